Source: an optimization exercise on an open RTL-to-GDS flow (aim: small area, a short achievable clock period and few clock cycles per item). Production flows keep margins and buffers that such runs may drop. In this exercise RTL edits were held to simulation tests only and were not proved equivalent to the original. Runs are listed by start time; runs that overlapped did not see each other's results, and the first one shown may already differ from the original design. Some runs may be left out. An edit can pass the tests and still lose a function that they never use. Power and IR drop assume default switching activity.

==> flow/design.v <==
module draw_line (
    input logic clk,
    input logic rst,                
    input logic [7:0] start_x_pos,  
    input logic [6:0] start_y_pos,  
    input logic [7:0] x_length,     
    input logic [7:0] y_length,     
    input logic start_line,
    output logic wr_valid,
    output logic [7:0] write_x_pos,
    output logic [6:0] write_y_pos,
    output logic running
);
localparam integer VGA_WIDTH_C = 160;
localparam integer VGA_HEIGHT_C = 120;
typedef enum logic {
    IDLE,
    WRITE_PIXELS
} line_state_t;
line_state_t line_state_reg;
logic [13:0] x_length_fp;  
assign x_length_fp = {7'b0000000, x_length};
logic [13:0] y_length_pos_fp, y_length_neg_fp, y_length_fp;  
assign y_length_pos_fp = {y_length, 6'b000000};    
assign y_length_neg_fp = {~y_length+1, 6'b000000};
assign y_length_fp = (y_length[7] == 1) ? y_length_neg_fp : y_length_pos_fp;
logic [13:0] div_slope_pipe0;
logic zero_check_pipe0;
logic [13:0] slope_out_pipe1;
logic [7:0] x_max_pipe0, x_max_pipe1;
logic [7:0] y_max_pipe0, y_max_pipe1;
logic [6:0] vert_slope_pipe0;  
logic [7:0] y_length_pipe0;
logic       y_sign_pipe0,      y_sign_pipe1;
logic [7:0] start_x_pos_pipe0, start_x_pos_pipe1;
logic [6:0] start_y_pos_pipe0, start_y_pos_pipe1;
logic       start_line_pipe0,  start_line_pipe1;
always_ff @(posedge clk) begin
    div_slope_pipe0 <= y_length_fp / x_length_fp;
    zero_check_pipe0 <= (x_length == 0) ? 1 : 0;
    x_max_pipe0    <= start_x_pos + x_length;
    y_max_pipe0 <= {1'b0, start_y_pos} + y_length;
    y_length_pipe0 <= y_length;
    start_x_pos_pipe0 <= start_x_pos;
    start_y_pos_pipe0 <= start_y_pos;
    y_sign_pipe0   <= y_length[7];
    y_length_pipe0 <= y_length;  
    start_line_pipe0 <= start_line;
    if (rst) start_line_pipe0 <= 0;
    slope_out_pipe1 <= (zero_check_pipe0) ? y_length_pipe0 : ((y_sign_pipe0) ? ~div_slope_pipe0 + 1 : div_slope_pipe0);
    start_x_pos_pipe1 <= start_x_pos_pipe0;
    start_y_pos_pipe1 <= start_y_pos_pipe0;
    x_max_pipe1 <= (x_max_pipe0 > VGA_WIDTH_C) ? VGA_WIDTH_C : x_max_pipe0;
    if (y_max_pipe0[7] == 1) begin
        y_max_pipe1 <= 0; 
    end else begin
        y_max_pipe1 <= (y_max_pipe0 > VGA_WIDTH_C) ? VGA_WIDTH_C : y_max_pipe0;
    end
    y_sign_pipe1   <= y_sign_pipe0;
    start_line_pipe1 <= start_line_pipe0;
    if (rst) start_line_pipe1 <= 0;
end
logic [13:0] y_ideal_reg;
logic [13:0] slope_reg;
logic [6:0] y_added_reg;  
logic [7:0] x_added_reg;
logic [7:0] x_max_reg;
logic [6:0] y_max_reg;
logic [13:0] y_difference;
logic inc_y_reg, inc_x_reg, inc_ideal_reg;
logic invalid_pixel_reg, invalid_pixel_s;
logic x_diff_reg;
logic [7:0] x_pos_out_reg;
logic [6:0] y_pos_out_reg;
logic [6:0] y_add_value_reg;
logic wr_valid_reg;
always_ff @(posedge clk) begin
    line_state_reg <= line_state_reg;
    y_ideal_reg <= y_ideal_reg;
    slope_reg <= slope_reg;
    y_added_reg <= y_added_reg;
    x_added_reg <= x_added_reg;
    x_diff_reg  <= x_diff_reg;
    x_max_reg <= x_max_reg;
    y_max_reg <= y_max_reg;
    wr_valid_reg <= 0;
    case (line_state_reg)
        IDLE: begin
            y_ideal_reg <= {1'b0, start_y_pos_pipe1, 6'b0};
            slope_reg <= slope_out_pipe1;
            y_added_reg <= 0;
            x_added_reg <= 0;
            x_diff_reg  <= 0;
            x_pos_out_reg  <= start_x_pos_pipe1;
            y_pos_out_reg  <= start_y_pos_pipe1;
            x_max_reg <= x_max_pipe1;
            y_max_reg <= y_max_pipe1;
            y_add_value_reg <= (y_sign_pipe1) ? 7'h7f : 7'h1;
            if (start_line_pipe1) begin
                line_state_reg <= WRITE_PIXELS;
                wr_valid_reg   <= 1;  
            end
        end
        WRITE_PIXELS : begin
            wr_valid_reg <= 1;
            if (invalid_pixel_reg || (x_pos_out_reg == x_max_reg && y_pos_out_reg == y_max_reg)) begin
                line_state_reg <= IDLE;
            end else begin
                if (slope_reg != 0 && y_pos_out_reg != y_ideal_reg[12:6]) begin
                    y_pos_out_reg <= y_pos_out_reg + y_add_value_reg;
                end else begin
                    if (x_pos_out_reg != x_max_reg) begin
                        x_pos_out_reg <= x_pos_out_reg + 1;
                    end
                    if (y_pos_out_reg != y_max_reg) begin
                        y_ideal_reg <= y_ideal_reg + slope_reg;
                    end
                end
            end
        end
        default : begin
            line_state_reg <= IDLE;
        end
    endcase
    if (rst) begin
        line_state_reg <= IDLE;
        wr_valid_reg   <= 0;
    end
end
assign invalid_pixel_s = (x_pos_out_reg > VGA_WIDTH_C-1) || (y_pos_out_reg > VGA_HEIGHT_C-1);
always_ff @(posedge clk) begin
    if (line_state_reg == IDLE)
        invalid_pixel_reg <= (start_x_pos_pipe1 > VGA_WIDTH_C-1) || (start_y_pos_pipe1 > VGA_HEIGHT_C-1);
    else
        invalid_pixel_reg <= invalid_pixel_s;
end
assign wr_valid = (invalid_pixel_s || invalid_pixel_reg) ? 0 : wr_valid_reg;
assign write_x_pos = x_pos_out_reg;
assign write_y_pos = y_pos_out_reg;
assign running = (line_state_reg == WRITE_PIXELS);
endmodule
==> flow/run.sh <==
#!/bin/bash
# synth_recipe.tcl (not shown) runs the flow's synth.tcl, then flattens the netlist and writes it again
# the make line also repeats each setting of config.mk as NAME=value (left out here)
make -C /OpenROAD-flow-scripts/flow DESIGN_CONFIG=/design/flow/config.mk WORK_HOME=/design/flow/orfs CLKGATE_MAP_FILE= SYNTH_SCRIPT=/design/flow/synth_recipe.tcl finish
==> flow/config.mk <==
export PLATFORM = sky130hd
export DESIGN_NAME = draw_line
export DESIGN_NICKNAME = draw_line
export VERILOG_FILES = /design/flow/design.v
export SDC_FILE = /design/flow/constraint.sdc
export NUM_CORES = 4
export LEC_CHECK = 0
export CAP_MARGIN = 20
export CORE_MARGIN = 2
export CORE_UTILIZATION = 40
export SLEW_MARGIN = 20
==> flow/constraint.sdc <==
create_clock -name core_clock -period 29.0 [get_ports {clk}]
set_input_delay 5.8000 -clock core_clock [delete_from_list [all_inputs] [get_ports {clk}]]
set_output_delay 5.8000 -clock core_clock [all_outputs]
set_load 0.01 [all_outputs]
==> results of run 1 <==
cell families after synthesis:
logic type,after synthesis,share of synthesized area
DFF,162,0.356
AOI/OAI and AO/OA,299,0.189
adders and majority gates,119,0.142
muxes,41,0.0433
buffers and inverters,84,0.0305
xor gates and xnor gates,113,0.0933
and+or+nand+nor,301,0.146
placed cells by master (no fill, tap or decap), types with 9 or more instances in the layout:
cell type and instances:
ha_1 108, a21o_1 37, inv_1 57, and2_1 18, nor2b_1 24, edfxtp_1 58
nand4_1 10, dfxtp_1 104, xnor2_1 54, mux2_2 26, nor2_1 74, o21a_1 28
nor3_1 22, buf_4 70, o21bai_1 17, o21ai_0 46, nand2_1 64, clkdlybuf4s50_1 48
nand2b_1 13, a21oi_1 61, clkbuf_16 17, o31ai_1 9, xor2_1 58, nand3_1 10
mux2i_1 12, a21oi_2 11
cells in the mapped netlist, types with 7 or more instances:
library cell | number | area share
a21o_1 | 37 | 0.026
a21oi_1 | 69 | 0.032
a31oi_1 | 10 | 0.0058
and2_1 | 19 | 0.011
and3_1 | 8 | 0.0047
clkbuf_1 | 14 | 0.0049
dfxtp_1 | 104 | 0.19
edfxtp_1 | 58 | 0.16
ha_1 | 114 | 0.13
inv_1 | 59 | 0.021
mux2_2 | 26 | 0.027
mux2i_1 | 12 | 0.011
nand2_1 | 64 | 0.022
nand2b_1 | 13 | 0.0076
nand3_1 | 10 | 0.0047
nand4_1 | 10 | 0.0058
nor2_1 | 77 | 0.027
nor2b_1 | 25 | 0.015
nor3_1 | 23 | 0.011
nor4_1 | 8 | 0.0047
o211ai_1 | 8 | 0.0056
o21a_1 | 28 | 0.020
o21ai_0 | 54 | 0.025
o21bai_1 | 17 | 0.012
o31ai_1 | 10 | 0.0070
or2_2 | 7 | 0.0041
or3_1 | 9 | 0.0052
xnor2_1 | 54 | 0.044
xor2_1 | 58 | 0.047
final timing paths:
kind,start,to,slack (ns),cells past startpoint
setup reg to reg,slope_reg[0],y_ideal_reg[12],26.08,16
setup / recovery,y_length[3],div_slope_pipe0[0],1.07,119
hold reg to reg,start_y_pos_pipe0[2],start_y_pos_pipe1[2],0.32,0
hold / removal,start_y_pos_pipe0[2],start_y_pos_pipe1[2],0.32,0
critical path, delay by kind of cell:
kind,cells,cell delay (ns)
simple gates,33,5.85
mux,4,1.16
compound gates,57,9.89
buf+inv,11,1.56
fa+ha+maj,14,3.90
layout make-up:
| type | instances | share of cell area |
|---|---|---|
| multi-input cells | 874 | 0.529 |
| flip-flops and latches | 162 | 0.295 |
| clock inverters | 14 | 0.00976 |
| clock buffers | 18 | 0.0339 |
| inverters | 64 | 0.0187 |
| repair buffers | 121 | 0.0805 |
| well taps | 341 | 0.0329 |
per-stage QoR:
stage | std cells | hold WS (ns) | utilization | cell area (sq um) | TNS, ns
3_3_place_gp | 1537 | 0.311 | 0.449 | 12000 | 0
4_1_cts | 1569 | 0.326 | 0.471 | 12600 | 0
2_1_floorplan | 1119 | 0.310 | - | 10800 | 0
3_5_place_dp | 1537 | 0.312 | 0.449 | 12000 | -0.555
6_report | 1594 | 0.324 | 0.486 | 13000 | 0
5_1_grt | 1594 | 0.335 | 0.486 | 13000 | -0.189
timing repair:
| item | CTS | global route |
|---|---|---|
| pin swaps | 0 | 24 |
| cloned | 0 | 1 |
| setup endpoints to repair | 1 | 1 |
| gates resized for setup | 4 | 52 |
| setup buffers | 0 | 24 |
metal layers:
metal | vias to the layer above | track usage | wire length, microns
li1 | 4315 | - | -
met1 | 3993 | 0.246 | 12700
met2 | 135 | 0.315 | 12600
met3 | 26 | 0.0242 | 670
met4 | 2 | 0.0416 | 296
met5 | - | 0 | 11
==> results.json, run 1 <==
{
  "grtUsageTotal": 0.183,
  "netlist_area_sq_um": 10800,
  "setup_violations": 0,
  "synth_edf_count": 58,
  "num_vias": 8471,
  "max_freq_ghz": 0.0358,
  "worstMarginPinSlew_ns": 0.780,
  "grt_pass1_wl_microns": 41700,
  "crit_arrival_ns": 28.22,
  "n_fill_cell": 2492,
  "htree_levels": 4,
  "synth-seq-cells": 162,
  "cp-end-kind": "flip-flop",
  "path_clk_slew_ns": 0.06,
  "period_share": 0.963,
  "cp-start-kind": "input port",
  "clock_path_buffers": 2,
  "core-area_sq_um": 26700,
  "fin_nets": 1393,
  "die_h_microns": 168,
  "period_minus_slack_ns": 27.93,
  "hold_viol": 0,
  "multiInputGateArea_sq_um": 6850,
  "postRouteAntennaNets": 0,
  "drive_above_1_share": 0.164,
  "rows": 60,
  "status": "timing/DRC/antenna clean",
  "synth_cell_types": 90,
  "area_growth_pct": 20.5,
  "synthCells": 1119,
  "final-seq-area_sq_um": 3820,
  "grt_overflow": 0,
  "synth_top_flop_cell": "dfxtp_1",
  "ios": 51,
  "grt_pass1_vias": 8078,
  "slew_headroom": 0.479,
  "portBuffers": 50,
  "post_drt_wl_per_cell_microns": 16.4,
  "grt_antenna_before_repair": 1,
  "yosysSeqAreaShare": 0.356,
  "cts_sinks": 162,
  "wirelength_microns": 26200,
  "critical_path.max_stage_delay_ns": 0.53,
  "cp_max_fo": 15,
  "hold_class": "reg2reg",
  "cts_hold_buf": 0,
  "drc": 0,
  "die_x_microns": 168,
  "clk_latency_ns": 0.42,
  "path_class": "in2reg",
  "start_util": 0.403,
  "die-area_sq_um": 28200,
  "cts_made_buffers": 17,
  "async_flop_share": 0,
  "preCtsSetupSlack_ns": -0.555,
  "gp_congestion": 0.879,
  "root_buffer": "clkbuf_16",
  "clock_skew_ns": 0.00758,
  "ys_warn_count": 1,
  "dr.first_iter.drc_count": 573,
  "syn_nets": 1272,
  "dp_hpwl_microns": 20300,
  "cap_violations": 0,
  "slowest_stage": "or4b_1",
  "slew_violations": 0,
  "avgViaCountPerCell": 5.31,
  "crit_top_cell": "o21a_1",
  "worstPathRequired_ns": 29.29,
  "cts_tree": "done",
  "diodes": 0,
  "dr.pass1.iters": 5,
  "grt_max_degree": 46,
  "worst_slack_ns": 1.07,
  "avgSynthCellArea_sq_um": 9.61
}
Testbench counts, summed over its fixed seeds: cycles 212,509, lines 2,400.
Power of run 1 is not shown: default switching activity piles up to over one toggle a cycle in this logic, so the estimate is an artifact.
==> inputs of run 2 (changes only) <==
==> flow/design.v (replaced) <==
module draw_line (
    input  logic       clk,
    input  logic       rst,           
    input  logic [7:0] start_x_pos,   
    input  logic [6:0] start_y_pos,   
    input  logic [7:0] x_length,      
    input  logic [7:0] y_length,      
    input  logic       start_line,
    output logic       wr_valid,
    output logic [7:0] write_x_pos,
    output logic [6:0] write_y_pos,
    output logic       running
);
    logic [7:0] x_reg;
    logic [6:0] y_reg;
    logic       run_reg, wv_reg;
    logic [7:0] xm_reg;       
    logic [6:0] ym_reg;       
    logic       dir_reg;      
    logic       neg_reg;      
    logic       nz_reg;       
    logic [12:0] ideal_reg;
    logic [12:0] slope_reg;   
    logic pv_reg;             
    logic ex_reg, ey_reg;     
    logic [7:0] rem_reg;
    logic [3:0] cnt_reg;
    logic [7:0] ymag;
    logic [6:0] lowor;
    always_comb begin
        lowor[0] = y_length[0];
        for (int i = 1; i < 7; i++) lowor[i] = lowor[i-1] | y_length[i];
        ymag[0] = y_length[0];
        for (int i = 1; i < 8; i++) ymag[i] = y_length[i] ^ (y_length[7] & lowor[i-1]);
    end
    logic in_xz, in_yz, in_off;
    assign in_xz  = (x_length == 8'd0);
    assign in_yz  = (y_length == 8'd0);
    assign in_off = (start_x_pos > 8'd159) || (start_y_pos > 7'd119);
    logic [8:0] dtry;
    logic [8:0] dsub;
    logic       qbit;
    assign dtry = {rem_reg, slope_reg[12]};
    assign dsub = dtry - {1'b0, xm_reg};
    assign qbit = ~dsub[8];
    logic [7:0] xsum, ysum;
    assign xsum = x_reg + xm_reg;
    assign ysum = {1'b0, y_reg} + {dir_reg, ym_reg};
    logic       off_cur, off_nxt, ystep;
    logic [7:0] x_nxt;
    logic [6:0] y_nxt;
    logic [12:0] ideal_nxt;
    logic       ex_nxt, ey_nxt;
    assign off_cur = (x_reg > 8'd159) || (y_reg > 7'd119);
    assign ystep   = nz_reg && (y_reg != ideal_reg[12:6]);
    always_comb begin
        x_nxt     = x_reg;
        y_nxt     = y_reg;
        ideal_nxt = ideal_reg;
        if (ystep) begin
            y_nxt = dir_reg ? y_reg - 7'd1 : y_reg + 7'd1;
        end else begin
            if (!ex_reg) x_nxt = x_reg + 8'd1;
            if (!ey_reg) ideal_nxt = ideal_reg + slope_reg + {12'd0, neg_reg};
        end
    end
    assign off_nxt = (x_nxt > 8'd159) || (y_nxt > 7'd119);
    assign ex_nxt  = (x_nxt == xm_reg);
    assign ey_nxt  = (y_nxt == ym_reg);
    always_ff @(posedge clk) begin
        if (start_line) begin
            x_reg     <= start_x_pos;
            y_reg     <= start_y_pos;
            ideal_reg <= {start_y_pos, 6'd0};
            xm_reg    <= x_length;
            ym_reg    <= y_length[6:0];
            dir_reg   <= y_length[7];
            neg_reg   <= y_length[7] & ~in_xz;
            nz_reg    <= ~in_yz;
            slope_reg <= in_xz ? {5'd0, y_length} : {ymag[6:0], 6'd0};
            rem_reg   <= {7'd0, ymag[7]};
            cnt_reg   <= (in_xz || in_yz) ? 4'd1 : 4'd13;
            pv_reg    <= in_off;
            ex_reg    <= in_xz;
            ey_reg    <= in_yz || (start_y_pos == 7'd0 && y_length[7]);
            run_reg   <= 1'b1;
            wv_reg    <= ~in_off;
        end else if (run_reg) begin
            if (pv_reg || (ex_reg && ey_reg)) begin
                run_reg <= 1'b0;
                wv_reg  <= 1'b0;
            end else if (cnt_reg != 4'd0) begin
                cnt_reg   <= cnt_reg - 4'd1;
                rem_reg   <= qbit ? dsub[7:0] : dtry[7:0];
                slope_reg <= (nz_reg && !ex_reg) ? {slope_reg[11:0], qbit ^ neg_reg} : slope_reg;
                if (cnt_reg == 4'd1) begin
                    xm_reg <= (xsum > 8'd160) ? 8'd160 : xsum;
                    ym_reg <= ysum[7] ? 7'd0 : ysum[6:0];
                end
            end else begin
                x_reg     <= x_nxt;
                y_reg     <= y_nxt;
                ideal_reg <= ideal_nxt;
                pv_reg    <= off_cur;
                ex_reg    <= ex_nxt;
                ey_reg    <= ey_nxt;
                run_reg   <= !(off_cur || (ex_nxt && ey_nxt));
                wv_reg    <= !(off_cur || off_nxt);
            end
        end else begin
            wv_reg <= 1'b0;
        end
        if (rst) begin
            run_reg <= 1'b0;
            wv_reg  <= 1'b0;
        end
    end
    assign wr_valid    = wv_reg;
    assign write_x_pos = x_reg;
    assign write_y_pos = y_reg;
    assign running     = run_reg;
endmodule
==> run 2 against run 1 <==
Effect of this change: register-to-register slack got worse by 0.34 ns; maximum frequency rose to 3.6 times the previous value; non-clock buffer count fell by 68; critical path depth fell by 113; synthesized area fell by 46%.
==> results.json, run 2 <==
{
  "setup_violations": 0,
  "cts_made_buffers": 9,
  "min_to": "ideal_reg[2]",
  "grt_antenna_before_repair": 0,
  "async_flop_share": 0,
  "slowest_stage": "or4_1",
  "syn_nets": 709,
  "worstPathRequired_ns": 29.10,
  "muxShareOfSynthArea": 0.0354,
  "r2r_end": "rem_reg[0]",
  "cp-start-kind": "input port",
  "peakVddDrop_uv": 39.0,
  "dp_cells": 842,
  "wirelength_microns": 14500,
  "hold_class": "reg2reg",
  "mostFrequentLayoutCells": "edfxtp_1 (61), nand2_1 (53), inv_1 (51), clkdlybuf4s50_1 (49), o21ai_0 (45)",
  "area_growth_pct": 16.8,
  "post_drt_wl_per_cell_microns": 16.9,
  "dr.pass1.iters": 5,
  "grtUsageMet3": 0.0378,
  "grt_pass1_wl_microns": 23700,
  "clk_latency_ns": 0.35,
  "layout_commonest_cell": "edfxtp_1",
  "synthTopCellsByArea": "edfxtp_1 (31%), ha_1 (8.8%), xnor2_1 (6.0%), dfxtp_1 (5.2%), xor2_1 (4.5%)",
  "synth_fa_ha_area_frac": 0.109,
  "use_met2": 0.334,
  "grt_pass1_vias": 4765,
  "busiest_layer": "met2",
  "grtUsageTotal": 0.191,
  "cp-end-kind": "flip-flop",
  "tns_ns": 0,
  "cts_hold_buf": 0,
  "synth-xor-area-share": 0.116,
  "status": "timing/DRC/antenna clean",
  "die_h_microns": 125,
  "cts_tree": "done",
  "die-area_sq_um": 15600,
  "synth_edf_count": 61,
  "dp_hpwl_microns": 10900,
  "clock_path_buffers": 2,
  "drive_above_1_share": 0.0490,
  "reg2reg_depth": 10,
  "netlist_area_sq_um": 5830,
  "portBuffers": 50,
  "die_x_microns": 125,
  "fin_nets": 750,
  "period_minus_slack_ns": 7.79,
  "critical_path.max_stage_delay_ns": 0.57,
  "synth-seq-cells": 76,
  "slew_headroom": 0.279,
  "cp_cell_sequence": "clkdlybuf4s50_1 > or4_1 > nor4_1 > nor2b_1 > o21ai_0 > o21a_1",
  "synth.top_cell.area_share": 0.314,
  "synth-simple-area-share": 0.146,
  "synth_cell_types": 56,
  "gp_congestion": 0.854,
  "path_clk_slew_ns": 0.06,
  "hold_viol": 0,
  "ios": 51,
  "start_util": 0.406,
  "cp_max_fo": 7,
  "instances_no_fill": 858,
  "post_cts_resized": 0,
  "period_share": 0.268,
  "power_w": 0.000381,
  "powerDensity_nw_per_um2": 56.0,
  "hold_start": "ideal_reg[2]",
  "grt_max_degree": 113,
  "avgViaCountPerCell": 5.51,
  "max_freq_ghz": 0.128,
  "r2r_setup_slack_ns": 25.74,
  "synth_top_flop_cell": "edfxtp_1",
  "postCtsSetupBuffers": 0,
  "avgSynthCellArea_sq_um": 9.28,
  "yosysSeqAreaShare": 0.366,
  "num_vias": 4730,
  "synthCells": 628,
  "final_core_util": 0.474,
  "path_class": "in2reg",
  "met1_usage": 0.238,
  "worstHoldPathCells": 2,
  "postRouteAntennaNets": 0,
  "synthTopCellsByCount": "edfxtp_1 (61), nand2_1 (53), inv_1 (51), o21ai_0 (45), ha_1 (41)",
  "clock_skew_ns": 0.00759,
  "path_buf_inv": 1,
  "rows": 44,
  "drc": 0,
  "synth_top_area_cell": "edfxtp_1",
  "cap_violations": 0,
  "yosysMostFrequentCell": "edfxtp_1",
  "power_leakage_nw": 2.68,
  "htree_levels": 3,
  "cts_sinks": 76,
  "worstMarginPinSlew_ns": 1.08,
  "diodes": 0,
  "dr.first_iter.drc_count": 304,
  "rsz0062_at_grt": "no",
  "ys_warn_count": 1,
  "cp_top_family": "simple AND/OR/NAND/NOR gates",
  "rr_startpoint": "xm_reg[0]",
  "root_buffer": "clkbuf_16",
  "synth_compound_area_frac": 0.180,
  "slew_violations": 0,
  "grt_overflow": 0,
  "crit_arrival_ns": 7.88,
  "synth_top_family_by_area": "compound AO/OA/AOI/OAI gates",
  "core-area_sq_um": 14400
}
[run 2: cell count changes after synthesis, sizes merged, moves of 12 or more]
| cell | change |
|---|---|
| nor2b | -19 |
| mux2 | -23 |
| ha | -73 |
| inv | -12 |
| xnor2 | -14 |
| and2 | -18 |
| o21a | -24 |
| dfxtp | -89 |
| a21o | -28 |
| a21oi | -42 |
| nor2 | -39 |
| xor2 | -27 |
[run 2: layout make-up]
type	instances	area (sq um)
clock buffer	9	225
clock inverter	7	91.3
fill	1363	7560
inverter	51	191
multi-input combinational	478	3420
sequential	76	2130
tap	184	230
timing repair buffer	53	520
[run 2: how the worst max path moves through the flow]
stage,start,endpoint,cells past startpoint
6_report,y_length[1],cnt_reg[2],6
5_1_grt,y_length[1],cnt_reg[3],6
4_1_cts,y_length[1],cnt_reg[2],6
3_5_place_dp,y_length[1],cnt_reg[2],6
3_3_place_gp,y_length[1],cnt_reg[2],6
2_1_floorplan,y_length[3],cnt_reg[2],5
[run 2: metal layers]
layer / vias up / part of all wire
met3: 9 / 0.036
met4: 0 / 0.010
met5: - / 0
met1: 2270 / 0.45
met2: 89 / 0.50
li1: 2362 / -
[run 2: through the flow]
stage                     hold slack, ns  setup slack [ns]  instance area [sq um]
after floorplan                    0.454             21.73                   5830
after global placement             0.469             20.95                   6490
after detailed placement           0.485             20.85                   6490
after CTS                          0.498             21.21                   6810
after global routing               0.537             21.06                   6810
final                              0.493             21.21                   6810
[run 2: where the power goes]
part	switching, W	leakage (nW)	internal (W)
logic	0.0000612	1.79	0.0000533
registers	0.0000141	0.732	0.000131
clock network	0.0000467	0.155	0.0000750
total	0.000122	2.68	0.000259
[run 2: worst register-to-register path: cells and delay by family, from the launching register on]
family,cells,cell delay (ns)
AO/OA/AOI/OAI,5,0.88
flip-flops,1,0.46
XOR/XNOR,1,0.53
adder cells (fa/ha/maj),2,0.68
multiplexers,1,0.41
AND/OR/NAND/NOR,1,0.12
[run 2: cells by family after synthesis]
kind of cell | Yosys count
AOI/OAI and AO/OA | 165
xor gates and xnor gates | 73
adders and majority gates | 47
buffers and inverters | 74
DFF | 76
muxes | 20
and+or+nand+nor | 173
Testbench counts for the RTL of run 2, summed over its fixed seeds: cycles 235,321, lines 2,400.
==> inputs of run 3 (changes only) <==
==> flow/design.v (replaced) <==
module draw_line (
    input  logic       clk,
    input  logic       rst,           
    input  logic [7:0] start_x_pos,   
    input  logic [6:0] start_y_pos,   
    input  logic [7:0] x_length,      
    input  logic [7:0] y_length,      
    input  logic       start_line,
    output logic       wr_valid,
    output logic [7:0] write_x_pos,
    output logic [6:0] write_y_pos,
    output logic       running
);
    logic [7:0] x_reg;
    logic [6:0] y_reg;
    logic       run_reg, wv_reg;
    logic [7:0] xr_reg;       
    logic [7:0] yr_reg;       
    logic       dir_reg;      
    logic [12:0] ideal_reg;
    logic [12:0] slope_reg;   
    logic [7:0] rem_reg;
    logic [3:0] cnt_reg;
    logic [7:0] ymag;
    logic [6:0] lowor;
    always_comb begin
        lowor[0] = y_length[0];
        for (int i = 1; i < 7; i++) lowor[i] = lowor[i-1] | y_length[i];
        ymag[0] = y_length[0];
        for (int i = 1; i < 8; i++) ymag[i] = y_length[i] ^ (y_length[7] & lowor[i-1]);
    end
    logic [8:0] dtry, dsub;
    logic [9:0] dcy;
    logic       qbit;
    always_comb begin
        dtry   = {rem_reg, slope_reg[12]};
        dcy[0] = 1'b1;
        for (int i = 0; i < 9; i++) begin
            logic b;
            b = (i < 8) ? ~xr_reg[i] : 1'b1;
            dsub[i]  = dtry[i] ^ b ^ dcy[i];
            dcy[i+1] = (dtry[i] & b) | (dcy[i] & (dtry[i] ^ b));
        end
        qbit = dcy[9];
    end
    function automatic logic at_ymax(input logic [7:0] yr, input logic [6:0] y, input logic dn);
        logic z7;
        z7 = (yr[6:0] == 7'd0);
        at_ymax = (z7 && !yr[7]) || (dn && (y == 7'd0) && (!yr[7] || z7));
    endfunction
    logic       ex_cur, ey_cur, stop_cur, go, ystep, xstep, iadd, div;
    logic [7:0] x_nxt, xr_nxt, yr_nxt;
    logic [6:0] y_nxt;
    logic [12:0] ideal_sum;
    logic       off_nxt, ex_nxt, ey_nxt;
    assign ex_cur   = (xr_reg == 8'd0);
    assign ey_cur   = at_ymax(yr_reg, y_reg, dir_reg);
    assign stop_cur = !wv_reg || (ex_cur && ey_cur);
    assign div      = (cnt_reg != 4'd0);
    assign go       = run_reg && !stop_cur && !div;
    assign ystep = go && (ex_cur || (y_reg != ideal_reg[12:6]));
    assign xstep = go && !ystep;
    assign iadd  = xstep && !ey_cur;
    always_comb begin
        logic c, b, u, a;
        c = xstep;
        b = xstep;
        for (int i = 0; i < 8; i++) begin
            x_nxt[i]  = x_reg[i] ^ c;
            c         = c & x_reg[i];
            xr_nxt[i] = xr_reg[i] ^ b;
            b         = b & ~xr_reg[i];
        end
        u = ystep;
        b = ystep;
        for (int i = 0; i < 7; i++) begin
            y_nxt[i] = y_reg[i] ^ u;
            u        = u & (y_reg[i] ^ dir_reg);
        end
        for (int i = 0; i < 8; i++) begin
            yr_nxt[i] = yr_reg[i] ^ b;
            b         = b & ~yr_reg[i];
        end
        a = dir_reg & iadd;
        for (int i = 0; i < 13; i++) begin
            logic sb;
            sb = slope_reg[i] & iadd;
            ideal_sum[i] = ideal_reg[i] ^ sb ^ a;
            a = (ideal_reg[i] & sb) | (a & (ideal_reg[i] ^ sb));
        end
    end
    assign off_nxt = (x_nxt > 8'd159) || (y_nxt > 7'd119);
    assign ex_nxt  = (xr_nxt == 8'd0);
    assign ey_nxt  = at_ymax(yr_nxt, y_nxt, dir_reg);
    always_ff @(posedge clk) begin
        x_reg     <= start_line ? start_x_pos : x_nxt;
        y_reg     <= start_line ? start_y_pos : y_nxt;
        xr_reg    <= start_line ? x_length : xr_nxt;
        yr_reg    <= start_line ? ymag : yr_nxt;
        ideal_reg <= start_line ? {start_y_pos, 6'd0} : ideal_sum;
        rem_reg   <= start_line ? {7'd0, ymag[7]} : (qbit ? dsub[7:0] : dtry[7:0]);
        if (start_line) begin
            dir_reg   <= y_length[7];
            slope_reg <= {ymag[6:0], 6'd0};
            cnt_reg   <= 4'd13;
        end else if (div) begin
            cnt_reg   <= cnt_reg - 4'd1;
            slope_reg <= {slope_reg[11:0], qbit ^ dir_reg};
        end
        if (start_line) begin
            run_reg <= 1'b1;
            wv_reg  <= (start_x_pos <= 8'd159) && (start_y_pos <= 7'd119);
        end else if (run_reg && stop_cur) begin
            run_reg <= 1'b0;
            wv_reg  <= 1'b0;
        end else if (go) begin
            run_reg <= !(off_nxt || (ex_nxt && ey_nxt));
            wv_reg  <= !off_nxt;
        end else if (!run_reg) begin
            wv_reg  <= 1'b0;
        end
        if (rst) begin
            run_reg <= 1'b0;
            wv_reg  <= 1'b0;
        end
    end
    assign wr_valid    = wv_reg;
    assign write_x_pos = x_reg;
    assign write_y_pos = y_reg;
    assign running     = run_reg;
endmodule
==> run 3 against run 2 <==
Effect of this change: maximum frequency up 3.3%; flip-flop and latch count down 4; setup slack better by 0.25 ns; still clean on timing, DRC and antenna; critical endpoint is now slope_reg[12]; synthesized area down 30%; first-iteration DRC count down 55%; count of clock-buffer cells in the layout up 1; global-route usage down 2.2 points; highest routed layer unchanged; final cell count down 29%; utilization up 2.0 points; non-clock buffer count unchanged.
==> results.json, run 3 <==
{
  "cap_violations": 0,
  "path_clk_slew_ns": 0.08,
  "worstMarginPinSlew_ns": 0.996,
  "worstHoldPathCells": 2,
  "clock_path_buffers": 2,
  "area_growth_pct": 18.9,
  "diodes": 0,
  "reg2reg_depth": 20,
  "clkPwrFrac": 0.283,
  "cp-end-kind": "flip-flop",
  "async_flop_share": 0,
  "dr.pass1.iters": 4,
  "grtUsageTotal": 0.168,
  "path_class": "in2reg",
  "status": "timing/DRC/antenna clean",
  "core-area_sq_um": 9860,
  "portBuffers": 50,
  "final_area_sq_um": 4870,
  "cp_top_family": "simple AND/OR/NAND/NOR gates",
  "instances_no_fill": 609,
  "drive_above_1_share": 0.0945,
  "intPower_w": 0.000179,
  "postRouteAntennaNets": 0,
  "die_x_microns": 105,
  "critical_path.max_stage_delay_ns": 0.58,
  "cts_made_buffers": 9,
  "path_buf_inv": 1,
  "die_h_microns": 105,
  "hold_class": "reg2reg",
  "htree_levels": 3,
  "r2r_end": "ideal_reg[11]",
  "post_cts_resized": 0,
  "pwr-share-seq": 0.483,
  "dp_hpwl_microns": 6520,
  "grt_max_degree": 90,
  "drc": 0,
  "synth_edf_count": 8,
  "rsz0062_at_grt": "no",
  "synthTopCellsByArea": "dfxtp_1 (31%), fa_1 (9.3%), ha_1 (7.0%), edfxtp_1 (5.9%), nand2_1 (4.8%)",
  "tns_ns": 0,
  "grt_antenna_before_repair": 0,
  "power_leakage_nw": 1.97,
  "grt_pass1_vias": 2990,
  "postCtsSetupBuffers": 0,
  "worstPathRequired_ns": 29.06,
  "placed_cell_area_sq_um": 4690,
  "setup_violations": 0,
  "clk_latency_ns": 0.34,
  "wirelength_microns": 8610,
  "grt_pass1_wl_microns": 14800,
  "p_sw_frac": 0.308,
  "cts_tree": "done",
  "comb_power_share": 0.233,
  "synth_top_flop_cell": "dfxtp_1",
  "min_to": "slope_reg[2]",
  "clock_skew_ns": 0.00989,
  "synthCells": 427,
  "synth_top_area_cell": "dfxtp_1",
  "die-area_sq_um": 11100,
  "rr_startpoint": "y_reg[2]",
  "root_buffer": "clkbuf_8",
  "synth-seq-cells": 72,
  "ios": 51,
  "yosysSeqAreaShare": 0.371,
  "period_share": 0.260,
  "slowest_stage": "or4_1",
  "cts_sinks": 72,
  "synth.top_cell.area_share": 0.313,
  "start_util": 0.416,
  "cts_hold_buf": 0,
  "hold_viol": 0,
  "mostFrequentLayoutCells": "dfxtp_1 (64), nand2_1 (52), clkdlybuf4s50_1 (49), inv_1 (46), ha_1 (23)",
  "period_minus_slack_ns": 7.54,
  "peakVddDrop_uv": 25.2,
  "p_switching_w": 0.0000799,
  "slew_violations": 0,
  "dp_cells": 593,
  "fin_nets": 547,
  "gp_congestion": 0.802,
  "max_freq_ghz": 0.133,
  "dr.first_iter.drc_count": 138,
  "cp_max_fo": 6,
  "syn_nets": 503,
  "synth_cell_types": 54,
  "slew_headroom": 0.336,
  "grt_overflow": 0,
  "final_core_util": 0.494,
  "r2r_setup_slack_ns": 22.18,
  "preCtsSetupSlack_ns": 21.09,
  "num_vias": 3010,
  "crit_arrival_ns": 7.60,
  "layout_commonest_cell": "dfxtp_1",
  "cp_cell_sequence": "clkdlybuf4s50_1 > or4_1 > or3_1 > nand2_1 > xor2_1 > mux2i_1",
  "cp-start-kind": "input port",
  "netlist_area_sq_um": 4100,
  "worst_slack_ns": 21.46,
  "powerDensity_nw_per_um2": 53.2,
  "post_drt_wl_per_cell_microns": 14.1,
  "ys_warn_count": 1,
  "avgViaCountPerCell": 4.94,
  "hold_start": "slope_reg[2]",
  "yosysMostFrequentCell": "dfxtp_1",
  "rows": 36,
  "avgSynthCellArea_sq_um": 9.60,
  "synthTopCellsByCount": "dfxtp_1 (64), nand2_1 (52), inv_1 (46), ha_1 (23)"
}
run 3: cell count changes after synthesis, moves of 9 or more:
cell | before | now
a21o_1 | 9 | 0
a21oi_1 | 30 | 11
dfxtp_1 | 15 | 64
edfxtp_1 | 61 | 8
fa_1 | 6 | 19
ha_1 | 41 | 23
nand3_1 | 15 | 6
nor2_1 | 40 | 22
o21ai_0 | 45 | 22
o22ai_1 | 13 | 0
o31ai_1 | 19 | 1
xnor2_1 | 40 | 5
xor2_1 | 30 | 20
run 3: worst min-delay path, stage by stage, from the launching register on:
cell	delay (ns)
dfxtp_1	0.33
nand2_1	0.06
a21oi_1	0.05
run 3: metal layers:
layer | routed length (microns) | global-route usage | share of wire
met5 | 0 | 0 | 0
met4 | 79 | 0.0429 | 0.0092
met3 | 328 | 0.0383 | 0.038
met2 | 3900 | 0.265 | 0.45
met1 | 4300 | 0.233 | 0.50
run 3: worst max path at each step:
stage	cells past startpoint	startpoint	to
floorplan	5	y_length[0]	slope_reg[12]
global placement	6	y_length[0]	slope_reg[12]
detailed placement	6	y_length[0]	slope_reg[12]
CTS	6	y_length[0]	slope_reg[12]
global route	6	y_length[0]	slope_reg[12]
finish	6	y_length[0]	slope_reg[12]
run 3: cell type report:
| type | count | area [sq um] |
|---|---|---|
| flip-flops and latches | 72 | 1520 |
| clock inverters | 6 | 32.5 |
| well taps | 133 | 166 |
| multi-input cells | 289 | 2310 |
| repair buffers | 53 | 518 |
| fillers | 933 | 4990 |
| clock buffers | 10 | 149 |
| inverters | 46 | 173 |
run 3: cell families (layout without fill, tap and decap cells):
| logic type | count (synthesis) | in the layout | share of synthesized area |
|---|---|---|---|
| AOI/OAI and AO/OA | 65 | 65 | 0.118 |
| xor gates and xnor gates | 25 | 25 | 0.0534 |
| adders and majority gates | 42 | 42 | 0.163 |
| buffers and inverters | 66 | 115 | 0.0647 |
| DFF | 72 | 72 | 0.371 |
| muxes | 29 | 29 | 0.0748 |
| and+or+nand+nor | 128 | 128 | 0.155 |
run 3: power by group through the flow:
stage	Clock [W]	Combinational, W	Sequential (W)
after floorplan	0	0.0000431	0.000125
after global placement	0	0.0000586	0.000127
after detailed placement	0	0.0000610	0.000128
after CTS	0.0000756	0.0000613	0.000125
after global routing	0.0000809	0.0000697	0.000128
final	0.0000735	0.0000605	0.000125
run 3: metrics by stage:
stage          power [W]  hold WS [ns]
3_5_place_dp    0.000189         0.466
6_report        0.000259         0.475
3_3_place_gp    0.000186         0.459
5_1_grt         0.000278         0.503
2_1_floorplan   0.000168         0.445
4_1_cts         0.000262         0.477
Testbench counts for the RTL of run 3, summed over its fixed seeds: cycles 230,894, lines 2,400.
==> inputs of run 4 (changes only) <==
==> flow/flow/run.sh (new file) <==
#!/bin/bash
set -euo pipefail
export BUFFER_PORTS_ARGS="-buffer_cell sky130_fd_sc_hd__buf_2"
bash standard.sh > standard.log 2>&1
==> flow/standard.sh (new file) <==
#!/bin/bash
# synth_recipe.tcl (not shown) runs the flow's synth.tcl, then flattens the netlist and writes it again
# the make line also repeats each setting of config.mk as NAME=value (left out here)
make -C /OpenROAD-flow-scripts/flow DESIGN_CONFIG=/design/flow/config.mk WORK_HOME=/design/flow/orfs CLKGATE_MAP_FILE= SYNTH_SCRIPT=/design/flow/synth_recipe.tcl "${@:-finish}"
removed: flow/run.sh
==> run 4 against run 3 <==
Effect of this change: synthesized cell count did not move; critical path depth unchanged; register-to-register slack is essentially flat; via count up 1.3%; clock power decreased by 9.5%; largest power group unchanged; sequential share of layout area increased by 1.9 points.
==> results.json, run 4 <==
{
  "slew_headroom": 0.332,
  "post_cts_resized": 0,
  "gp_congestion": 0.826,
  "clock_path_buffers": 2,
  "cts_tree": "done",
  "crit_arrival_ns": 7.22,
  "dr.first_iter.drc_count": 123,
  "max_freq_ghz": 0.140,
  "avgViaCountPerCell": 5.00,
  "grtUsageTotal": 0.168,
  "netlist_area_sq_um": 4100,
  "grt_antenna_before_repair": 0,
  "status": "timing/DRC/antenna clean",
  "slowest_stage": "or4_1",
  "path_buf_inv": 1,
  "async_flop_share": 0,
  "num_vias": 3048,
  "critical_path.max_stage_delay_ns": 0.55,
  "htree_levels": 3,
  "drc": 0,
  "start_util": 0.416,
  "cp-start-kind": "input port",
  "yosysMostFrequentCell": "dfxtp_1",
  "path_class": "in2reg",
  "final_core_util": 0.466,
  "core-area_sq_um": 9860,
  "synthTopCellsByArea": "dfxtp_1 (31%), fa_1 (9.3%), ha_1 (7.0%), edfxtp_1 (5.9%), nand2_1 (4.8%)",
  "clock_skew_ns": 0.00970,
  "post_drt_wl_per_cell_microns": 14.3,
  "grt_pass1_wl_microns": 14600,
  "die-area_sq_um": 11100,
  "cp_top_family": "simple AND/OR/NAND/NOR gates",
  "cp_cell_sequence": "buf_2 > or4_1 > or3_1 > nand2_1 > xor2_1 > mux2i_1",
  "power_leakage_nw": 1.96,
  "ys_warn_count": 1,
  "cts_hold_buf": 0,
  "cts_sinks": 72,
  "dr.pass1.iters": 4,
  "grt_pass1_vias": 2955,
  "worstPathRequired_ns": 29.07,
  "postCtsSetupBuffers": 0,
  "hold_viol": 0,
  "cts_made_buffers": 9,
  "path_clk_slew_ns": 0.07,
  "grt_max_degree": 90,
  "period_minus_slack_ns": 7.15,
  "synth_top_flop_cell": "dfxtp_1",
  "postRouteAntennaNets": 0,
  "rows": 36,
  "grt_overflow": 0,
  "portBuffers": 50,
  "wirelength_microns": 8700,
  "ios": 51,
  "final_area_sq_um": 4600,
  "setup_violations": 0,
  "cp-end-kind": "flip-flop",
  "avgSynthCellArea_sq_um": 9.60,
  "synth_cell_types": 54,
  "powerDensity_nw_per_um2": 53.9,
  "synthCells": 427,
  "worstMarginPinSlew_ns": 1.00,
  "synth-seq-cells": 72,
  "synth_top_area_cell": "dfxtp_1",
  "mostFrequentLayoutCells": "dfxtp_1 (64), nand2_1 (52), buf_2 (50), inv_1 (46), ha_1 (23)",
  "hold_class": "reg2reg",
  "synthTopCellsByCount": "dfxtp_1 (64), nand2_1 (52), inv_1 (46), ha_1 (23)",
  "syn_nets": 503,
  "area_growth_pct": 12.1,
  "cap_violations": 0,
  "layout_commonest_cell": "dfxtp_1",
  "synth.top_cell.area_share": 0.313,
  "die_h_microns": 105,
  "drive_above_1_share": 0.191,
  "rsz0062_at_grt": "no",
  "diodes": 0,
  "peakVddDrop_uv": 24.4,
  "yosysSeqAreaShare": 0.371,
  "dp_hpwl_microns": 6500,
  "period_share": 0.247,
  "clk_latency_ns": 0.35,
  "placed_cell_area_sq_um": 4450,
  "root_buffer": "clkbuf_8",
  "die_x_microns": 105,
  "fin_nets": 547,
  "synth_edf_count": 8,
  "tns_ns": 0,
  "slew_violations": 0,
  "cp_max_fo": 6
}
run 4: layout make-up:
class | count | area, sq um
clock inverter | 1 | 5.00
timing repair buffer | 53 | 273
sequential | 72 | 1520
multi-input combinational | 289 | 2310
clock buffer | 15 | 146
inverter | 46 | 173
tap | 133 | 166
fill | 990 | 5270
run 4: final timing paths:
check | from | end | slack, ns | cells after the start
worst min-delay path | slope_reg[3] | slope_reg[3] | 0.48 | 2
worst min register to register | slope_reg[3] | slope_reg[3] | 0.48 | 2
worst max register to register | y_reg[2] | ideal_reg[11] | 22.19 | 20
worst max-delay path | y_length[0] | slope_reg[12] | 21.85 | 6
run 4: metal layers:
metal	vias to the layer above	GRT usage	routed length [microns]
met5	-	0	0
met4	0	0.0600	117
met3	10	0.0365	368
met2	48	0.256	3990
met1	1459	0.233	4230
li1	1531	-	-
run 4: where the power goes:
part           internal [W]  switching [W]
clock network     0.0000312      0.0000353
logic             0.0000250      0.0000310
registers          0.000115      0.0000105
run 4: per-stage QoR:
step / hold WS (ns) / total power, W / worst slack (ns) / cells
floorplan: 0.445 / 0.000168 / 21.72 / 427
detailed placement: 0.470 / 0.000184 / 21.49 / 593
CTS: 0.481 / 0.000251 / 21.87 / 609
global placement: 0.458 / 0.000182 / 21.51 / 593
global route: 0.494 / 0.000267 / 21.76 / 609
finish: 0.479 / 0.000248 / 21.85 / 609
run 4: kinds of logic (layout without fill, tap and decap cells):
| group | Yosys count | after routing | share of synthesized area |
|---|---|---|---|
| AO/OA/AOI/OAI | 65 | 65 | 0.118 |
| XOR/XNOR | 25 | 25 | 0.0534 |
| adder cells (fa/ha/maj) | 42 | 42 | 0.163 |
| buffers and inverters | 66 | 115 | 0.0647 |
| flip-flops | 72 | 72 | 0.371 |
| multiplexers | 29 | 29 | 0.0748 |
| AND/OR/NAND/NOR | 128 | 128 | 0.155 |
run 4: worst reg2reg max path, cell delays in order (launching register included):
cell     delay (ns)
dfxtp_1        0.57
xor2_1         0.12
nor4_1         0.49
nand3_1        0.29
nor4_1         0.23
buf_4          0.23
nand2_1        0.09
fa_1           0.41
fa_1           0.39
fa_1           0.40
fa_1           0.41
fa_1           0.40
fa_1           0.42
fa_1           0.39
fa_1           0.39
fa_1           0.37
inv_1          0.07
fa_1           0.18
fa_1           0.18
fa_1           0.41
mux2_2         0.26
==> inputs of run 5 (changes only) <==
==> flow/flow/run.sh (replaced) <==
#!/bin/bash
set -euo pipefail
export BUFFER_PORTS_ARGS="-buffer_cell sky130_fd_sc_hd__buf_2"
export SETUP_SLACK_MARGIN=22.3
bash standard.sh > standard.log 2>&1
==> run 5 against run 4 <==
Effect of this change: still clean on timing, DRC and antenna; synthesized cell count is the same; critical path depth unchanged; total power increased by 7.8%; cell area up 6.5%; sequential power about the same; die area unchanged; final cell count rose by 2.6%; count of clock-buffer cells in the layout shrank 3; flip-flop and latch count is the same; utilization up 3.0 points; worst hold slack worse by 0.0065 ns; combinational power rose by 11%; critical endpoint unchanged.
==> results.json, run 5 <==
{
  "status": "timing/DRC/antenna clean",
  "hold_class": "reg2reg",
  "netlist_area_sq_um": 4100,
  "postRouteAntennaNets": 0,
  "grt_max_degree": 90,
  "yosysMostFrequentCell": "dfxtp_1",
  "die_x_microns": 105,
  "power_leakage_nw": 2.10,
  "grt_antenna_before_repair": 0,
  "dr.pass1.iters": 4,
  "cp_cell_sequence": "buf_6 > or4_4 > or3_4 > nand2_2 > xor2_2 > mux2i_1",
  "synth_cell_types": 54,
  "synthTopCellsByArea": "dfxtp_1 (31%), fa_1 (9.3%), ha_1 (7.0%), edfxtp_1 (5.9%), nand2_1 (4.8%)",
  "cp_max_fo": 2,
  "post_drt_wl_per_cell_microns": 14.3,
  "slew_headroom": 0.451,
  "intPower_w": 0.000186,
  "n_fill_cell": 963,
  "clock_skew_ns": 0.00850,
  "comb_power_share": 0.232,
  "gp_congestion": 0.807,
  "slew_violations": 0,
  "wirelength_microns": 8910,
  "worstMarginPinSlew_ns": 0.817,
  "fin_nets": 564,
  "setup_violations": 0,
  "synth_top_flop_cell": "dfxtp_1",
  "area_growth_pct": 19.4,
  "hold_viol": 0,
  "peakVddDrop_uv": 30.0,
  "p_sw_frac": 0.303,
  "tns_ns": 0,
  "die_h_microns": 105,
  "rsz0062_at_grt": "yes",
  "cap_violations": 0,
  "syn_nets": 503,
  "synth_top_area_cell": "dfxtp_1",
  "synth-seq-cells": 72,
  "period_minus_slack_ns": 7.02,
  "grt_pass1_vias": 3131,
  "p_switching_w": 0.0000808,
  "die-area_sq_um": 11100,
  "final-seq-area_sq_um": 1550,
  "htree_levels": 3,
  "path_class": "in2reg",
  "grtUsageTotal": 0.172,
  "drc": 0,
  "max_freq_ghz": 0.142,
  "pwr-share-seq": 0.463,
  "async_flop_share": 0,
  "ios": 51,
  "whs_ns": 0.472,
  "cts_tree": "done",
  "crit_arrival_ns": 7.10,
  "synthCells": 427,
  "clkPwrFrac": 0.305,
  "start_util": 0.416,
  "drive_above_1_share": 0.266,
  "rows": 36,
  "mostFrequentLayoutCells": "dfxtp_1 (55), nand2_1 (51), buf_2 (47), inv_1 (46), ha_1 (23)",
  "slowest_stage": "or4_4",
  "core-area_sq_um": 9860,
  "layout_commonest_cell": "dfxtp_1",
  "dp_hpwl_microns": 6590,
  "cts_made_buffers": 9,
  "synthTopCellsByCount": "dfxtp_1 (64), nand2_1 (52), inv_1 (46), ha_1 (23)",
  "path_clk_slew_ns": 0.08,
  "clk_latency_ns": 0.35,
  "cts_sinks": 72,
  "portBuffers": 50,
  "grt_pass1_wl_microns": 15100,
  "avgViaCountPerCell": 5.08,
  "yosysSeqAreaShare": 0.371,
  "period_share": 0.242,
  "critical_path.max_stage_delay_ns": 0.53,
  "synth_edf_count": 8,
  "root_buffer": "clkbuf_8",
  "worstPathRequired_ns": 29.07,
  "multiInputGateArea_sq_um": 2380,
  "ys_warn_count": 1,
  "num_vias": 3174,
  "diodes": 0,
  "clock_path_buffers": 2,
  "avgSynthCellArea_sq_um": 9.60,
  "synth.top_cell.area_share": 0.313,
  "dr.first_iter.drc_count": 137,
  "powerDensity_nw_per_um2": 54.6,
  "cp-start-kind": "input port",
  "grt_overflow": 0,
  "cp-end-kind": "flip-flop"
}
[run 5: cell counts after synthesis]
Identical to the previous run, type by type.
[run 5: metrics by stage]
| step | setup slack, ns | util | instances | instance area, sq um | power [W] |
|---|---|---|---|---|---|
| final | 21.98 | 0.496 | 625 | 4890 | 0.000267 |
| after CTS | 21.94 | 0.486 | 618 | 4790 | 0.000268 |
| after global routing | 21.90 | 0.496 | 625 | 4890 | 0.000284 |
| after detailed placement | 21.51 | 0.451 | 592 | 4450 | 0.000185 |
| after floorplan | 21.76 | - | 427 | 4110 | 0.000168 |
| after global placement | 21.55 | 0.451 | 592 | 4450 | 0.000182 |
[run 5: final timing paths]
path / from / to / slack, ns / cells past startpoint
setup / recovery: y_length[3] / slope_reg[12] / 21.98 / 6
hold / removal: slope_reg[0] / slope_reg[0] / 0.47 / 2
setup reg to reg: y_reg[0] / ideal_reg[11] / 22.57 / 20
hold reg to reg: slope_reg[0] / slope_reg[0] / 0.47 / 2
[run 5: per-layer routing]
layer	global-route usage	vias to the layer above	share of wire
li1	-	1570	-
met1	0.227	1521	0.47
met2	0.273	68	0.47
met3	0.0315	15	0.044
met4	0.0771	0	0.020
met5	0	-	0
[run 5: repair_timing]
action                     CTS  global route
setup endpoints to repair   33            12
hold endpoints to repair     0             0
pin swaps                    4             5
setup buffers               11             7
hold buffers                 0             0
gates resized for setup     22            13
[run 5: cell type report]
cell class / count / area share
multi-input cells: 289 / 0.487
flip-flops and latches: 72 / 0.316
repair buffers: 70 / 0.0872
inverters: 46 / 0.0353
well taps: 133 / 0.0340
clock buffers: 12 / 0.0317
clock inverters: 3 / 0.00869
[run 5: cell families (layout without fill, tap and decap cells)]
kind of cell / Yosys count / in the layout / synth area share
compound gates: 65 / 65 / 0.118
buf+inv: 66 / 131 / 0.0647
simple gates: 128 / 128 / 0.155
mux: 29 / 29 / 0.0748
xor+xnor: 25 / 25 / 0.0534
flops: 72 / 72 / 0.371
fa+ha+maj: 42 / 42 / 0.163
[run 5: worst max-delay path: cells and delay by family]
kind	cells	cell delay [ns]
buffers and inverters	1	0.09
xor gates and xnor gates	1	0.15
muxes	1	0.09
and+or+nand+nor	3	0.97
[run 5: power by group through the flow]
stage | combinational, W | sequential (W) | clock [W]
after floorplan | 0.0000432 | 0.000125 | 0
after global placement | 0.0000544 | 0.000127 | 0
after detailed placement | 0.0000569 | 0.000128 | 0
after CTS | 0.0000608 | 0.000124 | 0.0000834
after global routing | 0.0000716 | 0.000126 | 0.0000869
final | 0.0000620 | 0.000124 | 0.0000813
==> inputs of run 6 (changes only) <==
==> flow/flow/run.sh (replaced) <==
#!/bin/bash
set -euo pipefail
export BUFFER_PORTS_ARGS="-buffer_cell sky130_fd_sc_hd__buf_2"
export SETUP_SLACK_MARGIN=21.9
bash standard.sh > standard.log 2>&1
==> run 6 against run 5 <==
Effect of this change: largest power group unchanged; clock power up 3.0%; clock skew fell by 0.00053 ns; maximum frequency is 0.70% lower; count of clock-buffer cells in the layout up 2; die area unchanged; sequential share of layout area rose by 0.88 points; cell area decreased by 4.3%; synthesized area is the same; total power shrank 0.59%; still clean; critical path type unchanged.
==> results.json, run 6 <==
{
  "die_h_microns": 105,
  "area_growth_pct": 14.2,
  "hold_class": "reg2reg",
  "muxShareOfSynthArea": 0.0748,
  "rows": 36,
  "die-area_sq_um": 11100,
  "clock_skew_ns": 0.00797,
  "ios": 51,
  "cp-start-kind": "input port",
  "synthTopCellsByArea": "dfxtp_1 (31%), fa_1 (9.3%), ha_1 (7.0%), edfxtp_1 (5.9%), nand2_1 (4.8%)",
  "cts_sinks": 72,
  "cp_cell_sequence": "buf_2 > or4_4 > or3_4 > nand2_2 > xor2_2 > mux2i_1",
  "crit_arrival_ns": 7.13,
  "peakVddDrop_uv": 31.9,
  "status": "timing/DRC/antenna clean",
  "start_util": 0.416,
  "cts_tree": "done",
  "dp_hpwl_microns": 6470,
  "slew_headroom": 0.332,
  "dr.pass1.iters": 4,
  "path_clk_slew_ns": 0.08,
  "hold_start": "slope_reg[3]",
  "rsz0062_at_grt": "no",
  "synth_top_family_by_area": "adder cells",
  "min_to": "slope_reg[3]",
  "max_freq_ghz": 0.141,
  "synth_fa_ha_area_frac": 0.163,
  "fin_nets": 547,
  "avgSynthCellArea_sq_um": 9.60,
  "power_leakage_nw": 1.99,
  "dr.first_iter.drc_count": 100,
  "synthCells": 427,
  "reg2reg_depth": 20,
  "die_x_microns": 105,
  "r2r_setup_slack_ns": 22.23,
  "cts_hold_buf": 0,
  "clock_path_buffers": 2,
  "syn_nets": 503,
  "num_vias": 3064,
  "hold_viol": 0,
  "post_drt_wl_per_cell_microns": 14.0,
  "grt_pass1_vias": 3001,
  "avgViaCountPerCell": 5.03,
  "synth_top_area_cell": "dfxtp_1",
  "wirelength_microns": 8540,
  "gp_congestion": 0.806,
  "slowest_stage": "or4_4",
  "critical_path.max_stage_delay_ns": 0.54,
  "tns_ns": 0,
  "worstHoldPathCells": 2,
  "rr_startpoint": "cnt_reg[0]",
  "yosysSeqAreaShare": 0.371,
  "n_fill_cell": 958,
  "cap_violations": 0,
  "grt_pass1_wl_microns": 14400,
  "yosysMostFrequentCell": "dfxtp_1",
  "drive_above_1_share": 0.212,
  "drc": 0,
  "worstMarginPinSlew_ns": 1.00,
  "grt_antenna_before_repair": 0,
  "slew_violations": 0,
  "synthTopCellsByCount": "dfxtp_1 (64), nand2_1 (52), inv_1 (46), ha_1 (23)",
  "grt_overflow": 0,
  "ys_warn_count": 1,
  "setup_violations": 0,
  "core-area_sq_um": 9860,
  "synth-simple-area-share": 0.155,
  "path_class": "in2reg",
  "cp-end-kind": "flip-flop",
  "worstPathRequired_ns": 29.06,
  "root_buffer": "clkbuf_8",
  "placed_cell_area_sq_um": 4440,
  "cp_num_cells": 6,
  "grtUsageTotal": 0.164,
  "period_share": 0.244,
  "clk_latency_ns": 0.34,
  "layout_commonest_cell": "dfxtp_1",
  "period_minus_slack_ns": 7.07,
  "async_flop_share": 0,
  "final_area_sq_um": 4680,
  "synth_compound_area_frac": 0.118,
  "final_core_util": 0.475,
  "synth-xor-area-share": 0.0534,
  "cts_made_buffers": 9,
  "synth-seq-cells": 72,
  "postRouteAntennaNets": 0,
  "synth.top_cell.area_share": 0.313,
  "grt_max_degree": 90,
  "synth_cell_types": 54,
  "cp_max_fo": 3,
  "synth_top_flop_cell": "dfxtp_1",
  "synth_edf_count": 8,
  "netlist_area_sq_um": 4100,
  "path_buf_inv": 1,
  "htree_levels": 3,
  "cp_top_family": "simple AND/OR/NAND/NOR gates",
  "powerDensity_nw_per_um2": 56.7,
  "mostFrequentLayoutCells": "dfxtp_1 (64), nand2_1 (51), buf_2 (50), inv_1 (46), ha_1 (23)",
  "power_w": 0.000265,
  "diodes": 0,
  "r2r_end": "ideal_reg[11]",
  "portBuffers": 50
}
==> run 6: report_power, final <==
| group | leakage, nW | switching (W) | internal, W |
|---|---|---|---|
| clock | 0.103 | 0.0000368 | 0.0000469 |
| sequential | 0.619 | 0.0000104 | 0.000115 |
| combinational | 1.27 | 0.0000315 | 0.0000252 |
==> run 6: logic make-up (layout without fill, tap and decap cells) <==
family                     after synthesis  after routing
and+or+nand+nor                        128            128
muxes                                   29             29
xor gates and xnor gates                25             25
buffers and inverters                   66            115
DFF                                     72             72
AOI/OAI and AO/OA                       65             65
adders and majority gates               42             42
==> run 6: worst max-delay path by stage <==
stage	start	endpoint	slack, ns
floorplan	y_length[0]	slope_reg[12]	21.75
global placement	y_length[0]	slope_reg[12]	21.55
detailed placement	y_length[0]	slope_reg[12]	21.51
CTS	y_length[3]	slope_reg[12]	21.90
global route	y_length[3]	slope_reg[12]	21.90
finish	y_length[3]	slope_reg[12]	21.93
==> run 6: tightest hold or removal path: stages (launching register included) <==
cell and delay, ns:
dfxtp_1 0.33, nand2_1 0.06, a21oi_1 0.05
==> run 6: metal layers <==
| layer | global-route usage | share of wire |
|---|---|---|
| met1 | 0.228 | 0.50 |
| met2 | 0.255 | 0.45 |
| met3 | 0.0396 | 0.038 |
| met4 | 0.0429 | 0.010 |
| met5 | 0 | 0 |
==> run 6: per-stage QoR <==
step	hold WS, ns	instances	setup slack [ns]
detailed placement	0.467	592	21.51
finish	0.473	609	21.93
floorplan	0.445	427	21.75
CTS	0.474	609	21.90
global placement	0.460	592	21.55
global route	0.490	609	21.90
==> run 6: what timing repair did <==
item,in CTS,in global routing
buffers inserted,1,0
endpoints found under the setup margin,1,3
resized for setup,2,3
pin swaps,2,0
==> run 6: final cells by class <==
type | count | area (sq um) | area share
clock inverter | 2 | 37.5 | 0.00802
timing repair buffer | 53 | 273 | 0.0583
inverter | 46 | 173 | 0.0369
tap | 133 | 166 | 0.0356
sequential | 72 | 1520 | 0.325
clock buffer | 14 | 173 | 0.0369
multi-input combinational | 289 | 2340 | 0.499
==> inputs of run 7 (changes only) <==
--- a/flow/design.v
+++ b/flow/design.v
@@ -16,4 +16,4 @@
     logic       run_reg, wv_reg;
-    logic [7:0] xr_reg;       
-    logic [7:0] yr_reg;       
+    logic [7:0] xn_reg;       
+    logic [7:0] yn_reg;       
     logic       dir_reg;      
@@ -23,10 +23,2 @@
     logic [3:0] cnt_reg;
-    logic [7:0] ymag;
-    logic [6:0] lowor;
-    always_comb begin
-        lowor[0] = y_length[0];
-        for (int i = 1; i < 7; i++) lowor[i] = lowor[i-1] | y_length[i];
-        ymag[0] = y_length[0];
-        for (int i = 1; i < 8; i++) ymag[i] = y_length[i] ^ (y_length[7] & lowor[i-1]);
-    end
     logic [8:0] dtry, dsub;
@@ -35,3 +27,3 @@
     always_comb begin
-        dtry   = {rem_reg, slope_reg[12]};
+        dtry   = {rem_reg, slope_reg[12] ^ (dir_reg && (cnt_reg >= 4'd7) && (slope_reg[11:6] != 6'd0))};
         dcy[0] = 1'b1;
@@ -39,3 +31,3 @@
             logic b;
-            b = (i < 8) ? ~xr_reg[i] : 1'b1;
+            b = (i < 8) ? xn_reg[i] : 1'b1;
             dsub[i]  = dtry[i] ^ b ^ dcy[i];
@@ -45,9 +37,9 @@
     end
-    function automatic logic at_ymax(input logic [7:0] yr, input logic [6:0] y, input logic dn);
-        logic z7;
-        z7 = (yr[6:0] == 7'd0);
-        at_ymax = (z7 && !yr[7]) || (dn && (y == 7'd0) && (!yr[7] || z7));
+    function automatic logic at_ymax(input logic [7:0] yn, input logic [6:0] y, input logic dn);
+        logic z;
+        z = (yn == 8'd0);
+        at_ymax = z || (dn && (y == 7'd0) && yn[7]);
     endfunction
     logic       ex_cur, ey_cur, stop_cur, go, ystep, xstep, iadd, div;
-    logic [7:0] x_nxt, xr_nxt, yr_nxt;
+    logic [7:0] x_nxt, xn_nxt, yn_nxt;
     logic [6:0] y_nxt;
@@ -55,4 +47,4 @@
     logic       off_nxt, ex_nxt, ey_nxt;
-    assign ex_cur   = (xr_reg == 8'd0);
-    assign ey_cur   = at_ymax(yr_reg, y_reg, dir_reg);
+    assign ex_cur   = (xn_reg == 8'hff);
+    assign ey_cur   = at_ymax(yn_reg, y_reg, dir_reg);
     assign stop_cur = !wv_reg || (ex_cur && ey_cur);
@@ -70,7 +62,7 @@
             c         = c & x_reg[i];
-            xr_nxt[i] = xr_reg[i] ^ b;
-            b         = b & ~xr_reg[i];
+            xn_nxt[i] = xn_reg[i] ^ b;
+            b         = b & xn_reg[i];
         end
         u = ystep;
-        b = ystep;
+        b = ystep || (div && (cnt_reg == 4'd13) && !dir_reg);
         for (int i = 0; i < 7; i++) begin
@@ -80,11 +72,9 @@
         for (int i = 0; i < 8; i++) begin
-            yr_nxt[i] = yr_reg[i] ^ b;
-            b         = b & ~yr_reg[i];
+            yn_nxt[i] = yn_reg[i] ^ b;
+            b         = b & yn_reg[i];
         end
-        a = dir_reg & iadd;
+        a = dir_reg;
         for (int i = 0; i < 13; i++) begin
-            logic sb;
-            sb = slope_reg[i] & iadd;
-            ideal_sum[i] = ideal_reg[i] ^ sb ^ a;
-            a = (ideal_reg[i] & sb) | (a & (ideal_reg[i] ^ sb));
+            ideal_sum[i] = ideal_reg[i] ^ slope_reg[i] ^ a;
+            a = (ideal_reg[i] & slope_reg[i]) | (a & (ideal_reg[i] ^ slope_reg[i]));
         end
@@ -92,14 +82,14 @@
     assign off_nxt = (x_nxt > 8'd159) || (y_nxt > 7'd119);
-    assign ex_nxt  = (xr_nxt == 8'd0);
-    assign ey_nxt  = at_ymax(yr_nxt, y_nxt, dir_reg);
+    assign ex_nxt  = (xn_nxt == 8'hff);
+    assign ey_nxt  = at_ymax(yn_nxt, y_nxt, dir_reg);
     always_ff @(posedge clk) begin
-        x_reg     <= start_line ? start_x_pos : x_nxt;
-        y_reg     <= start_line ? start_y_pos : y_nxt;
-        xr_reg    <= start_line ? x_length : xr_nxt;
-        yr_reg    <= start_line ? ymag : yr_nxt;
-        ideal_reg <= start_line ? {start_y_pos, 6'd0} : ideal_sum;
-        rem_reg   <= start_line ? {7'd0, ymag[7]} : (qbit ? dsub[7:0] : dtry[7:0]);
+        x_reg   <= start_line ? start_x_pos : x_nxt;
+        y_reg   <= start_line ? start_y_pos : y_nxt;
+        xn_reg  <= start_line ? ~x_length : xn_nxt;
+        yn_reg  <= start_line ? (y_length ^ {8{~y_length[7]}}) : yn_nxt;
+        ideal_reg <= start_line ? {start_y_pos, 6'd0} : (iadd ? ideal_sum : ideal_reg);
+        rem_reg <= start_line ? {7'd0, y_length[7] && (y_length[6:0] == 7'd0)} : (qbit ? dsub[7:0] : dtry[7:0]);
         if (start_line) begin
             dir_reg   <= y_length[7];
-            slope_reg <= {ymag[6:0], 6'd0};
+            slope_reg <= {y_length[6:0], 6'd0};
             cnt_reg   <= 4'd13;
==> flow/flow/run.sh (replaced) <==
#!/bin/bash
set -euo pipefail
export BUFFER_PORTS_ARGS="-buffer_cell sky130_fd_sc_hd__buf_2"
bash standard.sh > standard.log 2>&1
==> run 7 against run 6 <==
Effect of this change: still clean; total power rose by 2.2%; register-to-register slack improved by 1.4 ns; clock skew up 0.0053 ns; count of clock-buffer cells in the layout is 5 lower; synthesized cell count fell by 1.4%; routed wire length is 6.5% higher; critical path depth down 5; cell area fell by 0.29%; critical path type is now reg2out; critical endpoint is now write_y_pos[0].
==> results.json, run 7 <==
{
  "status": "timing/DRC/antenna clean",
  "yosysMostFrequentCell": "dfxtp_1",
  "preCtsSetupSlack_ns": 21.62,
  "muxShareOfSynthArea": 0.0705,
  "clkPwrFrac": 0.297,
  "diodes": 0,
  "path_clk_slew_ns": 0.08,
  "period_minus_slack_ns": 7.05,
  "die-area_sq_um": 11200,
  "synth-simple-area-share": 0.155,
  "netlist_area_sq_um": 4150,
  "postRouteAntennaNets": 0,
  "p_switching_w": 0.0000855,
  "tns_ns": 0,
  "die_x_microns": 106,
  "synth_fa_ha_area_frac": 0.167,
  "synth_edf_count": 15,
  "cts_hold_buf": 0,
  "area_growth_pct": 12.5,
  "worstMarginPinSlew_ns": 0.966,
  "dr.pass1.iters": 4,
  "endpoint": "write_y_pos[0]",
  "r2r_end": "ideal_reg[12]",
  "root_buffer": "clkbuf_8",
  "yosysSeqAreaShare": 0.383,
  "clock_skew_ns": 0.0132,
  "post_cts_resized": 0,
  "worstPathRequired_ns": 23.20,
  "portBuffers": 50,
  "synth_compound_area_frac": 0.106,
  "mostFrequentLayoutCells": "dfxtp_1 (57), nand2_1 (54), buf_2 (50), inv_1 (27), ha_1 (25)",
  "rows": 37,
  "cts_tree": "done",
  "synthTopCellsByArea": "dfxtp_1 (27%), edfxtp_1 (11%), fa_1 (9.2%), ha_1 (7.5%), mux2_2 (4.9%)",
  "fin_nets": 537,
  "cp_num_cells": 1,
  "postCtsSetupBuffers": 0,
  "grt_max_degree": 95,
  "clock_path_buffers": 2,
  "synthTopCellsByCount": "dfxtp_1 (57), nand2_1 (54), inv_1 (27), ha_1 (25)",
  "crit_arrival_ns": 1.25,
  "die_h_microns": 106,
  "critPathLaunch": "y_reg[0]",
  "dp_hpwl_microns": 6770,
  "period_share": 0.243,
  "async_flop_share": 0,
  "path_class": "reg2out",
  "grt_pass1_wl_microns": 15000,
  "pwr-share-seq": 0.473,
  "drive_above_1_share": 0.200,
  "synthCells": 421,
  "ios": 51,
  "intPower_w": 0.000186,
  "slew_violations": 0,
  "synth_cell_types": 53,
  "grt_overflow": 0,
  "htree_levels": 3,
  "synth-xor-area-share": 0.0675,
  "path_buf_inv": 1,
  "drc": 0,
  "ys_warn_count": 1,
  "core-area_sq_um": 10200,
  "cp_cell_sequence": "buf_2",
  "gp_congestion": 0.758,
  "synth_top_flop_cell": "dfxtp_1",
  "dr.first_iter.drc_count": 141,
  "hold_viol": 0,
  "layout_commonest_cell": "dfxtp_1",
  "max_freq_ghz": 0.142,
  "cts_sinks": 72,
  "worst_slack_ns": 21.95,
  "cp-start-kind": "flip-flop",
  "start_util": 0.407,
  "wirelength_microns": 9100,
  "hold_class": "reg2reg",
  "p_sw_frac": 0.315,
  "hold_start": "ideal_reg[0]",
  "slew_headroom": 0.356,
  "grtUsageTotal": 0.174,
  "synth_top_area_cell": "dfxtp_1",
  "cts_made_buffers": 9,
  "rsz0062_at_grt": "no",
  "comb_power_share": 0.230,
  "clk_latency_ns": 0.36,
  "power_leakage_nw": 1.98,
  "cp-end-kind": "output port",
  "slowest_stage": "dfxtp_1",
  "reg2reg_depth": 17,
  "rr_startpoint": "dir_reg",
  "cp_top_family": "flip-flops",
  "avgViaCountPerCell": 5.17,
  "syn_nets": 499,
  "critical_path.max_stage_delay_ns": 0.66,
  "num_vias": 3103,
  "cap_violations": 0,
  "setup_violations": 0,
  "cp_max_fo": 12,
  "synth_top_family_by_area": "adder cells",
  "synth.top_cell.area_share": 0.275,
  "peakVddDrop_uv": 23.1,
  "avgSynthCellArea_sq_um": 9.86,
  "grt_pass1_vias": 3036,
  "grt_antenna_before_repair": 0,
  "post_drt_wl_per_cell_microns": 15.2,
  "n_fill_cell": 1002,
  "powerDensity_nw_per_um2": 58.1,
  "synth-seq-cells": 72,
  "r2r_setup_slack_ns": 23.62
}
## run 7: changes by cell type in the layout (fill, tap and decap cells not counted), sizes merged, moves of 6 or more
cell and change:
o31ai +8, o21ai -7, mux2i -7, a21oi +11, inv -17, xor2 -8
xnor2 +15, edfxtp +7, dfxtp -7, a211oi -6
## run 7: cells by family (layout without fill, tap and decap cells)
family	count (synthesis)	after routing
xor+xnor	32	32
buf+inv	52	95
simple gates	127	127
fa+ha+maj	44	44
compound gates	67	67
flops	72	72
mux	27	27
## run 7: power groups by stage
stage / clock (W) / sequential, W / combinational, W
after CTS: 0.0000821 / 0.000128 / 0.0000636
after floorplan: 0 / 0.000127 / 0.0000488
after detailed placement: 0 / 0.000131 / 0.0000634
after global placement: 0 / 0.000130 / 0.0000603
final: 0.0000805 / 0.000128 / 0.0000624
after global routing: 0.0000866 / 0.000130 / 0.0000721
## run 7: per-layer routing
layer | wire (microns) | global-route usage | share of wire | vias to the layer above
li1 | - | - | - | 1529
met1 | 4330 | 0.234 | 0.48 | 1493
met2 | 4160 | 0.278 | 0.46 | 71
met3 | 500 | 0.0445 | 0.055 | 10
met4 | 101 | 0.0461 | 0.011 | 0
met5 | 0 | 0 | 0 | -
## run 7: worst min path at each step
stage / slack (ns) / depth (start not counted) / to
after floorplan: 0.46 / 2 / ideal_reg[0]
after global placement: 0.47 / 2 / ideal_reg[0]
after detailed placement: 0.47 / 2 / ideal_reg[0]
after CTS: 0.48 / 2 / ideal_reg[0]
after global routing: 0.51 / 2 / slope_reg[0]
final: 0.48 / 2 / ideal_reg[0]
## run 7: final cells by class
class / instances / area, sq um / area share
Multi-Input combinational cell: 297 / 2350 / 0.503
Sequential cell: 72 / 1590 / 0.341
Timing Repair Buffer: 51 / 258 / 0.0552
Tap cell: 136 / 170 / 0.0365
Clock buffer: 9 / 124 / 0.0265
Inverter: 28 / 105 / 0.0225
Clock inverter: 7 / 68.8 / 0.0147
## run 7: per-stage QoR
step	util	total power, W	std cells	hold WS [ns]	instance area (sq um)
after floorplan	-	0.000176	421	0.458	4150
after global placement	0.439	0.000190	584	0.466	4470
after detailed placement	0.439	0.000194	584	0.472	4470
after CTS	0.458	0.000274	600	0.484	4670
after global routing	0.458	0.000289	600	0.505	4670
final	0.458	0.000271	600	0.481	4670
Testbench counts for the RTL of run 7, summed over its fixed seeds: cycles 230,895, lines 2,400.
==> inputs of run 8 (changes only) <==
==> flow/flow/run.sh (replaced) <==
#!/bin/bash
set -euo pipefail
export BUFFER_PORTS_ARGS="-buffer_cell sky130_fd_sc_hd__buf_2"
export SETUP_SLACK_MARGIN=22.0
bash standard.sh > standard.log 2>&1
==> run 8 against run 7 <==
Effect of this change: routed wire length up 0.21%; total power about the same; flip-flop and latch count stayed put; maximum frequency grew 1.6%.
==> results.json, run 8 <==
{
  "die_x_microns": 106,
  "die-area_sq_um": 11200,
  "netlist_area_sq_um": 4150,
  "grt_pass1_vias": 3036,
  "slew_violations": 0,
  "wl_met3_microns": 545,
  "slew_headroom": 0.533,
  "grt_overflow": 0,
  "postRouteAntennaNets": 0,
  "cts_made_buffers": 9,
  "synth_top_area_cell": "dfxtp_1",
  "syn_nets": 499,
  "path_clk_slew_ns": 0.08,
  "slowest_stage": "dfxtp_1",
  "area_growth_pct": 12.6,
  "rsz0062_at_grt": "no",
  "grtUsageTotal": 0.174,
  "avgViaCountPerCell": 5.18,
  "path_buf_inv": 1,
  "num_vias": 3105,
  "root_buffer": "clkbuf_8",
  "cp_cell_sequence": "buf_2",
  "synthCells": 421,
  "worst_slack_ns": 22.06,
  "portBuffers": 50,
  "path_class": "reg2out",
  "drive_above_1_share": 0.207,
  "drc": 0,
  "synthTopCellsByArea": "dfxtp_1 (27%), edfxtp_1 (11%), fa_1 (9.2%), ha_1 (7.5%), mux2_2 (4.9%)",
  "synthTopCellsByCount": "dfxtp_1 (57), nand2_1 (54), inv_1 (27), ha_1 (25)",
  "met1_length_microns": 4300,
  "preCtsSetupSlack_ns": 21.62,
  "clk_latency_ns": 0.36,
  "yosysSeqAreaShare": 0.383,
  "ys_warn_count": 1,
  "synth_cell_types": 53,
  "cap_violations": 0,
  "powerDensity_nw_per_um2": 58.1,
  "synth-seq-cells": 72,
  "critical_path.max_stage_delay_ns": 0.58,
  "worstPathRequired_ns": 23.20,
  "synth_edf_count": 15,
  "hold_viol": 0,
  "diodes": 0,
  "async_flop_share": 0,
  "max_freq_ghz": 0.144,
  "die_h_microns": 106,
  "grt_max_degree": 95,
  "fin_nets": 537,
  "cp_max_fo": 9,
  "dp_hpwl_microns": 6770,
  "clock_path_buffers": 2,
  "cp-end-kind": "output port",
  "start_util": 0.407,
  "dr.first_iter.drc_count": 141,
  "mostFrequentLayoutCells": "nand2_1 (54), dfxtp_1 (54), buf_2 (50), inv_1 (27), ha_1 (25)",
  "core-area_sq_um": 10200,
  "ios": 51,
  "n_fill_cell": 1001,
  "grt_pass1_wl_microns": 15000,
  "avgSynthCellArea_sq_um": 9.86,
  "rows": 37,
  "post_drt_wl_per_cell_microns": 15.2,
  "dr_wl_met2_microns": 4170,
  "r2r_setup_slack_ns": 23.63,
  "tns_ns": 0,
  "cts_hold_buf": 0,
  "period_share": 0.239,
  "routed.top_layer": "met4",
  "gp_congestion": 0.758,
  "clock_skew_ns": 0.0132,
  "worstMarginPinSlew_ns": 0.700,
  "grt_antenna_before_repair": 0,
  "setup_violations": 0,
  "wirelength_microns": 9120,
  "cp_top_family": "flip-flops",
  "power_leakage_nw": 1.98,
  "dr.pass1.iters": 4,
  "status": "timing/DRC/antenna clean",
  "cts_sinks": 72,
  "htree_levels": 3,
  "synth.top_cell.area_share": 0.275,
  "cts_tree": "done",
  "power_w": 0.000271,
  "synth_top_flop_cell": "dfxtp_1",
  "peakVddDrop_uv": 23.1,
  "yosysMostFrequentCell": "dfxtp_1",
  "crit_arrival_ns": 1.14,
  "cp-start-kind": "flip-flop",
  "hold_class": "reg2reg",
  "period_minus_slack_ns": 6.94
}
## run 8: per-layer routing
metal,up-vias,track usage
met4,0,0.0461
met3,10,0.0445
met1,1485,0.234
met2,80,0.278
met5,-,0
li1,1530,-
## run 8: cells by family after synthesis
logic type | count (synthesis) | share of synthesized area
simple gates | 127 | 0.155
flops | 72 | 0.383
compound gates | 67 | 0.106
buf+inv | 52 | 0.0503
fa+ha+maj | 44 | 0.167
xor+xnor | 32 | 0.0675
mux | 27 | 0.0705
## run 8: timing repair
action,4_1_cts,5_1_grt
cloned,0,0
setup buffers,0,0
resized for setup,1,3
endpoints found under the setup margin,1,16
## run 8: power breakdown
group / switching, W / internal (W)
clock network: 0.0000407 / 0.0000398
registers: 0.0000125 / 0.000116
logic: 0.0000324 / 0.0000301
## run 8: worst paths after layout
path,cells past startpoint,from,endpoint
worst min-delay path,2,ideal_reg[0],ideal_reg[0]
worst max register to register,17,dir_reg,ideal_reg[12]
worst min register to register,2,ideal_reg[0],ideal_reg[0]
worst max-delay path,1,y_reg[1],write_y_pos[1]
## run 8: cell type report
cell class	instances	area [sq um]	area share
flip-flops and latches	72	1600	0.341
clock buffers	9	124	0.0265
multi-input cells	297	2350	0.503
clock inverters	7	68.8	0.0147
repair buffers	51	262	0.0559
inverters	28	105	0.0225
well taps	136	170	0.0364
## run 8: stage by stage
stage               utilization  hold WS [ns]  std cells  area [sq um]
finish                    0.459         0.481        600          4670
global route              0.459         0.505        600          4670
CTS                       0.458         0.484        600          4670
detailed placement        0.439         0.472        584          4470
global placement          0.439         0.466        584          4470
floorplan                     -         0.458        421          4150

afterwards: timing with drivers on the ports:
Ports are ideal in the flow. The routed layouts listed here were re-timed in OpenROAD. Step 1 assumes that a clkbuf_16 drives the clock port and a buf_2 every other input. Step 2 times the ports against the registers' clock, not the clock port: input delays grow and output delays shrink by t, the midpoint of the rising clock arrivals with the driver on. Slacks: no drivers / after step 1 / after step 2; pairs: no drivers / after step 1.
| run | t (ns) | slack for setup (ns) | cell pins on the clock port's net |
|---|---|---|---|
| run 1 | 0.452 | 1.070 / 1.059 / 0.607 | 1 |
| run 2 | 0.383 | 21.215 / 21.233 / 20.850 | 1 |
| run 3 | 0.369 | 21.464 / 21.472 / 21.103 | 1 |
| run 4 | 0.376 | 21.851 / 21.864 / 21.489 | 1 |
| run 5 | 0.376 | 21.976 / 21.974 / 21.599 | 1 |
| run 6 | 0.366 | 21.926 / 21.938 / 21.571 | 1 |
| run 7 | 0.384 | 21.951 / 21.919 / 21.612 | 1 |
| run 8 | 0.385 | 22.059 / 22.027 / 21.806 | 1 |
After both steps setup and hold are still met in every run listed. The setup slack of run 1, which loses most, moves by -0.011 ns with the drivers and by -0.463 ns with both steps.
